Source: an optimization exercise on an open RTL-to-GDS flow (aim: small area). Production flows keep margins and buffers that such runs may drop.
In this exercise RTL edits were held to simulation tests only and were not proved equivalent to the original.
Runs are listed by start time; runs that overlapped did not see each other's results, and the first one shown may already differ from the original design.
Not every run is shown, and edits may drop behaviour that the tests do not exercise.
Power is estimated from default activity; no workload was simulated.

File: design/flow/flow/run.sh
#!/bin/bash
# Standard ORFS layout via standard.sh, with these changes:
#  - synthesis is synth_recipe.tcl unchanged except that ABC maps the
#    combinational logic with an area-oriented script (flow/area.abc) and
#    without a222oi_1 (its pins leave met1 spacing violations after
#    detailed routing); the flip-flops are mapped before ABC runs, so they
#    are the same cells with the same names as in the standard synthesis
#  - ports are buffered with buf_2 instead of the slow clkdlybuf4s50_1
#  - CTS with clkbuf_8 only and no dummy loads
set -euo pipefail
W=$(pwd)
sed "s#log_cmd abc {\*}\$abc_args#log_cmd abc {*}[lreplace \$abc_args 1 1 $W/flow/area.abc] -dont_use sky130_fd_sc_hd__a222oi_1#" \
  "$FLOW_HOME/scripts/synth.tcl" > "$W/synth_area.tcl"
grep -q "flow/area.abc" "$W/synth_area.tcl"
sed "s#source \$::env(SCRIPTS_DIR)/synth.tcl#source $W/synth_area.tcl#" \
  "$W/synth_recipe.tcl" > "$W/my_synth.tcl"
grep -q "synth_area.tcl" "$W/my_synth.tcl"
bash standard.sh SYNTH_SCRIPT="$W/my_synth.tcl" \
  GPL_TIMING_DRIVEN=0 \
  SETUP_SLACK_MARGIN=0.05 \
  "BUFFER_PORTS_ARGS=-buffer_cell sky130_fd_sc_hd__buf_2" \
  "CTS_ARGS=-sink_clustering_enable -repair_clock_nets -dont_use_dummy_load -buf_list sky130_fd_sc_hd__clkbuf_8" \
  finish > "$W/standard.log" 2>&1
File: design/flow/flow/area.abc
strash
&get -n
&dch -f
&nf -R 1000
&put
strash
dch -f
&get -n
&nf -R 1000 -a
&put
File: design/flow/standard.sh
#!/bin/bash
# synth_recipe.tcl (not shown) runs the flow's synth.tcl, then flattens the netlist and writes it again
# the make line also repeats each setting of config.mk as NAME=value (left out here)
make -C /OpenROAD-flow-scripts/flow DESIGN_CONFIG=/design/flow/config.mk WORK_HOME=/design/flow/orfs CLKGATE_MAP_FILE= SYNTH_SCRIPT=/design/flow/synth_recipe.tcl "${@:-finish}"
File: design/flow/config.mk
export PLATFORM = sky130hd
export DESIGN_NAME = TINYCPU
export DESIGN_NICKNAME = TINYCPU
export VERILOG_FILES = /design/flow/design.v
export SDC_FILE = /design/flow/constraint.sdc
export NUM_CORES = 4
export LEC_CHECK = 0
export CAP_MARGIN = 20
export CORE_MARGIN = 2
export CORE_UTILIZATION = 40
export SETUP_SLACK_MARGIN = 0.3
export SLEW_MARGIN = 20
File: design/flow/constraint.sdc
create_clock -name core_clock -period 7.0 [get_ports {clk}]
set_input_delay 1.4000 -clock core_clock [delete_from_list [all_inputs] [get_ports {clk}]]
set_output_delay 1.4000 -clock core_clock [all_outputs]
set_load 0.01 [all_outputs]
File: design/flow/design.v
module ALU(
	input wire [7:0] X,
	input wire [7:0] B,
	input wire sub,
	output wire [7:0] S,
	output wire cout
);
	wire [7:0] b = B ^ {8{sub}};
	wire [7:0] p = X ^ b;
	wire [7:0] g = X & b;
	wire g0  = g[0] | (p[0] & sub);
	wire G10 = g[1] | (p[1] & g0);
	wire G32 = g[3] | (p[3] & g[2]), P32 = p[3] & p[2];
	wire G54 = g[5] | (p[5] & g[4]), P54 = p[5] & p[4];
	wire G76 = g[7] | (p[7] & g[6]), P76 = p[7] & p[6];
	wire G20 = g[2] | (p[2] & G10);
	wire G30 = G32 | (P32 & G10);
	wire G64 = g[6] | (p[6] & G54), P64 = p[6] & P54;
	wire G74 = G76 | (P76 & G54), P74 = P76 & P54;
	wire G40 = g[4] | (p[4] & G30);
	wire G50 = G54 | (P54 & G30);
	wire G60 = G64 | (P64 & G30);
	wire G70 = G74 | (P74 & G30);
	wire [7:0] c = {G60, G50, G40, G30, G20, G10, g0, sub};
	assign S = p ^ c;
	assign cout = G70;
endmodule
module PC(
	input wire [7:0] new_pc,
	output reg [7:0] pc,
	input wire clk,
	input wire rst_
);
	always @(posedge clk or negedge rst_)
		if (!rst_) pc <= 8'h00;
		else       pc <= new_pc;
endmodule
module REGFILE(
	input wire [7:1] selX,
	input wire [7:1] selY,
	input wire [7:1] wM,
	input wire [7:1] wE,
	input wire okE,
	input wire [7:0] M,
	input wire [7:0] E,
	output wire [7:0] X,
	output wire [7:0] Y,
	input wire clk
);
	reg [7:0] rf [1:7];
	wire [7:0] xs [0:7];
	wire [7:0] ys [0:7];
	assign xs[0] = 8'h00;
	assign ys[0] = 8'h00;
	genvar i;
	generate for (i = 1; i < 8; i = i + 1) begin : g
		wire m = wM[i];
		wire e = wE[i] & ~wM[i] & okE;
		wire h = ~(wM[i] | wE[i]);
		always @(posedge clk)
			rf[i] <= ({8{m}} & M) | ({8{e}} & E) | ({8{h}} & rf[i]);
		assign xs[i] = xs[i-1] | ({8{selX[i]}} & rf[i]);
		assign ys[i] = ys[i-1] | ({8{selY[i]}} & rf[i]);
	end endgenerate
	assign X = xs[7];
	assign Y = ys[7];
endmodule
module TINYCPU(
	output wire [7:0] ram_addr,
	output wire [7:0] ram_wdat,
	input wire [7:0] ram_rdat,
	output wire ram_rd_,ram_wr_,
	output wire [7:0] rom_addr,
	input wire [23:0] rom_data,
	input wire clk,rst_
);
	wire [3:0] ins = rom_data[23:20];
	wire [3:0] fun = rom_data[19:16];
	wire [7:0] b1  = rom_data[15:8];
	wire [7:0] b2  = rom_data[7:0];
	wire [2:0] rA  = rom_data[14:12];
	wire [2:0] rB  = rom_data[10:8];
	wire [2:0] rC  = rom_data[6:4];
	wire i_ld   = ins == 4'h1;
	wire i_st   = ins == 4'h2;
	wire i_opr  = ins == 4'h3;
	wire i_opi  = ins == 4'h4;
	wire i_jxx  = ins == 4'h5;
	wire i_push = ins == 4'h6;
	wire i_pop  = ins == 4'h7;
	wire i_call = ins == 4'h8;
	wire i_ret  = ins == 4'h9;
	wire i_hlt  = ins == 4'hf;
	wire i_nop  = ins == 4'h0;
	wire i_jmp  = i_jxx && fun == 4'h0;
	wire x_rb   = ins[3:1] == 3'b011;
	wire x_r7   = ins[3:1] == 3'b100;
	wire [7:0] pc;
	wire [7:0] X, Y, S, new_pc;
	wire cout;
	PC pc0(.new_pc(new_pc), .pc(pc), .clk(clk), .rst_(rst_));
	assign rom_addr = pc;
	wire [7:1] hA, hB, hC;
	genvar i;
	generate for (i = 1; i < 8; i = i + 1) begin : dec
		assign hA[i] = rA == i;
		assign hB[i] = rB == i;
		assign hC[i] = rC == i;
	end endgenerate
	wire [7:1] selX = x_r7 ? 7'b1000000 : x_rb ? hB : hA;
	wire [7:1] selY = i_push ? hA : hB;
	wire [7:1] wM = ({7{i_ld}} & hB) | ({7{i_pop}} & hA);
	wire [7:1] wE = ({7{i_opr}} & hC) | ({7{i_opi | i_push | i_pop}} & hB) |
	                ({7{i_call | i_ret}} & 7'b1000000);
	REGFILE regfile(.selX(selX), .selY(selY), .wM(wM), .wE(wE), .okE(ok),
	                .M(ram_rdat), .E(S), .X(X), .Y(Y), .clk(clk));
	wire [7:0] B = (i_ld | i_st | i_opi) ? b2 : (x_rb | x_r7) ? 8'h01 : Y;
	wire sub = fun[0] | i_jxx;
	wire ok = fun[3:1] == 3'b000;
	ALU alu(.X(X), .B(B), .sub(sub), .S(S), .cout(cout));
	wire eq = S == 8'h00;
	wire taken = (fun == 4'h1 && eq) || (fun == 4'h2 && !eq) ||
	             (fun == 4'h3 && !cout) || (fun == 4'h4 && cout && !eq);
	wire [1:0] len = i_hlt ? 2'd0 : (i_nop | i_ret) ? 2'd1 : (i_jmp | i_call) ? 2'd2 : 2'd3;
	wire [7:0] valP = pc + {6'b0, len};
	assign new_pc = (i_jmp | i_call) ? b1 :
	                (i_jxx & taken) ? b2 :
	                i_ret ? ram_rdat : valP;
	wire popret = i_pop | i_ret;
	wire okS = ok & ~popret;
	assign ram_addr = ({8{popret}} & X) | ({8{okS}} & S);
	assign ram_wdat = i_call ? valP : Y;
	assign ram_rd_ = ~(i_ld | i_pop | i_ret);
	assign ram_wr_ = ~(i_st | i_push | i_call);
endmodule
==> results of run 1 <==
==> kinds of logic (layout without fill, tap and decap cells) <==
family	after synthesis	in the layout	synth area share (%)
muxes	10	10	2.426
DFF	64	64	31.24
buffers and inverters	25	118	2.219
xor gates and xnor gates	18	18	3.728
adders and majority gates	12	12	4.261
and+or+nand+nor	200	200	21.83
AOI/OAI and AO/OA	210	210	34.29
==> through the flow <==
stage	instance area (µm²)	setup WS, ps	instances	setup TNS (ps)
3_3_place_gp	4695	-1053	734	-8227
2_1_floorplan	4229	497.8	539	0
3_5_place_dp	4742	-1039	736	-8113
4_1_cts	5238	41.25	764	0
5_1_grt	5310	-9.514	768	-9.514
6_report	5310	222.7	768	0
==> metal layers <==
metal	up-vias	share of wire (%)	GRT usage (%)
met1	2371	38	43.63
met2	462	42	51.46
met4	0	6.8	21.06
li1	2268	-	-
met5	-	0	0
met3	96	13	10.09
==> registers in the layout (all words and copies together) (netlist names) <==
| name | count |
|---|---|
| regfile.rf | 56 |
| pc0.pc | 8 |
==> report_power, final <==
group	switching [mW]	total (mW)	internal [mW]
combinational	0.372	0.611	0.238
clock	0.137	0.252	0.115
sequential	0.0787	0.535	0.456
total	0.589	1.40	0.809
==> final cells by class <==
class	instances	area [µm²]
inverters	25	93.84
flip-flops and latches	64	1321
well taps	136	170.2
clock buffers	9	123.9
repair buffers	84	499.2
fillers	1033	4967
multi-input cells	450	3102
==> Yosys cell counts (5+ instances only) <==
library cell | instances | area, µm²
nand3_1 | 14 | 70.07
nand4_1 | 10 | 62.56
nor3_1 | 14 | 70.07
dfrtp_1 | 8 | 200.2
a22oi_1 | 92 | 690.7
a21oi_1 | 26 | 130.1
a22o_1 | 5 | 43.79
xor2_1 | 14 | 122.6
dfxtp_1 | 56 | 1121
a221o_1 | 13 | 130.1
o22ai_1 | 21 | 131.4
nor2_1 | 38 | 142.6
o21ai_0 | 36 | 180.2
clkinv_1 | 25 | 93.84
ha_1 | 8 | 100.1
nand2_1 | 91 | 341.6
mux2i_1 | 8 | 80.08
==> worst max-delay path: stages <==
cell	delay [ps]
buf_2	180
nand2b_1	210
nor2_4	60
buf_12	160
mux2i_4	220
a22oi_1	230
nand4_1	130
buf_4	180
o22ai_2	180
mux2_1	380
fa_1	450
clkinv_1	100
a21o_1	110
a21oi_1	90
o21bai_1	150
a21o_1	210
xor2_2	300
clkinv_1	230
o2bb2ai_1	230
buf_2	170
==> what timing repair did <==
item | 4_1_cts | 5_1_grt
hold endpoints to repair | 0 | 0
pin swaps | 6 | 1
resized for setup | 36 | 7
gates cloned | 0 | 0
setup endpoints to repair | 14 | 5
buffers inserted | 19 | 4
==> worst paths after layout <==
path | to | start | cells after the start
min reg2reg | regfile.rf[4][3] | regfile.rf[4][3] | 2
max in group asynchronous | pc0.pc[7] | rst_ | 1
max | ram_addr[6] | rom_data[20] | 20
min in group asynchronous | pc0.pc[1] | rst_ | 1
min | regfile.rf[4][3] | regfile.rf[4][3] | 2
max reg2reg | pc0.pc[0] | regfile.rf[7][0] | 20
==> reports/qor.yml, run 1 <==
global_routing:
  grt_pass1_wl_um: 28910
  grt_usage_pct: 34.43
  antenna_found_initial: 0
  grt_pass1_vias: 4902
  grt_max_degree: 18
  gr-total-overflow: 0
sta:
  setup_violations: 0
  slew_headroom_pct: 21.28
  tightest_slew_ps: 1176
  fin_skew_ps: 18.66
  fin_crit_sh_pct: 96.82
  hold_viol: 0
  rsz0062_at_grt: "true"
  timing.hold.ws_ps: 469.4
  clock.fmax_mhz: 147.6
  period_minus_slack_ps: 6777
  slew_viol_final: 0
yosys:
  synth_area_um2: 4229
  yosysWarnings: 3
  synth_top_flop_cell: "dfxtp_1"
  synthCells: 539
  synth_edf_count: 0
  async_flop_share_pct: 12.50
  yosys_register_bits: 64
  syn-num-nets: 585
  syn_avg_cell_area_um2: 7.846
  yosysSeqAreaShare_pct: 31.24
  synth_cell_types: 42
setup_path:
  end_kind: "output pin"
  cp.required_ps: 5600
  cp_max_fo: 10
  start_kind: "input port"
  rrSetupSlack_ps: 2280
  cp.arrival_ps: 5380
  path_class: "input port to output pin"
cts:
  clkLatencyLatePin_ps: 360
  h-tree-depth: 3
  cts-root-buf: "clkbuf_8"
  cts_made_buffers: 9
  clockBufferDepth: 2
  clk_pin_slew_worst_paths_ps: 70
  cts_tree: "built"
  numClockSinks: 64
  cts.hold.buffers_added: 0
finish:
  layout_commonest_cell: "a22oi_1"
  final_util_pct: 51.67
  drive_gt1_share_pct: 19.94
  finalNetCount: 680
  syn2layout_area_growth_pct: 25.56
  n_antenna_cell: 0
  final_cell_mix: "a22oi_1, nand2_1, buf_2"
drt:
  drt_iter0_drc: 895
  wl_um: 19490
  drt.antenna.violating_nets: 0
  drc: 0
  drt_pass1_iterations: 8
  vias: 5197
  wl_per_cell_um: 25.38
  viasPerCell: 6.767
pwr:
  max-vdd-ir-drop_mv: 0.1259
  p_leak_nw: 2.082
  power_per_cell_area_nw_per_um2: 263.2
  power.total_mw: 1.398
place:
  gp_congestion: 0.9558
  numPortBuffers: 59
  dp_hpwl_um: 12820
floorplan:
  start_util_pct: 41.15
  core_um2: 10280
  num_rows: 37
  die_w_um: 106.8
  design.die.area_um2: 11410
  chipHeight_um: 106.8
  ioPinCount: 60
job:
  maxCapViolations: 0
hold_path:
  hp-class: "flop to flop"
outcome:
  status: "timing/DRC/antenna clean"
==> run 2: changes to the inputs <==
--- a/design/flow/flow/run.sh
+++ b/design/flow/flow/run.sh
@@ -9,2 +9,4 @@
 #  - CTS with clkbuf_8 only and no dummy loads
+#  - no extraction of full/half adder cells before ABC (fa_1/ha_1 carry
+#    chains are slow and ABC cannot restructure them)
 set -euo pipefail
@@ -19,3 +21,4 @@
   GPL_TIMING_DRIVEN=0 \
-  SETUP_SLACK_MARGIN=0.05 \
+  SETUP_SLACK_MARGIN=0.1 \
+  ADDER_MAP_FILE= \
   "BUFFER_PORTS_ARGS=-buffer_cell sky130_fd_sc_hd__buf_2" \
==> reports/qor.yml, run 2 <==
finish:
  final.fill_count: 1027  # -0.58%
  register_area_um2: 1321  # unchanged
  n_antenna_cell: 0  # unchanged
  final_cell_mix: "a22oi_1, buf_2, dfxtp_1"
  fin_area_um2: 4926  # -7.2%
  multi_input_area_um2: 2948  # -5.0%
  layout_commonest_cell: "a22oi_1"
  syn2layout_area_growth_pct: 18.83
  drive_gt1_share_pct: 15.74  # -4.2 points
  largest_reg_flops: 56  # unchanged
  reg.largest.list: "regfile.rf (56), pc0.pc (8)"
  regMostFlops: "regfile.rf"
  finalNetCount: 627  # -7.8%
place:
  gp_congestion: 0.9403  # -1.6%
  dp_hpwl_um: 12260  # -4.4%
  placed_area_um2: 4647  # -2.0%
  dp_slack_ps: -430.1  # +609.0 ps
  numPortBuffers: 59  # unchanged
yosys:
  synth_commonest_cells: "a22oi_1, dfxtp_1, nor2_1"
  yosysSeqAreaShare_pct: 31.87  # +0.63 points
  yosys-top-cells-area: "dfxtp_1, a22oi_1, o21ai_0, nor2_1, dfrtp_1"
  synthCells: 520  # -3.5%
  synth_top_cell_by_area: "dfxtp_1"
  syn-num-nets: 554  # -5.3%
  synth_area_um2: 4145  # -2.0%
  synthMostInstantiatedCell: "a22oi_1"
  yosys_register_bits: 64  # unchanged
  synth_top_area_share_pct: 27.04  # +0.54 points
  syn_avg_cell_area_um2: 7.972  # +1.6%
  async_flop_share_pct: 12.50  # unchanged
  yosysWarnings: 3  # unchanged
  synth_edf_count: 0  # unchanged
  synth_top_flop_cell: "dfxtp_1"
  synth_cell_types: 38  # -9.5%
cts:
  clockBufferDepth: 2  # unchanged
  clkLatencyLatePin_ps: 350  # about the same
  h-tree-depth: 3  # unchanged
  cts.hold.buffers_added: 0  # unchanged
  numClockSinks: 64  # unchanged
  cts_tree: "built"
  clk_pin_slew_worst_paths_ps: 70  # about the same
  cts-root-buf: "clkbuf_8"
  cts_made_buffers: 9  # unchanged
global_routing:
  grt_pass1_wl_um: 26610  # -8.0%
  grt_pass1_vias: 4654  # -5.1%
  antenna_found_initial: 0  # unchanged
  grt_max_degree: 18  # unchanged
  grt_usage_pct: 31.42  # -3.0 points
  gr-total-overflow: 0  # unchanged
sta:
  clock.fmax_mhz: 147.6  # about the same
  fin_crit_sh_pct: 96.79  # about the same
  tightest_slew_ps: 1114  # -62.03 ps
  period_minus_slack_ps: 6775  # -1.841 ps
  hold_viol: 0  # unchanged
  setup_violations: 0  # unchanged
  timing.hold.ws_ps: 514.6  # +45.19 ps
  slew_viol_final: 0  # unchanged
  fin_ws_ps: 224.5  # +1.841 ps
  slew_headroom_pct: 25.71  # +4.4 points
  tns_ps: 0  # unchanged
  fin_skew_ps: 33.90  # +15.25 ps
  rsz0062_at_grt: "true"
floorplan:
  num_rows: 37  # unchanged
  start_util_pct: 40.70  # -0.45 points
  ioPinCount: 60  # unchanged
  design.die.area_um2: 11190  # -1.9%
  chipHeight_um: 105.8  # -0.96%
  core_um2: 10180  # -0.90%
  die_w_um: 105.8  # -0.96%
drt:
  viasPerCell: 6.818  # +0.76%
  drc: 0  # unchanged
  drt_pass1_iterations: 6  # -2
  wl_um: 17500  # -10%
  vias: 4957  # -4.6%
  wl_per_cell_um: 24.08  # -5.1%
  drt_iter0_drc: 632  # -29%
  drt.antenna.violating_nets: 0  # unchanged
pwr:
  p_leak_nw: 1.700  # -18%
  max-vdd-ir-drop_mv: 0.1074  # -15%
  power_per_cell_area_nw_per_um2: 271.8  # +3.2%
hold_path:
  hp-class: "flop to flop"
setup_path:
  end_kind: "output pin"
  cp.required_ps: 5600  # about the same
  cp.arrival_ps: 5380  # about the same
  path_class: "input port to output pin"
  cp_max_fo: 10  # unchanged
  start_kind: "input port"
job:
  maxCapViolations: 0  # unchanged
outcome:
  status: "timing/DRC/antenna clean"
==> run 2: per-layer routing <==
metal | vias up | global-route usage (%) | part of all wire, %
met4 | 0 | 12.69 | 3.3
met2 | 342 | 49.40 | 45
met5 | - | 0 | 0
li1 | 2211 | - | -
met3 | 49 | 7.050 | 11
met1 | 2355 | 41.70 | 41
==> run 2: critical path, stage by stage <==
cell and delay, ps:
buf_2 140, nand2b_1 230, nor2_4 460, nor2_1 120, a21oi_2 500, a22oi_1 140
nand4_1 230, a22oi_1 110, xnor2_1 220, nand2_1 90, a21oi_1 330, nand3b_1 160
nand2_1 120, nand3_1 100, nand2_1 110, a21oi_1 300, xnor2_2 250, o22ai_1 170
buf_2 190
==> run 2: path summary, 6_finish.rpt <==
check	slack (ps)	start	endpoint	depth (start not counted)
max in group asynchronous	5920	rst_	pc0.pc[6]	1
worst min-delay path	510	regfile.rf[3][1]	regfile.rf[3][1]	2
worst max-delay path	220	rom_data[23]	ram_addr[7]	19
worst min register to register	510	regfile.rf[3][1]	regfile.rf[3][1]	2
min in group asynchronous	880	rst_	pc0.pc[3]	1
worst max register to register	2860	regfile.rf[7][1]	pc0.pc[7]	18
==> run 2: cell type report <==
type / count / area share (%)
tap: 136 / 3.454
timing repair buffer: 62 / 6.528
inverter: 11 / 0.8382
multi-input combinational: 445 / 59.84
clock buffer: 9 / 2.515
sequential: 64 / 26.82
==> run 2: kinds of logic after synthesis <==
group,after synthesis,share of synthesized area [%]
buffers and inverters,11,0.9961
multiplexers,7,1.721
XOR/XNOR,24,5.071
adder cells (fa/ha/maj),2,0.4830
flip-flops,64,31.87
AND/OR/NAND/NOR,187,22.67
AO/OA/AOI/OAI,225,37.19
==> run 2: report_power, final <==
group,internal (mW),switching [mW]
sequential,0.455,0.0749
combinational,0.213,0.348
clock,0.114,0.133
total,0.783,0.555
==> run 2: through the flow <==
stage          std cells  total power, mW  utilization (%)
2_1_floorplan        520           0.8709                -
3_3_place_gp         715            1.052            45.27
3_5_place_dp         717            1.063            45.63
4_1_cts              726            1.314            47.76
5_1_grt              727            1.418            48.37
6_report             727            1.339            48.37
==> run 2: repair_timing <==
action,4_1_cts,5_1_grt
endpoints found under the hold margin,0,0
pin swaps,0,1
endpoints found under the setup margin,6,4
gates resized for setup,18,6
setup buffers,0,0
==> run 3: changes to the inputs <==
--- a/design/flow/design.v
+++ b/design/flow/design.v
@@ -110,3 +110,3 @@
 	wire [7:1] selX = x_r7 ? 7'b1000000 : x_rb ? hB : hA;
-	wire [7:1] selY = i_push ? hA : hB;
+	wire [7:1] selY = i_push ? hA : i_call ? 7'b0 : hB;
 	wire [7:1] wM = ({7{i_ld}} & hB) | ({7{i_pop}} & hA);
@@ -131,3 +131,3 @@
 	assign ram_addr = ({8{popret}} & X) | ({8{okS}} & S);
-	assign ram_wdat = i_call ? valP : Y;
+	assign ram_wdat = Y | ({8{i_call}} & valP);
 	assign ram_rd_ = ~(i_ld | i_pop | i_ret);
--- a/design/flow/flow/run.sh
+++ b/design/flow/flow/run.sh
@@ -7,6 +7,7 @@
 #    are the same cells with the same names as in the standard synthesis
-#  - ports are buffered with buf_2 instead of the slow clkdlybuf4s50_1
-#  - CTS with clkbuf_8 only and no dummy loads
 #  - no extraction of full/half adder cells before ABC (fa_1/ha_1 carry
 #    chains are slow and ABC cannot restructure them)
+#  - ports are buffered with buf_1 instead of the slow clkdlybuf4s50_1
+#  - CTS with clkbuf_4 only and no dummy loads
+#  - a denser floorplan for shorter wires
 set -euo pipefail
@@ -20,7 +21,9 @@
 bash standard.sh SYNTH_SCRIPT="$W/my_synth.tcl" \
+  ADDER_MAP_FILE= \
   GPL_TIMING_DRIVEN=0 \
   SETUP_SLACK_MARGIN=0.1 \
-  ADDER_MAP_FILE= \
-  "BUFFER_PORTS_ARGS=-buffer_cell sky130_fd_sc_hd__buf_2" \
-  "CTS_ARGS=-sink_clustering_enable -repair_clock_nets -dont_use_dummy_load -buf_list sky130_fd_sc_hd__clkbuf_8" \
+  CORE_UTILIZATION=50 \
+  PLACE_DENSITY=0.65 \
+  "BUFFER_PORTS_ARGS=-buffer_cell sky130_fd_sc_hd__buf_1" \
+  "CTS_ARGS=-sink_clustering_enable -repair_clock_nets -dont_use_dummy_load -buf_list sky130_fd_sc_hd__clkbuf_4" \
   finish > "$W/standard.log" 2>&1
==> design/flow/flow/area.abc (replaced) <==
strash
&get -n
&dch -f
&nf -R 1000 -C 32 -F 8
&put
strash
dch -f
&get -n
&nf -R 1000 -a -C 32 -A 4
&put
==> reports/qor.yml, run 3 <==
outcome:
  status: "timing/DRC/antenna clean"
floorplan:
  core_um2: 7767  # -24%
  die_w_um: 93.79  # -11%
  ioPinCount: 60  # unchanged
  chipHeight_um: 93.79  # -11%
  start_util_pct: 51.90  # +11 points
  num_rows: 32  # -14%
  design.die.area_um2: 8797  # -21%
yosys:
  synth_top_cell_by_area: "dfxtp_1"
  yosysWarnings: 3  # unchanged
  yosys-top-cells-area: "dfxtp_1, a22oi_1, o21ai_0, o22ai_1, dfrtp_1"
  synth_top_area_share_pct: 27.81  # +0.76 points
  yosys_register_bits: 64  # unchanged
  async_flop_share_pct: 12.50  # unchanged
  yosysSeqAreaShare_pct: 32.77  # +0.90 points
  synth_commonest_cells: "a22oi_1, o21ai_0, dfxtp_1"
  syn-num-nets: 539  # -2.7%
  synth_cell_types: 35  # -7.9%
  synth_top_flop_cell: "dfxtp_1"
  syn_avg_cell_area_um2: 7.983  # +0.14%
  synthCells: 505  # -2.9%
  synth_edf_count: 0  # unchanged
  synthMostInstantiatedCell: "a22oi_1"
  synth_area_um2: 4031  # -2.7%
finish:
  n_antenna_cell: 0  # unchanged
  syn2layout_area_growth_pct: 18.13
  regMostFlops: "regfile.rf"
  layout_commonest_cell: "a22oi_1"
  drive_gt1_share_pct: 8.007  # -7.7 points
  reg.largest.list: "regfile.rf (56), pc0.pc (8)"
  final_cell_mix: "a22oi_1, o21ai_0, buf_1, dfxtp_1, nand2_1"
  multi_input_area_um2: 2869  # -2.7%
  finalNetCount: 623  # -0.64%
  largest_reg_flops: 56  # unchanged
  register_area_um2: 1321  # unchanged
  final.fill_count: 763  # -26%
drt:
  drt.antenna.violating_nets: 0  # unchanged
  viasPerCell: 7.206  # +5.7%
  drc: 0  # unchanged
  drt_iter0_drc: 677  # +7.1%
  wl_um: 16750  # -4.3%
  vias: 4965  # +0.16%
  drt_pass1_iterations: 6  # unchanged
  wl_per_cell_um: 24.30  # +0.94%
sta:
  clock.fmax_mhz: 146.4  # -0.83%
  tightest_slew_ps: 1280  # +166.1 ps
  slew_headroom_pct: 14.24  # -11 points
  slew_viol_final: 0  # unchanged
  setup_violations: 0  # unchanged
  fin_skew_ps: 27.21  # -6.694 ps
  hold_viol: 0  # unchanged
  rsz0062_at_grt: "false"
  period_minus_slack_ps: 6832  # +56.61 ps
  tns_ps: 0  # unchanged
  fin_crit_sh_pct: 97.60  # +0.81 points
setup_path:
  r2r_cells: 15  # -3
  critPathLaunch: "rom_data[22]"
  cp.arrival_ps: 5430  # +50 ps
  cp.required_ps: 5600  # about the same
  end_kind: "output pin"
  reg2reg_to: "pc0.pc[1]"
  cp_max_fo: 10  # unchanged
  path_class: "input port to output pin"
  rrSetupSlack_ps: 2900  # +40 ps
  start_kind: "input port"
  r2r_start: "regfile.rf[5][1]"
global_routing:
  gr-total-overflow: 0  # unchanged
  grt_pass1_wl_um: 25210  # -5.3%
  grt_max_degree: 17  # -1
  antenna_found_initial: 0  # unchanged
  grt_pass1_vias: 4467  # -4.0%
  grt_usage_pct: 38.46  # +7.0 points
place:
  dp_hpwl_um: 11230  # -8.4%
  gp_congestion: 0.9296  # -1.1%
  numPortBuffers: 59  # unchanged
cts:
  cts_made_buffers: 9  # unchanged
  clkLatencyLatePin_ps: 420  # +70 ps
  clockBufferDepth: 2  # unchanged
  clk_pin_slew_worst_paths_ps: 80  # about the same
  numClockSinks: 64  # unchanged
  cts.hold.buffers_added: 0  # unchanged
  cts_tree: "built"
  h-tree-depth: 3  # unchanged
  cts-root-buf: "clkbuf_4"
pwr:
  power.total_mw: 1.269  # -5.2%
  power_per_cell_area_nw_per_um2: 266.4  # -2.0%
  p_leak_nw: 1.540  # -9.4%
  max-vdd-ir-drop_mv: 0.1194  # +11%
hold_path:
  hold_start: "regfile.rf[5][2]"
  hold_path_depth: 2  # unchanged
  hp-class: "flop to flop"
  hold_end: "regfile.rf[5][2]"
job:
  maxCapViolations: 0  # unchanged
run 3: changes by cell type after synthesis, moves of 7 or more:
cell     change
a221o_1     -14
a22oi_1      +7
and4_1      +10
nand2_1      +8
nand4_1      -8
nor2_1      -23
nor3_1      -13
o21ai_0     +40
o22ai_1     +11
o31ai_1      -7
run 3: layout make-up:
cell class / instances / area share, %
repair buffers: 73 / 7.199
inverters: 9 / 0.7094
clock buffers: 9 / 1.419
well taps: 102 / 2.680
multi-input cells: 432 / 60.25
flip-flops and latches: 64 / 27.75
run 3: cell families (layout without fill, tap and decap cells):
family	after synthesis	after routing	share of synthesized area, %
adders and majority gates	3	3	0.7449
DFF	64	64	32.77
AOI/OAI and AO/OA	254	254	40.07
muxes	4	4	1.024
and+or+nand+nor	144	144	18.68
buffers and inverters	9	91	0.8379
xor gates and xnor gates	27	27	5.866
run 3: worst max path at each step:
stage,end,slack [ps]
after CTS,ram_addr[7],110
final,ram_addr[4],170
after global routing,ram_addr[4],100
after detailed placement,ram_addr[7],-1360
after floorplan,ram_addr[7],450
after global placement,ram_addr[7],-1250
run 3: per-layer routing:
metal	routed length (µm)	up-vias	GRT usage (%)
met3	2161	80	9.631
met2	7344	381	60.60
met1	6411	2326	49.58
met5	0	-	0
met4	827	0	17.27
li1	-	2178	-
run 3: what timing repair did:
action,in CTS,in global routing
pin swaps,7,1
resized for setup,27,9
setup buffers,10,1
endpoints found under the hold margin,0,0
setup endpoints to repair,16,8
run 3: report_power, final:
| group | internal [mW] | switching [mW] |
|---|---|---|
| clock | 0.0598 | 0.128 |
| sequential | 0.455 | 0.0757 |
| combinational | 0.212 | 0.339 |
run 3: stage by stage:
stage	setup slack [ps]	cells	util, %	area, µm²	hold slack (ps)
CTS	110.3	686	60.45	4696	520.7
floorplan	451.5	505	-	4031	470.7
finish	167.9	689	61.31	4762	521.2
global route	96.51	689	61.31	4762	538.6
detailed placement	-1363	667	56.62	4398	494.3
global placement	-1247	666	56.39	4380	485.4
run 3: worst max-delay path, stage by stage:
cell	delay, ps
buf_2	150
nor2b_4	150
nand2_2	200
nand2_1	280
o22ai_1	990
a22oi_1	220
and4_1	340
xor2_1	200
a21oi_1	320
o31ai_2	130
xnor2_1	660
o22ai_1	200
buf_1	180
==> run 4: changes to the inputs <==
--- a/design/flow/flow/run.sh
+++ b/design/flow/flow/run.sh
@@ -24,4 +24,4 @@
   SETUP_SLACK_MARGIN=0.1 \
-  CORE_UTILIZATION=50 \
-  PLACE_DENSITY=0.65 \
+  CORE_UTILIZATION=65 \
+  PLACE_DENSITY=0.72 \
   "BUFFER_PORTS_ARGS=-buffer_cell sky130_fd_sc_hd__buf_1" \
==> reports/qor.yml, run 4 <==
floorplan:
  start_util_pct: 67.69  # +16 points
  die_w_um: 82.76  # -12%
  chipHeight_um: 82.76  # -12%
  ioPinCount: 60  # unchanged
  core_um2: 5956  # -23%
  num_rows: 28  # -13%
  design.die.area_um2: 6848  # -22%
yosys:
  synth_top_area_share_pct: 27.81  # unchanged
  synth_area_um2: 4031  # unchanged
  synth_commonest_cells: "a22oi_1, o21ai_0, dfxtp_1"
  syn-num-nets: 539  # unchanged
  async_flop_share_pct: 12.50  # unchanged
  yosysSeqAreaShare_pct: 32.77  # unchanged
  yosys_register_bits: 64  # unchanged
  synth_top_flop_cell: "dfxtp_1"
  yosys-top-cells-area: "dfxtp_1, a22oi_1, o21ai_0, o22ai_1, dfrtp_1"
  yosysWarnings: 3  # unchanged
  synth_top_cell_by_area: "dfxtp_1"
  synth_cell_types: 35  # unchanged
  synthCells: 505  # unchanged
  synth_edf_count: 0  # unchanged
  synthMostInstantiatedCell: "a22oi_1"
  syn_avg_cell_area_um2: 7.983  # unchanged
setup_path:
  end_kind: "output pin"
  cp.required_ps: 5600  # about the same
  start_kind: "input port"
  cp_max_fo: 10  # unchanged
  cp.arrival_ps: 5420  # about the same
  path_class: "input port to output pin"
  r2r_cells: 15  # unchanged
  rrSetupSlack_ps: 2720  # -180 ps
job:
  maxCapViolations: 0  # unchanged
cts:
  h-tree-depth: 3  # unchanged
  clkLatencyLatePin_ps: 430  # about the same
  cts.hold.buffers_added: 0  # unchanged
  numClockSinks: 64  # unchanged
  clockBufferDepth: 2  # unchanged
  clk_pin_slew_worst_paths_ps: 90  # about the same
  cts-root-buf: "clkbuf_4"
  cts_made_buffers: 9  # unchanged
  cts_tree: "built"
pwr:
  p_int_mw: 0.7239  # -0.39%
  seqPwrFrac_pct: 41.7  # about the same
  p_leak_nw: 1.489  # -3.3%
  comb_power_share_pct: 43.5  # about the same
  power_per_cell_area_nw_per_um2: 274.2  # +2.9%
  power.total_mw: 1.272  # +0.23%
  max-vdd-ir-drop_mv: 0.1921  # +61%
  clkPwrFrac_pct: 14.8  # about the same
  p_sw_mw: 0.5478  # +1.1%
  swShare_pct: 43.07  # +0.35 points
sta:
  hold_viol: 0  # unchanged
  setup_violations: 0  # unchanged
  fin_crit_sh_pct: 97.43  # -0.17 points
  fin_skew_ps: 32.62  # +5.410 ps
  timing.hold.ws_ps: 519.1  # -2.140 ps
  clock.fmax_mhz: 146.6  # +0.17%
  rsz0062_at_grt: "true"
  slew_viol_final: 0  # unchanged
  tightest_slew_ps: 1256  # -24.75 ps
  period_minus_slack_ps: 6820  # -11.76 ps
  slew_headroom_pct: 15.89  # +1.7 points
place:
  numPortBuffers: 59  # unchanged
  placed_area_um2: 4359  # -0.88%
  gp_congestion: 0.9851  # +6.0%
  dp_hpwl_um: 10720  # -4.5%
global_routing:
  gr-total-overflow: 0  # unchanged
  antenna_found_initial: 0  # unchanged
  grt_pass1_vias: 4478  # +0.25%
  grt_usage_pct: 47.57  # +9.1 points
  grt_pass1_wl_um: 23450  # -7.0%
  grt_max_degree: 17  # unchanged
finish:
  final.fill_count: 469  # -39%
  layout_commonest_cell: "a22oi_1"
  drive_gt1_share_pct: 6.563  # -1.4 points
  finalNetCount: 615  # -1.3%
  largest_reg_flops: 56  # unchanged
  n_antenna_cell: 0  # unchanged
  fin_area_um2: 4638  # -2.6%
  multi_input_area_um2: 2854  # -0.52%
  register_area_um2: 1321  # unchanged
  final_cell_mix: "a22oi_1, o21ai_0, buf_1, dfxtp_1, nand2_1"
  regMostFlops: "regfile.rf"
  syn2layout_area_growth_pct: 15.05
  reg.largest.list: "regfile.rf (56), pc0.pc (8)"
drt:
  wl_per_cell_um: 24.80  # +2.1%
  route.met3.wl_um: 2843  # +32%
  top_layer: "met4"
  drc: 0  # unchanged
  drt.antenna.violating_nets: 0  # unchanged
  viasPerCell: 7.885  # +9.4%
  vias: 5157  # +3.9%
  dr_wl_met2_um: 6785  # -7.6%
  wl_um: 16220  # -3.1%
  m1WireLength_um: 5471  # -15%
  drt_pass1_iterations: 10  # +4
  drt_iter0_drc: 995  # +47%
outcome:
  status: "timing/DRC/antenna clean"
hold_path:
  hold_path_depth: 2  # unchanged
  hp-class: "flop to flop"
## run 4: cell types whose count changed in the layout (fill, tap and decap cells not counted)
cell | before | now
buf_4 | 13 | 5
buf_12 | 1 | 0
buf_2 | 1 | 2
nand2_4 | 0 | 1
nand2_8 | 1 | 0
o22ai_1 | 23 | 24
o22ai_2 | 3 | 2
## run 4: cell type report
type | instances | area share (%)
tap | 75 | 2.023
inverter | 9 | 0.7284
sequential | 64 | 28.49
clock buffer | 9 | 1.457
multi-input combinational | 432 | 61.53
timing repair buffer | 65 | 5.773
## run 4: logic make-up (layout without fill, tap and decap cells)
group / after synthesis / after routing / synth area share (%)
multiplexers: 4 / 4 / 1.024
flip-flops: 64 / 64 / 32.77
XOR/XNOR: 27 / 27 / 5.866
AO/OA/AOI/OAI: 254 / 254 / 40.07
AND/OR/NAND/NOR: 144 / 144 / 18.68
adder cells (fa/ha/maj): 3 / 3 / 0.7449
buffers and inverters: 9 / 83 / 0.8379
## run 4: worst paths after layout
kind	startpoint	end
setup / recovery	rom_data[22]	ram_addr[4]
setup reg to reg	regfile.rf[4][1]	pc0.pc[3]
max in group asynchronous	rst_	pc0.pc[0]
hold reg to reg	regfile.rf[1][1]	regfile.rf[1][1]
hold / removal	regfile.rf[1][1]	regfile.rf[1][1]
min in group asynchronous	rst_	pc0.pc[3]
## run 4: timing repair
| action | CTS | global route |
|---|---|---|
| setup endpoints to repair | 18 | 8 |
| gates resized for setup | 23 | 10 |
| pin swaps | 1 | 1 |
| setup buffers | 1 | 3 |
## run 4: power groups by stage
stage	clock network [mW]	logic (mW)	registers (mW)
4_1_cts	0.180	0.524	0.525
2_1_floorplan	0	0.343	0.528
3_5_place_dp	0	0.500	0.533
3_3_place_gp	0	0.481	0.528
5_1_grt	0.194	0.599	0.539
6_report	0.188	0.553	0.530
## run 4: stage by stage
stage               util [%]  instances  setup WS, ps  TNS, ps
global placement       72.98        639         -1067    -8007
detailed placement     73.19        640         -1209    -9975
finish                 77.88        654         179.7        0
global route           77.88        654         36.42        0
CTS                    76.30        650         80.03        0
floorplan                  -        505         451.5        0
## run 4: worst max-delay path, stage by stage
cell and delay [ps]:
buf_2 150, nor2b_4 150, nand2_2 170, or2_4 320, nand2_4 210, o22ai_4 400
a22oi_1 170, and4_1 280, o21ai_0 220, xor2_1 260, xor2_1 140, a21oi_1 320
o31ai_2 150, xnor2_1 670, o22ai_1 210, buf_1 180
## run 4: metal layers
layer / track usage (%) / vias to the layer above
met3: 15.98 / 143
li1: - / 2164
met5: 0 / -
met1: 58.94 / 2303
met4: 28.85 / 0
met2: 71.29 / 547
==> run 5: changes to the inputs <==
--- a/design/flow/flow/run.sh
+++ b/design/flow/flow/run.sh
@@ -22,3 +22,4 @@
   ADDER_MAP_FILE= \
-  GPL_TIMING_DRIVEN=0 \
+  GPL_TIMING_DRIVEN=1 \
+  GPL_KEEP_OVERFLOW=0 \
   SETUP_SLACK_MARGIN=0.1 \
==> reports/qor.yml, run 5 <==
yosys:
  synthMostInstantiatedCell: "a22oi_1"
  syn-num-nets: 539  # unchanged
  synth_cell_types: 35  # unchanged
  syn_avg_cell_area_um2: 7.983  # unchanged
  yosys-top-cells-area: "dfxtp_1, a22oi_1, o21ai_0, o22ai_1, dfrtp_1"
  yosysWarnings: 3  # unchanged
  synth_commonest_cells: "a22oi_1, o21ai_0, dfxtp_1"
  yosysSeqAreaShare_pct: 32.77  # unchanged
  synthCells: 505  # unchanged
  synth_top_area_share_pct: 27.81  # unchanged
  synth_top_cell_by_area: "dfxtp_1"
  synth_area_um2: 4031  # unchanged
  synth_edf_count: 0  # unchanged
  yosys_register_bits: 64  # unchanged
  synth_top_flop_cell: "dfxtp_1"
  async_flop_share_pct: 12.50  # unchanged
drt:
  wl_per_cell_um: 25.43  # +2.5%
  viasPerCell: 8.037  # +1.9%
  drt_iter0_drc: 967  # -2.8%
  vias: 5280  # +2.4%
  wl_um: 16710  # +3.0%
  drt_pass1_iterations: 8  # -2
  drc: 0  # unchanged
  drt.antenna.violating_nets: 0  # unchanged
setup_path:
  slowest_delay_ps: 900  # +230 ps
  cp_max_fo: 9  # -1
  cp.arrival_ps: 5430  # about the same
  crit_path_top_delay_cell: "a31oi_1"
  start_kind: "input port"
  end_kind: "output pin"
  crit_chain: "buf_1, nand3_1, and3_1, a31oi_1, a22oi_1, and4_1, xor2_1, a21oi_1, o31ai_2, xnor2_1, o22ai_1, buf_1"
  cpMostUsedCell: "buf_1"
  path_class: "input port to output pin"
  cp.required_ps: 5600  # about the same
global_routing:
  gr-total-overflow: 0  # unchanged
  antenna_found_initial: 0  # unchanged
  grt_max_degree: 17  # unchanged
  grt_pass1_vias: 4449  # -0.65%
  grt_usage_pct: 47.83  # +0.25 points
  grt_pass1_wl_um: 23700  # +1.1%
floorplan:
  die_w_um: 82.76  # unchanged
  chipHeight_um: 82.76  # unchanged
  start_util_pct: 67.69  # unchanged
  core_um2: 5956  # unchanged
  ioPinCount: 60  # unchanged
  design.die.area_um2: 6848  # unchanged
  num_rows: 28  # unchanged
finish:
  n_antenna_cell: 0  # unchanged
  final.fill_count: 449  # -4.3%
  final_util_pct: 78.17  # +0.29 points
  drive_gt1_share_pct: 6.701  # +0.14 points
  final_cell_mix: "a22oi_1, o21ai_0, buf_1"
  finalNetCount: 618  # +0.49%
  largest_reg_flops: 56  # unchanged
  layout_commonest_cell: "a22oi_1"
  syn2layout_area_growth_pct: 15.49
  reg.largest.list: "regfile.rf (56), pc0.pc (8)"
  regMostFlops: "regfile.rf"
sta:
  fin_ws_ps: 172.6  # -7.095 ps
  hold_viol: 0  # unchanged
  period_minus_slack_ps: 6827  # +7.095 ps
  setup_violations: 0  # unchanged
  timing.hold.ws_ps: 516.1  # -2.921 ps
  slew_viol_final: 0  # unchanged
  fin_skew_ps: 45.45  # +12.83 ps
  clock.fmax_mhz: 146.5  # -0.10%
  fin_crit_sh_pct: 97.53  # +0.10 points
  tightest_slew_ps: 1247  # -8.443 ps
  slew_headroom_pct: 16.46  # +0.57 points
  tns_ps: 0  # unchanged
  rsz0062_at_grt: "false"
pwr:
  power_per_cell_area_nw_per_um2: 276.4  # +0.80%
  max-vdd-ir-drop_mv: 0.2268  # +18%
  p_leak_nw: 1.502  # +0.87%
place:
  numPortBuffers: 59  # unchanged
  dp_hpwl_um: 11400  # +6.4%
  gp_congestion: 1.065  # +8.1%
  dp_slack_ps: -764.4  # +444.7 ps
outcome:
  status: "timing/DRC/antenna clean"
cts:
  h-tree-depth: 3  # unchanged
  numClockSinks: 64  # unchanged
  cts_made_buffers: 9  # unchanged
  cts-root-buf: "clkbuf_4"
  clockBufferDepth: 2  # unchanged
  clkLatencyLatePin_ps: 430  # about the same
  clk_pin_slew_worst_paths_ps: 80  # about the same
  cts_tree: "built"
job:
  maxCapViolations: 0  # unchanged
hold_path:
  hp-class: "flop to flop"
run 5: area by class of cell:
cell class	count	area [µm²]	share of cell area [%]
Multi-Input combinational cell	432	2848	61.17
Clock buffer	9	67.56	1.451
Timing Repair Buffer	68	291.5	6.262
Sequential cell	64	1321	28.38
Tap cell	75	93.84	2.016
Inverter	9	33.78	0.7256
run 5: metal layers:
| layer | GRT usage, % | routed length, µm | vias to the layer above |
|---|---|---|---|
| li1 | - | - | 2168 |
| met3 | 21.41 | 2845 | 173 |
| met5 | 0 | 0 | - |
| met2 | 68.63 | 6726 | 610 |
| met1 | 59.19 | 5866 | 2329 |
| met4 | 27.21 | 1270 | 0 |
run 5: worst paths after layout:
| check | startpoint | end | slack [ps] | cells after the start |
|---|---|---|---|---|
| worst max register to register | regfile.rf[4][1] | pc0.pc[2] | 2820 | 15 |
| worst max-delay path | rom_data[10] | ram_addr[4] | 170 | 12 |
| max in group asynchronous | rst_ | pc0.pc[1] | 5740 | 1 |
| worst min-delay path | regfile.rf[6][2] | regfile.rf[6][2] | 520 | 2 |
| min in group asynchronous | rst_ | pc0.pc[4] | 890 | 1 |
| worst min register to register | regfile.rf[6][2] | regfile.rf[6][2] | 520 | 2 |
run 5: what timing repair did:
| item | CTS | global route |
|---|---|---|
| endpoints found under the setup margin | 8 | 6 |
| buffers inserted | 1 | 7 |
| gates resized for setup | 17 | 13 |
| pin swaps | 1 | 4 |
| hold buffers | 0 | 0 |
run 5: cells by family after synthesis:
group           synth area share (%)
flops                          32.77
mux                            1.024
fa+ha+maj                     0.7449
buf+inv                       0.8379
compound gates                 40.07
xor+xnor                       5.866
simple gates                   18.68
run 5: critical path: cells and delay by family:
| kind | cells | cell delay (ps) |
|---|---|---|
| compound gates | 5 | 1760 |
| simple gates | 3 | 920 |
| xor+xnor | 2 | 900 |
| buf+inv | 2 | 450 |
run 5: power by group:
group	internal (mW)	switching [mW]	leakage [nW]	total [mW]
combinational	0.210	0.351	0.903	0.560
sequential	0.455	0.0894	0.557	0.545
clock	0.0597	0.122	0.0414	0.182
total	0.725	0.562	1.50	1.29
run 5: metrics by stage:
step | instance area, µm² | instances | power [mW]
2_1_floorplan | 4031 | 505 | 0.8712
4_1_cts | 4518 | 650 | 1.234
3_5_place_dp | 4359 | 640 | 1.045
3_3_place_gp | 4347 | 639 | 1.027
5_1_grt | 4656 | 657 | 1.340
6_report | 4656 | 657 | 1.287
==> run 6: changes to the inputs <==
--- a/design/flow/flow/run.sh
+++ b/design/flow/flow/run.sh
@@ -11,3 +11,2 @@
 #  - CTS with clkbuf_4 only and no dummy loads
-#  - a denser floorplan for shorter wires
 set -euo pipefail
@@ -24,5 +23,3 @@
   GPL_KEEP_OVERFLOW=0 \
-  SETUP_SLACK_MARGIN=0.1 \
-  CORE_UTILIZATION=65 \
-  PLACE_DENSITY=0.72 \
+  SETUP_SLACK_MARGIN=0.05 \
   "BUFFER_PORTS_ARGS=-buffer_cell sky130_fd_sc_hd__buf_1" \
==> reports/qor.yml, run 6 <==
outcome:
  status: "timing/DRC/antenna clean"
cts:
  clockBufferDepth: 2  # unchanged
  cts_tree: "built"
  cts_made_buffers: 9  # unchanged
  clkLatencyLatePin_ps: 430  # about the same
  h-tree-depth: 3  # unchanged
  cts-root-buf: "clkbuf_4"
  cts.hold.buffers_added: 0  # unchanged
  numClockSinks: 64  # unchanged
  clk_pin_slew_worst_paths_ps: 70  # about the same
finish:
  final_cell_mix: "a22oi_1, o21ai_0, buf_1"
  final_util_pct: 47.96  # -30 points
  reg.largest.list: "regfile.rf (56), pc0.pc (8)"
  n_antenna_cell: 0  # unchanged
  syn2layout_area_growth_pct: 16.29
  fin_area_um2: 4688  # +0.70%
  largest_reg_flops: 56  # unchanged
  drive_gt1_share_pct: 6.239  # -0.46 points
  fin_cells: 710  # +8.1%
  regMostFlops: "regfile.rf"
  layout_commonest_cell: "a22oi_1"
  finalNetCount: 613  # -0.81%
global_routing:
  gr-total-overflow: 0  # unchanged
  grt_usage_pct: 31.76  # -16 points
  grt_pass1_wl_um: 26390  # +11%
  antenna_found_initial: 0  # unchanged
  grt_max_degree: 17  # unchanged
  grt_pass1_vias: 4432  # -0.38%
floorplan:
  core_um2: 9774  # +64%
  design.die.area_um2: 10900  # +59%
  chipHeight_um: 104.4  # +26%
  die_w_um: 104.4  # +26%
  ioPinCount: 60  # unchanged
  num_rows: 36  # +29%
  start_util_pct: 41.24  # -26 points
setup_path:
  reg2reg_to: "pc0.pc[1]"
  r2r_start: "regfile.rf[4][1]"
  end_kind: "output pin"
  r2r_cells: 15  # unchanged
  critPathLaunch: "rom_data[22]"
  cp.arrival_ps: 5370  # -60 ps
  cp-endpoint: "ram_addr[4]"
  cp_max_fo: 10  # +1
  cp.required_ps: 5600  # about the same
  path_class: "input port to output pin"
  start_kind: "input port"
  rrSetupSlack_ps: 2730  # -90 ps
yosys:
  synth_cell_types: 35  # unchanged
  synthMostInstantiatedCell: "a22oi_1"
  synth_edf_count: 0  # unchanged
  synth_area_um2: 4031  # unchanged
  synth_top_area_share_pct: 27.81  # unchanged
  yosys_register_bits: 64  # unchanged
  yosys-top-cells-area: "dfxtp_1, a22oi_1, o21ai_0, o22ai_1, dfrtp_1"
  async_flop_share_pct: 12.50  # unchanged
  synth_commonest_cells: "a22oi_1, o21ai_0, dfxtp_1"
  syn_avg_cell_area_um2: 7.983  # unchanged
  syn-num-nets: 539  # unchanged
  synthCells: 505  # unchanged
  synth_top_flop_cell: "dfxtp_1"
  yosysWarnings: 3  # unchanged
  synth_top_cell_by_area: "dfxtp_1"
  yosysSeqAreaShare_pct: 32.77  # unchanged
drt:
  drt_pass1_iterations: 6  # -2
  wl_per_cell_um: 24.88  # -2.2%
  drt.antenna.violating_nets: 0  # unchanged
  vias: 4788  # -9.3%
  drt_iter0_drc: 642  # -34%
  wl_um: 17670  # +5.7%
  drc: 0  # unchanged
  viasPerCell: 6.744  # -16%
place:
  numPortBuffers: 59  # unchanged
  dp_hpwl_um: 12890  # +13%
  gp_congestion: 0.9667  # -9.2%
  placed_area_um2: 4451  # +2.1%
  placed_cells: 699  # +9.2%
pwr:
  clkPwrFrac_pct: 14.4  # +0.3 points
  p_sw_mw: 0.5572  # -0.88%
  seqPwrFrac_pct: 42.3  # about the same
  p_leak_nw: 1.477  # -1.6%
  max-vdd-ir-drop_mv: 0.1113  # -51%
  p_int_mw: 0.7240  # about the same
  swShare_pct: 43.49  # -0.19 points
  power_per_cell_area_nw_per_um2: 273.3  # -1.1%
  comb_power_share_pct: 43.3  # -0.2 points
sta:
  rsz0062_at_grt: "true"
  slew_viol_final: 0  # unchanged
  clock.fmax_mhz: 147.7  # +0.82%
  tightest_slew_ps: 1170  # -77.38 ps
  period_minus_slack_ps: 6772  # -55.27 ps
  fin_crit_sh_pct: 96.74  # -0.79 points
  timing.hold.ws_ps: 529.6  # +13.46 ps
  hold_viol: 0  # unchanged
  tns_ps: 0  # unchanged
  fin_skew_ps: 32.48  # -12.98 ps
  setup_violations: 0  # unchanged
  slew_headroom_pct: 22.01  # +5.5 points
hold_path:
  hp-class: "flop to flop"
job:
  maxCapViolations: 0  # unchanged
## run 6: cell counts after synthesis
Identical to the previous run, type by type.
## run 6: cell type report
type / count / area (µm²)
clock buffer: 9 / 67.56
fill: 1039 / 5086
inverter: 9 / 33.78
multi-input combinational: 432 / 2845
sequential: 64 / 1321
tap: 133 / 166.4
timing repair buffer: 63 / 254.0
## run 6: repair_timing
item                                    in CTS  in global routing
gates cloned                                 0                  0
gates resized for setup                     17                 13
pin swaps                                    1                  1
endpoints found under the setup margin       6                  8
setup buffers                                1                  1
## run 6: worst min path at each step
stage	end	start	slack, ps	cells past startpoint
detailed placement	regfile.rf[4][6]	regfile.rf[4][6]	500	2
floorplan	regfile.rf[1][1]	regfile.rf[1][1]	470	2
global placement	regfile.rf[4][6]	regfile.rf[4][6]	500	2
global route	regfile.rf[5][1]	regfile.rf[5][1]	550	2
finish	regfile.rf[4][2]	regfile.rf[4][2]	530	2
CTS	regfile.rf[4][2]	regfile.rf[4][2]	520	2
## run 6: per-stage QoR
step                      setup slack (ps)  power, mW
final                                227.9      1.281
after floorplan                      451.5     0.8712
after detailed placement            -945.4      1.055
after global placement              -736.4      1.057
after CTS                            94.07      1.258
after global routing                -33.36      1.359
## run 6: cell families (layout without fill, tap and decap cells)
kind of cell	Yosys count	after routing	share of synthesized area (%)
xor gates and xnor gates	27	27	5.866
DFF	64	64	32.77
and+or+nand+nor	144	144	18.68
adders and majority gates	3	3	0.7449
buffers and inverters	9	81	0.8379
AOI/OAI and AO/OA	254	254	40.07
muxes	4	4	1.024
## run 6: power by group through the flow
stage | Combinational, mW | Clock [mW] | Sequential (mW)
after floorplan | 0.343 | 0 | 0.528
after detailed placement | 0.511 | 0 | 0.544
after global placement | 0.507 | 0 | 0.549
after global routing | 0.611 | 0.199 | 0.550
after CTS | 0.534 | 0.186 | 0.537
final | 0.554 | 0.185 | 0.542
## run 6: worst max-delay path: stages
cell and delay [ps]:
clkbuf_2 180, nor2b_4 250, nand2_2 160, or2_4 380, nand2_4 220, o22ai_2 240
a22oi_1 230, and4_1 290, clkinv_1 80, o22ai_1 230, mux2i_1 160, a21oi_1 340
o31ai_2 130, xnor2_1 780, o22ai_1 140, buf_1 170
## run 6: metal layers
metal | share of wire, % | track usage [%]
met4 | 3.3 | 15.44
met3 | 10 | 9.273
met2 | 46 | 48.65
met1 | 41 | 40.74
met5 | 0 | 0
==> run 7: changes to the inputs <==
--- a/design/flow/flow/run.sh
+++ b/design/flow/flow/run.sh
@@ -23,3 +23,3 @@
   GPL_KEEP_OVERFLOW=0 \
-  SETUP_SLACK_MARGIN=0.05 \
+  SETUP_SLACK_MARGIN=0.1 \
   "BUFFER_PORTS_ARGS=-buffer_cell sky130_fd_sc_hd__buf_1" \
==> reports/qor.yml, run 7 <==
job:
  maxCapViolations: 0  # unchanged
place:
  placed_area_um2: 4451  # unchanged
  numPortBuffers: 59  # unchanged
  gp_congestion: 0.9667  # unchanged
  dp_hpwl_um: 12890  # unchanged
sta:
  slew_viol_final: 0  # unchanged
  timing.hold.ws_ps: 526.8  # -2.787 ps
  fin_crit_sh_pct: 96.79  # about the same
  period_minus_slack_ps: 6775  # +3.312 ps
  tns_ps: 0  # unchanged
  fin_skew_ps: 31.89  # -0.5896 ps
  rsz0062_at_grt: "true"
  setup_violations: 0  # unchanged
  slew_headroom_pct: 20.33  # -1.7 points
  tightest_slew_ps: 1195  # +25.14 ps
  hold_viol: 0  # unchanged
  clock.fmax_mhz: 147.6  # about the same
yosys:
  synth_simple_gate_area_share_pct: 18.68  # unchanged
  synth_edf_count: 0  # unchanged
  syn-num-nets: 539  # unchanged
  yosys_register_bits: 64  # unchanged
  synth_cell_types: 35  # unchanged
  synthAdderAreaFrac_pct: 0.7449  # unchanged
  synth_compound_area_share_pct: 40.07  # unchanged
  synthMostInstantiatedCell: "a22oi_1"
  synth_top_family_by_area: "compound AO/OA/AOI/OAI gates"
  syn_avg_cell_area_um2: 7.983  # unchanged
  async_flop_share_pct: 12.50  # unchanged
  synth_top_area_share_pct: 27.81  # unchanged
  synth_commonest_cells: "a22oi_1, o21ai_0, dfxtp_1"
  yosysWarnings: 3  # unchanged
  muxShareOfSynthArea_pct: 1.024  # unchanged
  synth_area_um2: 4031  # unchanged
  synthXorXnorAreaFrac_pct: 5.866  # unchanged
  yosysSeqAreaShare_pct: 32.77  # unchanged
  yosys-top-cells-area: "dfxtp_1, a22oi_1, o21ai_0, o22ai_1, dfrtp_1"
  synth_top_flop_cell: "dfxtp_1"
  synth_top_cell_by_area: "dfxtp_1"
  synthCells: 505  # unchanged
drt:
  drc: 0  # unchanged
  viasPerCell: 6.732  # -0.17%
  wl_um: 17690  # +0.15%
  vias: 4780  # -0.17%
  drt.antenna.violating_nets: 0  # unchanged
  drt_pass1_iterations: 7  # +1
  drt_iter0_drc: 605  # -5.8%
  wl_per_cell_um: 24.92  # +0.15%
setup_path:
  path_class: "input port to output pin"
  end_kind: "output pin"
  r2r_start: "regfile.rf[6][1]"
  reg2reg_to: "pc0.pc[1]"
  cp_max_fo: 10  # unchanged
  rrSetupSlack_ps: 2710  # -20 ps
  cp-endpoint: "ram_addr[4]"
  start_kind: "input port"
  critPathLaunch: "rom_data[22]"
  cp.required_ps: 5600  # about the same
  r2r_cells: 15  # unchanged
  cp.arrival_ps: 5380  # about the same
cts:
  cts_made_buffers: 9  # unchanged
  clkLatencyLatePin_ps: 430  # about the same
  cts-root-buf: "clkbuf_4"
  clk_pin_slew_worst_paths_ps: 70  # about the same
  h-tree-depth: 3  # unchanged
  numClockSinks: 64  # unchanged
  cts.hold.buffers_added: 0  # unchanged
  cts_tree: "built"
  clockBufferDepth: 2  # unchanged
finish:
  finalNetCount: 613  # unchanged
  fin_area_um2: 4682  # -0.13%
  syn2layout_area_growth_pct: 16.14
  layout_commonest_cell: "a22oi_1"
  final.fill_count: 1038  # -0.096%
  n_antenna_cell: 0  # unchanged
  final_cell_mix: "a22oi_1, o21ai_0, buf_1"
  regMostFlops: "regfile.rf"
  largest_reg_flops: 56  # unchanged
  reg.largest.list: "regfile.rf (56), pc0.pc (8)"
  final_util_pct: 47.90  # -0.064 points
  drive_gt1_share_pct: 6.066  # -0.17 points
global_routing:
  antenna_found_initial: 0  # unchanged
  grt_pass1_vias: 4432  # unchanged
  grt_max_degree: 17  # unchanged
  gr-total-overflow: 0  # unchanged
  grt_pass1_wl_um: 26390  # unchanged
  grt_usage_pct: 31.76  # unchanged
pwr:
  power.total_mw: 1.280  # about the same
  max-vdd-ir-drop_mv: 0.1116  # +0.28%
  p_leak_nw: 1.476  # about the same
  power_per_cell_area_nw_per_um2: 273.4  # about the same
floorplan:
  chipHeight_um: 104.4  # unchanged
  num_rows: 36  # unchanged
  design.die.area_um2: 10900  # unchanged
  start_util_pct: 41.24  # unchanged
  die_w_um: 104.4  # unchanged
  core_um2: 9774  # unchanged
  ioPinCount: 60  # unchanged
outcome:
  status: "timing/DRC/antenna clean"
hold_path:
  hp-class: "flop to flop"
-- run 7: power by group --
| group | internal, mW | total (mW) | switching [mW] |
|---|---|---|---|
| combinational | 0.209 | 0.554 | 0.346 |
| sequential | 0.455 | 0.543 | 0.0877 |
| clock | 0.0597 | 0.183 | 0.123 |
| total | 0.723 | 1.28 | 0.557 |
-- run 7: cell type report --
type	count	area, µm²	share of cell area (%)
Sequential cell	64	1321	28.22
Timing Repair Buffer	63	254.0	5.425
Tap cell	133	166.4	3.554
Clock buffer	9	67.56	1.443
Inverter	9	33.78	0.7215
Multi-Input combinational cell	432	2839	60.64
-- run 7: critical path, stage by stage --
cell	delay, ps
buf_2	170
nor2b_4	250
nand2_2	160
or2_4	380
nand2_4	220
o22ai_2	230
a22oi_1	230
and4_1	290
clkinv_1	80
o22ai_1	230
mux2i_1	160
a21oi_1	350
o31ai_2	130
xnor2_1	790
o22ai_1	130
buf_1	170
-- run 7: per-stage QoR --
stage	cells	worst slack [ps]
floorplan	505	451.5
global placement	697	-736.4
detailed placement	699	-945.4
CTS	709	130.7
global route	710	-22.39
finish	710	224.6
-- run 7: cells by family (layout without fill, tap and decap cells) --
| kind of cell | Yosys count | in the layout |
|---|---|---|
| AO/OA/AOI/OAI | 254 | 254 |
| AND/OR/NAND/NOR | 144 | 144 |
| flip-flops | 64 | 64 |
| XOR/XNOR | 27 | 27 |
| buffers and inverters | 9 | 81 |
| multiplexers | 4 | 4 |
| adder cells (fa/ha/maj) | 3 | 3 |
-- run 7: worst min-delay path by stage --
stage,start,slack (ps),endpoint,cells after the start
6_report,regfile.rf[4][2],530,regfile.rf[4][2],2
5_1_grt,regfile.rf[5][1],550,regfile.rf[5][1],2
4_1_cts,regfile.rf[4][2],520,regfile.rf[4][2],2
3_5_place_dp,regfile.rf[4][6],500,regfile.rf[4][6],2
3_3_place_gp,regfile.rf[4][6],500,regfile.rf[4][6],2
2_1_floorplan,regfile.rf[1][1],470,regfile.rf[1][1],2
-- run 7: repair_timing --
item | in CTS | in global routing
setup buffers | 1 | 1
pin swaps | 1 | 1
resized for setup | 18 | 11
setup endpoints to repair | 13 | 8
-- run 7: layer usage --
metal	global-route usage [%]	vias up	routed length [µm]
li1	-	2152	-
met1	40.74	2290	7293
met2	48.65	292	7995
met3	9.273	46	1802
met4	15.44	0	602
met5	0	-	0
==> run 8: changes to the inputs <==
--- a/design/flow/flow/run.sh
+++ b/design/flow/flow/run.sh
@@ -23,3 +23,3 @@
   GPL_KEEP_OVERFLOW=0 \
-  SETUP_SLACK_MARGIN=0.1 \
+  SETUP_SLACK_MARGIN=0 \
   "BUFFER_PORTS_ARGS=-buffer_cell sky130_fd_sc_hd__buf_1" \
==> reports/qor.yml, run 8 <==
finish:
  fin_area_um2: 4681  # about the same
  fin_cells: 709  # -0.14%
  drive_gt1_share_pct: 6.076  # +0.011 points
  finalNetCount: 612  # -0.16%
  reg.largest.list: "regfile.rf (56), pc0.pc (8)"
  layout_commonest_cell: "a22oi_1"
  regMostFlops: "regfile.rf"
  final_util_pct: 47.89  # about the same
  largest_reg_flops: 56  # unchanged
  n_antenna_cell: 0  # unchanged
  syn2layout_area_growth_pct: 16.11  # about the same
  final_cell_mix: "a22oi_1, o21ai_0, buf_1"
cts:
  cts-root-buf: "clkbuf_4"
  cts_tree: "built"
  clk_pin_slew_worst_paths_ps: 70  # about the same
  cts.hold.buffers_added: 0  # unchanged
  h-tree-depth: 3  # unchanged
  clkLatencyLatePin_ps: 430  # about the same
  numClockSinks: 64  # unchanged
  cts_made_buffers: 9  # unchanged
  clockBufferDepth: 2  # unchanged
drt:
  viasPerCell: 6.763  # +0.46%
  wl_per_cell_um: 24.83  # -0.35%
  vias: 4795  # +0.31%
  drc: 0  # unchanged
  drt.antenna.violating_nets: 0  # unchanged
  wl_um: 17610  # -0.49%
  drt_iter0_drc: 622  # +2.8%
  drt_pass1_iterations: 6  # -1
setup_path:
  r2r_cells: 15  # unchanged
  start_kind: "input port"
  r2r_start: "regfile.rf[6][1]"
  rrSetupSlack_ps: 2700  # about the same
  path_class: "input port to output pin"
  cp_max_fo: 10  # unchanged
  cp.arrival_ps: 5390  # about the same
  reg2reg_to: "pc0.pc[1]"
  cp.required_ps: 5600  # about the same
  end_kind: "output pin"
sta:
  fin_ws_ps: 209.2  # -15.38 ps
  clock.fmax_mhz: 147.3  # -0.23%
  setup_violations: 0  # unchanged
  hold_viol: 0  # unchanged
  fin_skew_ps: 30.83  # -1.053 ps
  slew_viol_final: 0  # unchanged
  slew_headroom_pct: 20.76  # +0.43 points
  tightest_slew_ps: 1189  # -6.491 ps
  fin_crit_sh_pct: 97.01  # +0.22 points
  period_minus_slack_ps: 6791  # +15.38 ps
yosys:
  synthAdderAreaFrac_pct: 0.7449  # unchanged
  yosysWarnings: 3  # unchanged
  syn_avg_cell_area_um2: 7.983  # unchanged
  synth_cell_types: 35  # unchanged
  synth_top_cell_by_area: "dfxtp_1"
  synthXorXnorAreaFrac_pct: 5.866  # unchanged
  synthCells: 505  # unchanged
  yosys_register_bits: 64  # unchanged
  muxShareOfSynthArea_pct: 1.024  # unchanged
  synth_commonest_cells: "a22oi_1, o21ai_0, dfxtp_1"
  synth_top_family_by_area: "compound AO/OA/AOI/OAI gates"
  async_flop_share_pct: 12.50  # unchanged
  synth_edf_count: 0  # unchanged
  synth_compound_area_share_pct: 40.07  # unchanged
  synth_top_flop_cell: "dfxtp_1"
  synth_area_um2: 4031  # unchanged
  synth_top_area_share_pct: 27.81  # unchanged
  yosysSeqAreaShare_pct: 32.77  # unchanged
  synthMostInstantiatedCell: "a22oi_1"
  syn-num-nets: 539  # unchanged
  synth_simple_gate_area_share_pct: 18.68  # unchanged
  yosys-top-cells-area: "dfxtp_1, a22oi_1, o21ai_0, o22ai_1, dfrtp_1"
hold_path:
  hold_start: "regfile.rf[4][2]"
  hp-class: "flop to flop"
  hold_end: "regfile.rf[4][2]"
  hold_path_depth: 2  # unchanged
pwr:
  clkPwrFrac_pct: 14.4  # about the same
  seqPwrFrac_pct: 42.4  # about the same
  comb_power_share_pct: 43.2  # about the same
  p_sw_mw: 0.5555  # -0.21%
  p_leak_nw: 1.474  # -0.17%
  swShare_pct: 43.46  # about the same
  power.total_mw: 1.278  # -0.16%
  max-vdd-ir-drop_mv: 0.1107  # -0.77%
  power_per_cell_area_nw_per_um2: 273.0  # -0.13%
  p_int_mw: 0.7226  # -0.12%
place:
  dp_hpwl_um: 12890  # unchanged
  placed_cells: 699  # unchanged
  placed_area_um2: 4451  # unchanged
  numPortBuffers: 59  # unchanged
  dp_slack_ps: -945.4  # unchanged
  gp_congestion: 0.9667  # unchanged
floorplan:
  core_um2: 9774  # unchanged
  num_rows: 36  # unchanged
  ioPinCount: 60  # unchanged
  start_util_pct: 41.24  # unchanged
  die_w_um: 104.4  # unchanged
  design.die.area_um2: 10900  # unchanged
  chipHeight_um: 104.4  # unchanged
global_routing:
  grt_pass1_vias: 4431  # -0.023%
  antenna_found_initial: 0  # unchanged
  gr-total-overflow: 0  # unchanged
  grt_usage_pct: 31.71  # -0.053 points
  grt_max_degree: 17  # unchanged
  grt_pass1_wl_um: 26340  # -0.21%
outcome:
  status: "timing/DRC/antenna clean"
job:
  maxCapViolations: 0  # unchanged
-- run 8: cell counts after synthesis --
Identical to the previous run, type by type.
-- run 8: what timing repair did --
item,CTS,global route
cloned,0,0
gates resized for setup,16,14
pin swaps,1,1
endpoints found under the setup margin,6,9
buffers inserted,1,0
endpoints found under the hold margin,0,0
-- run 8: power groups by stage --
stage / logic (mW) / registers, mW / clock network, mW
floorplan: 0.343 / 0.528 / 0
global placement: 0.507 / 0.549 / 0
detailed placement: 0.511 / 0.544 / 0
CTS: 0.534 / 0.537 / 0.186
global route: 0.608 / 0.550 / 0.199
finish: 0.552 / 0.542 / 0.184
-- run 8: kinds of logic (layout without fill, tap and decap cells) --
kind of cell / Yosys count / in the layout
XOR/XNOR: 27 / 27
AND/OR/NAND/NOR: 144 / 144
adder cells (fa/ha/maj): 3 / 3
multiplexers: 4 / 4
buffers and inverters: 9 / 80
AO/OA/AOI/OAI: 254 / 254
flip-flops: 64 / 64
-- run 8: worst max-delay path by stage --
stage                  endpoint  slack (ps)  cells past startpoint         start
finish              ram_addr[4]         210                     15  rom_data[22]
global route        ram_addr[7]         -20                     19  rom_data[22]
CTS                 ram_addr[7]          20                     19  rom_data[22]
detailed placement  ram_addr[7]        -950                     19  rom_data[21]
global placement    ram_addr[7]        -740                     19  rom_data[21]
floorplan           ram_addr[7]         450                     17  rom_data[22]
-- run 8: routing by layer --
layer | global-route usage [%] | up-vias | part of all wire (%)
li1 | - | 2149 | -
met4 | 15.44 | 0 | 3.4
met5 | 0 | - | 0
met3 | 9.273 | 46 | 10
met1 | 40.63 | 2295 | 41
met2 | 48.60 | 305 | 45
-- run 8: final cells by class --
type / instances / area [µm²]
fillers: 1037 / 5094
clock buffers: 9 / 67.56
repair buffers: 62 / 246.5
flip-flops and latches: 64 / 1321
inverters: 9 / 33.78
well taps: 133 / 166.4
multi-input cells: 432 / 2845
-- run 8: through the flow --
stage          TNS (ps)  hold slack [ps]
3_5_place_dp      -6181            501.7
2_1_floorplan         0            470.7
6_report              0            524.7
4_1_cts               0            522.2
5_1_grt          -25.19            553.7
3_3_place_gp      -4219            502.0
-- run 8: worst max-delay path: stages --
cell	delay, ps
clkbuf_2	180
nor2b_4	250
nand2_2	160
or2_4	380
nand2_4	220
o22ai_2	230
a22oi_1	260
and4_1	290
o21ai_0	120
xor2_1	190
xnor2_1	400
o31ai_2	150
xnor2_1	840
o22ai_1	140
buf_1	180

port drivers added, routing unchanged:
The results above use ideal ports. As a check the final layouts listed here were re-extracted and re-timed, cells and wires unchanged.
Step 1 (the two cells are an assumption about what drives the block):
set clk [get_ports {clk}]
set_driving_cell -lib_cell sky130_fd_sc_hd__clkbuf_16 $clk
set_driving_cell -lib_cell sky130_fd_sc_hd__buf_2 [delete_from_list [all_inputs] $clk]
Step 2 moves the port delays by t, midway between the first and last clock arrival at a register: inputs arrive t later, outputs are due t later. That takes back most of the time a late clock gives input paths.
a / b / c = ideal ports / drivers / drivers and shift; a / b = the first two.
| run | t, ns | setup WS [ns] | clock arrival spread, ns | slew at the worst register clock pin (ns) |
|---|---|---|---|---|
| run 1 | 0.381 | 0.223 / 0.198 / 0.198 | 0.019 / 0.019 | 0.07 / 0.07 |
| run 2 | 0.372 | 0.225 / 0.205 / 0.205 | 0.034 / 0.034 | 0.08 / 0.08 |
| run 3 | 0.441 | 0.168 / 0.149 / 0.149 | 0.028 / 0.027 | 0.12 / 0.12 |
| run 4 | 0.446 | 0.180 / 0.161 / 0.161 | 0.033 / 0.032 | 0.12 / 0.12 |
| run 5 | 0.433 | 0.173 / 0.145 / 0.145 | 0.046 / 0.045 | 0.12 / 0.12 |
| run 6 | 0.448 | 0.228 / 0.199 / 0.199 | 0.033 / 0.033 | 0.12 / 0.12 |
| run 7 | 0.442 | 0.225 / 0.196 / 0.196 | 0.032 / 0.031 | 0.11 / 0.11 |
| run 8 | 0.442 | 0.209 / 0.180 / 0.180 | 0.031 / 0.031 | 0.11 / 0.11 |
After both steps every run listed still meets setup and hold.
